Context: an optimization exercise on an open-source flow, tuned for small area and a short achievable clock period. The choices shown serve that exercise and are no tape-out recipe.
Where RTL was checked, it was by simulation tests only, not by an equivalence proof against the original.
The runs stand in the order in which they began. Some may have run side by side, so a run need not build on the results above it, and the first need not be the original design.
The series may have gaps, and a smaller design here may also do less where the tests do not look.
No functional check of the RTL was part of run 1.
Power is estimated from default activity; no workload was simulated.

[design.v]
module top_mips (
    input wire clk,
    input wire reset,
    output wire [31:0] imem_addr,
    input wire [31:0] imem_rdata,
    output wire [31:0] dmem_addr,
    output wire [31:0] dmem_wdata,
    output wire dmem_we,
    input wire [31:0] dmem_rdata,
    output wire [31:0] aluresout,
    output wire [31:0] shift_resultout,
    output wire [31:0] GP_DATA_INout
);
    reg [31:0] PC;
    wire [31:0] PC_plus_4;
    reg [31:0] next_PC;
    wire [1:0] PC_MUX_SEL;
    wire [31:0] instruction;
    wire [31:0] immediate_extended;
    wire [15:0] immediate;
    wire [25:0] jump_index;
    wire [4:0] RS, RT, RD;
    wire [4:0] CAD;
    wire [4:0] shamt;
    wire [31:0] portA_data, portB_data;
    reg [31:0] GP_data_in;
    wire GP_WE;
    wire [1:0] GP_MUX_SEL;
    wire [31:0] ALU_result;
    wire [31:0] ALU_operand_B;
    wire [3:0] ALU_function;
    wire ALU_OP_MUX_SEL;
    wire [2:0] af;
    wire [31:0] shift_result;
    wire [1:0] shift_function;
    wire [31:0] memory_data_out;
    wire memory_WE;
    wire E;  
    wire branch_taken;
    wire [31:0] branch_target;
    wire [31:0] jump_target;
    reg E_delayed;
    reg GP_WE_delayed;
    reg [4:0] CAD_delayed;
    reg [31:0] data_in_delayed;
    assign RS = instruction[25:21];
    assign RT = instruction[20:16];
    assign RD = instruction[15:11];
    assign immediate = instruction[15:0];
    assign jump_index = instruction[25:0];
    assign shamt = instruction[10:6];
    assign PC_plus_4 = PC + 32'd4;
    assign branch_target = PC_plus_4 + (immediate_extended << 2);
    assign jump_target = {PC_plus_4[31:28], jump_index, 2'b00};
    always @(*) begin
        case (PC_MUX_SEL)
            2'b00: next_PC = PC_plus_4;               
            2'b01: next_PC = branch_taken ? branch_target : PC_plus_4;  
            2'b10: next_PC = jump_target;              
            2'b11: next_PC = portA_data;               
            default: next_PC = PC_plus_4;
        endcase
    end
    always @(posedge clk or posedge reset) begin
        if (reset)
            PC <= 32'h00000000;
        else
            PC <= next_PC;
    end
    always @(posedge clk or posedge reset) begin
        if (reset) begin
            E_delayed <= 1'b0;
            GP_WE_delayed <= 1'b0;
            CAD_delayed <= 5'b0;
            data_in_delayed <= 32'b0;
        end else begin
            E_delayed <= E;
            GP_WE_delayed <= GP_WE;
            CAD_delayed <= CAD;
            data_in_delayed <= GP_data_in;
        end
    end
    assign ALU_operand_B = ALU_OP_MUX_SEL ? immediate_extended : portB_data;
    always @(*) begin
        case (GP_MUX_SEL)
            2'b00: GP_data_in = ALU_result;           
            2'b01: GP_data_in = memory_data_out;      
            2'b10: GP_data_in = shift_result;         
            2'b11: GP_data_in = PC_plus_4;            
            default: GP_data_in = ALU_result;
        endcase
    end
    Memory_Module memory_inst (
        .clk(clk),
        .reset(reset),
        .address(ALU_result),
        .write_data(portB_data),
        .WE(memory_WE),
        .instruction_address(PC),
        .mem_instruction(imem_rdata),
        .mem_data(dmem_rdata),
        .instruction(instruction),
        .data_out(memory_data_out),
        .E(E)
    );
    Instruction_Decoder decoder_inst (
        .instruction(instruction),
        .PC_MUX_SEL(PC_MUX_SEL),
        .GP_MUX_SEL(GP_MUX_SEL),
        .ALU_OP_MUX_SEL(ALU_OP_MUX_SEL),
        .ALU_function(ALU_function),
        .shift_function(shift_function),
        .GP_WE(GP_WE),
        .memory_WE(memory_WE),
        .CAD(CAD),
        .af(af)
    );
    GP_Registers gp_inst (
        .clk(clk),
        .reset(reset),
        .portA_addr(RS),
        .portB_addr(RT),
        .write_addr(CAD_delayed),
        .write_data(data_in_delayed),
        .write_enable(E_delayed & GP_WE_delayed),
        .portA_data(portA_data),
        .portB_data(portB_data)
    );
    ALU alu_inst (
        .operand_A(portA_data),
        .operand_B(ALU_operand_B),
        .ALU_function(ALU_function),
        .result(ALU_result),
        .zero_flag(),
        .overflow_flag()
    );
    Shifter shifter_inst (
        .data_in(portB_data),
        .shift_amount(shamt),
        .shift_variable(portA_data[4:0]),
        .shift_function(shift_function),
        .result(shift_result)
    );
    Immediate_Extension ext_inst (
        .immediate(immediate),
        .extension_type(af[2]),
        .extended_immediate(immediate_extended)
    );
    BCE bce_inst (
        .portA_data(portA_data),
        .portB_data(portB_data),
        .instruction(instruction),
        .branch_taken(branch_taken)
    );
    assign aluresout = ALU_result;
    assign shift_resultout = shift_result;
    assign GP_DATA_INout = GP_data_in;
    assign imem_addr = PC;
    assign dmem_addr = ALU_result;
    assign dmem_wdata = portB_data;
    assign dmem_we = memory_WE;
endmodule
module Memory_Module (
    input wire clk,
    input wire reset,
    input wire [31:0] address,
    input wire [31:0] write_data,
    input wire WE,
    input wire [31:0] instruction_address,
    input wire [31:0] mem_instruction,
    input wire [31:0] mem_data,
    output reg [31:0] instruction,
    output reg [31:0] data_out,
    output reg E
);
    always @(posedge clk or posedge reset) begin
        if (reset) begin
            E <= 1'b0;
            instruction <= 32'b0;
        end else begin
            instruction <= mem_instruction;
            E <= 1'b1;
        end
    end
    always @(posedge clk) begin
        if (!WE)
            data_out <= mem_data;
    end
endmodule
module GP_Registers (
    input wire clk,
    input wire reset,
    input wire [4:0] portA_addr,
    input wire [4:0] portB_addr,
    input wire [4:0] write_addr,
    input wire [31:0] write_data,
    input wire write_enable,
    output wire [31:0] portA_data,
    output wire [31:0] portB_data
);
    reg [31:0] registers [0:31];
    integer i;
    always @(posedge clk or posedge reset) begin
        if (reset) begin
            for (i = 0; i < 32; i = i + 1)
                registers[i] <= 32'b0;
        end else if (write_enable && write_addr != 5'b0) begin
            registers[write_addr] <= write_data;
        end
    end
    assign portA_data = (portA_addr == 5'b0) ? 32'b0 : registers[portA_addr];
    assign portB_data = (portB_addr == 5'b0) ? 32'b0 : registers[portB_addr];
endmodule
module ALU (
    input wire [31:0] operand_A,
    input wire [31:0] operand_B,
    input wire [3:0] ALU_function,
    output reg [31:0] result,
    output wire zero_flag,
    output wire overflow_flag
);
    always @(*) begin
        case (ALU_function)
            4'b0000: result = operand_A + operand_B;      
            4'b0001: result = operand_A - operand_B;      
            4'b0010: result = operand_A & operand_B;      
            4'b0011: result = operand_A | operand_B;      
            4'b0100: result = operand_A ^ operand_B;      
            4'b0101: result = ~(operand_A | operand_B);   
            4'b0110: result = (operand_A < operand_B) ? 32'b1 : 32'b0;  
            4'b0111: result = ($unsigned(operand_A) < $unsigned(operand_B)) ? 32'b1 : 32'b0;  
            default: result = 32'b0;
        endcase
    end
    assign zero_flag = (result == 32'b0);
    assign overflow_flag = 1'b0;  
endmodule
module Shifter (
    input wire [31:0] data_in,
    input wire [4:0] shift_amount,
    input wire [4:0] shift_variable,
    input wire [1:0] shift_function,
    output reg [31:0] result
);
    wire [4:0] actual_shift = (shift_function[1]) ? shift_variable : shift_amount;
    always @(*) begin
        case (shift_function[0])
            1'b0: result = data_in << actual_shift;      
            1'b1: result = data_in >> actual_shift;      
            default: result = $signed(data_in) >>> actual_shift;  
        endcase
    end
endmodule
module Immediate_Extension (
    input wire [15:0] immediate,
    input wire extension_type,
    output wire [31:0] extended_immediate
);
    assign extended_immediate = extension_type ? 
                               {16'b0, immediate} :          
                               {{16{immediate[15]}}, immediate};  
endmodule
module BCE (
    input wire [31:0] portA_data,
    input wire [31:0] portB_data,
    input wire [31:0] instruction,
    output reg branch_taken
);
    wire [5:0] opcode = instruction[31:26];
    wire [4:0] rt = instruction[20:16];
    always @(*) begin
        case (opcode)
            6'b000001:  
                branch_taken = rt[0] ? ($signed(portA_data) >= 0) : ($signed(portA_data) < 0);
            6'b000100:  
                branch_taken = (portA_data == portB_data);
            6'b000101:  
                branch_taken = (portA_data != portB_data);
            6'b000110:  
                branch_taken = ($signed(portA_data) <= 0);
            6'b000111:  
                branch_taken = ($signed(portA_data) > 0);
            default: branch_taken = 1'b0;
        endcase
    end
endmodule
module Instruction_Decoder (
    input wire [31:0] instruction,
    output reg [1:0] PC_MUX_SEL,
    output reg [1:0] GP_MUX_SEL,
    output reg ALU_OP_MUX_SEL,
    output reg [3:0] ALU_function,
    output reg [1:0] shift_function,
    output reg GP_WE,
    output reg memory_WE,
    output reg [4:0] CAD,
    output reg [2:0] af
);
    wire [5:0] opcode = instruction[31:26];
    wire [5:0] funct = instruction[5:0];
    wire [4:0] rt = instruction[20:16];
    wire [4:0] rd = instruction[15:11];
    always @(*) begin
        PC_MUX_SEL = 2'b00;
        GP_MUX_SEL = 2'b00;
        ALU_OP_MUX_SEL = 1'b0;
        ALU_function = 4'b0000;
        shift_function = 2'b00;
        GP_WE = 1'b0;
        memory_WE = 1'b0;
        CAD = 5'b0;
        af = 3'b000;
        case (opcode)
            6'b000000: begin  
                GP_WE = 1'b1;
                CAD = rd;
                case (funct)
                    6'b100000: ALU_function = 4'b0000;  
                    6'b100010: ALU_function = 4'b0001;  
                    6'b100100: ALU_function = 4'b0010;  
                    6'b100101: ALU_function = 4'b0011;  
                    6'b100110: ALU_function = 4'b0100;  
                    6'b100111: ALU_function = 4'b0101;  
                    6'b101010: ALU_function = 4'b0110;  
                    6'b101011: ALU_function = 4'b0111;  
                    6'b000000: begin  
                        GP_MUX_SEL = 2'b10;
                        shift_function = 2'b00;
                    end
                    6'b000010: begin  
                        GP_MUX_SEL = 2'b10;
                        shift_function = 2'b01;
                    end
                    6'b001000: begin  
                        PC_MUX_SEL = 2'b11;
                        GP_WE = 1'b0;
                    end
                    6'b001001: begin  
                        PC_MUX_SEL = 2'b11;
                        GP_MUX_SEL = 2'b11;
                        CAD = 5'd31;
                    end
                endcase
            end
            6'b100011: begin  
                ALU_OP_MUX_SEL = 1'b1;
                GP_WE = 1'b1;
                GP_MUX_SEL = 2'b01;
                CAD = rt;
                af[2] = 1'b0;  
            end
            6'b101011: begin  
                ALU_OP_MUX_SEL = 1'b1;
                memory_WE = 1'b1;
                af[2] = 1'b0;  
            end
            6'b001000: begin  
                ALU_OP_MUX_SEL = 1'b1;
                GP_WE = 1'b1;
                CAD = rt;
                af[2] = 1'b0;  
            end
            6'b001100: begin  
                ALU_OP_MUX_SEL = 1'b1;
                ALU_function = 4'b0010;
                GP_WE = 1'b1;
                CAD = rt;
                af[2] = 1'b1;  
            end
            6'b001101: begin  
                ALU_OP_MUX_SEL = 1'b1;
                ALU_function = 4'b0011;
                GP_WE = 1'b1;
                CAD = rt;
                af[2] = 1'b1;  
            end
            6'b000001, 6'b000100, 6'b000101, 6'b000110, 6'b000111: begin
                PC_MUX_SEL = 2'b01;
            end
            6'b000010: begin  
                PC_MUX_SEL = 2'b10;
            end
            6'b000011: begin  
                PC_MUX_SEL = 2'b10;
                GP_WE = 1'b1;
                GP_MUX_SEL = 2'b11;
                CAD = 5'd31;
            end
        endcase
    end
endmodule
[config.mk]
export PLATFORM = sky130hd
export DESIGN_NAME = top_mips
export DESIGN_NICKNAME = top_mips
export VERILOG_FILES = /design/flow/design.v
export SDC_FILE = /design/flow/constraint.sdc
export NUM_CORES = 4
export LEC_CHECK = 0
export ABC_CLOCK_PERIOD_IN_PS = 8000
export CAP_MARGIN = 20
export CORE_MARGIN = 2
export CORE_UTILIZATION = 35
export SETUP_SLACK_MARGIN = 0.5
export SLEW_MARGIN = 20
[run.sh]
#!/bin/bash
# synth_recipe.tcl (not shown) runs the flow's synth.tcl, then flattens the netlist and writes it again
# the make line also repeats each setting of config.mk as NAME=value (left out here)
make -C /OpenROAD-flow-scripts/flow DESIGN_CONFIG=/design/flow/config.mk WORK_HOME=/design/flow/orfs CLKGATE_MAP_FILE= SYNTH_SCRIPT=/design/flow/synth_recipe.tcl finish
[constraint.sdc]
create_clock -name core_clock -period 10.0 [get_ports {clk}]
set_input_delay 2.0000 -clock core_clock [delete_from_list [all_inputs] [get_ports {clk}]]
set_output_delay 2.0000 -clock core_clock [all_outputs]
set_load 0.01 [all_outputs]
==> results.yml, run 1 <==
worst_setup_path:
  critPathMostFrequentCell: "buf_4"
  critPathSlowestCell: "a2111oi_0"
  r2r_setup_slack_ns: 3.09
  worstPathArrival_ns: 7.56
  worstSetupPathType: "reg2out"
  timing.rr.start: "memory_inst.instruction[22]"
  crit_required_ns: 8.00
  slowest_delay_ns: 1.01
  rr_endpoint: "PC[29]"
  reg2reg_depth: 17
  crit_chain: "buf_4 -> nand3b_4 -> nor2_4 -> buf_4 -> buf_4 -> a2111oi_0 -> nand4_1 -> o21ai_4 -> inv_1 -> ha_1 -> inv_1 -> a21oi_1 -> a311oi_1 -> o21ai_0 -> buf_4 -> a211oi_1 -> o21ai_0 -> buf_4 -> nor2_4 -> nor2_1 -> buf_4 -> clkdlybuf4s50_1"
  critPathLaunchType: "flop"
  path_max_fanout: 15
  end_kind: "output port"
clocking:
  cts_tree: "done"
  clock_latency_ns: 0.84
  clockBufferDepth: 3
  cts_made_buffers: 130
  clockRootBuffer: "clkbuf_16"
  ctsHoldBuffers: 0
  htree_num_levels: 4
  cts.sinks: 1128
  clk_pin_slew_ns: 0.06
synthesis:
  synthSimpleGateAreaFrac_pct: 19.67
  yosys_warnings: 8
  synthDistinctLibCells: 107
  async_flop_share_pct: 97.16
  postSynthCellCount: 7199
  synth_ff_type: "dfrtp_1"
  yosys.area_share.adder_pct: 2.453
  synth_xor_area_share_pct: 1.081
  synth_nets: 7403
  synth_area_per_cell_sq_um: 9.905
  synth-compound-area-share_pct: 13.21
  synth_edf_count: 32
  synth_area_sq_um: 71310
  synth-seq-cells: 1128
  synth_top_family_by_area: "simple AND/OR/NAND/NOR gates"
  muxShareOfSynthArea_pct: 18.47
  ys_seq_area_share_pct: 39.81
grt:
  grt_pass1_vias: 68040
  grt_pass1_wl_mm: 572.9
  grt_max_degree: 156
  track_usage_pct: 39.48
  antenna_found_initial: 51
  grt-ovfl-total: 0
timing:
  fmax_mhz: 104.6
  finalHoldWorstSlack_ns: 0.3450
  rsz0062_at_grt: "true"
  slew_headroom_pct: 11.49
  final.setup_skew_ns: 0.05136
  hold_viol: 0
  setup_violations: 0
  worstMarginPinSlew_ns: 1.328
  worst_slack_ns: 0.4416
  tns_ns: 0
  fin_crit_ns: 9.558
  maxSlewViolCount: 0
  min_period_over_period_pct: 95.58
min_path:
  hold_path_startpoint: "memory_inst.E"
  whs_path_depth: 0
  hold_class: "reg2reg"
  hold_path_end: "E_delayed"
drt:
  vias: 73120
  drt_pass1_iterations: 9
  post-route-drc-count: 0
  ant_nets: 0
  dr.first_iter.drc_count: 12840
  wl_mm: 423.9
  via_per_inst: 7.118
  wl_per_cell_um: 41.27
placement:
  post_dp_cell_area_sq_um: 78530
  preCtsSetupSlack_ns: 0.4463
  hpwl_mm: 276.5
  dp_cells: 9882
  io_buffers: 258
  gp_congestion: 1.037
pwr:
  power_density_nw_per_um2: 143.3
  p_leak_nw: 40.44
  peakVddDrop_uv: 195.3
flow_run:
  drv_cap: 0
layout:
  syn2layout_area_growth_pct: 19.39
  post_route_cells_drive_above_1_share_pct: 28.66
  final_area_sq_um: 85130
  nets: 7663
  instances_no_fill: 10270
floorplanning:
  die_y_um: 455.4
  initial_core_util_pct: 35.24
  num_rows: 165
  ios: 259
  fp.dieW_um: 455.4
  core-area_sq_um: 202300
  dieArea_sq_um: 207400
run_status:
  status: "complete, no violations"
-- flip-flops by register name, indices dropped and copies added, names as in the netlist --
signal and cells:
memory_inst.data_out 32, PC 32, gp_inst.registers 992, memory_inst.instruction 32
memory_inst.E 1, E_delayed 1, CAD_delayed 5, data_in_delayed 32
GP_WE_delayed 1
-- where the power goes --
| part | internal [mW] | leakage (nW) | switching, mW |
|---|---|---|---|
| clock network | 2.87 | 2.17 | 2.20 |
| logic | 0.779 | 22.8 | 1.44 |
| registers | 4.68 | 15.5 | 0.237 |
| total | 8.33 | 40.4 | 3.87 |
-- cells in the mapped netlist, drive strengths merged (31+ instances only) --
| cell | count | area, sq um |
|---|---|---|
| and3 | 724 | 4529 |
| a31oi | 31 | 193.9 |
| inv | 140 | 525.5 |
| nand4 | 229 | 1433 |
| o21ai | 178 | 909.6 |
| a221o | 41 | 410.4 |
| a2bb2oi | 53 | 489.2 |
| ha | 135 | 1689 |
| a2111oi | 204 | 1797 |
| mux2 | 1012 | 11400 |
| a221oi | 119 | 1049 |
| xnor2 | 60 | 525.5 |
| dfrtp | 1096 | 27430 |
| mux2i | 80 | 800.8 |
| edfxtp | 32 | 960.9 |
| a21o | 49 | 367.9 |
| nor2 | 311 | 1175 |
| nand2 | 242 | 908.4 |
| buf | 286 | 1545 |
| a22oi | 48 | 360.4 |
| a21oi | 254 | 1294 |
| nand3 | 654 | 3278 |
| nor4 | 85 | 563.0 |
| mux4 | 43 | 968.4 |
| clkbuf | 452 | 1698 |
| nor3 | 51 | 260.3 |
-- what timing repair did --
item | CTS | global route
cloned | 15 | 6
buffers inserted | 45 | 50
gates resized for setup | 96 | 138
pin swaps | 16 | 27
setup endpoints to repair | 42 | 41
-- critical path: cells and delay by family, from the launching register on --
family	cells	cell delay, ns
AO/OA/AOI/OAI	7	2.73
buffers and inverters	9	2.02
adder cells (fa/ha/maj)	1	0.31
flip-flops	1	0.59
AND/OR/NAND/NOR	5	1.05
-- layout make-up --
class	count	area, sq um
antenna	42	105.1
clock buffer	184	3779
clock inverter	47	629.4
fill	19510	117200
inverter	144	548.0
multi-input combinational	5205	40480
sequential	1128	28430
tap	2672	3343
timing repair buffer	850	7810
-- cell families (layout without fill, tap and decap cells) --
kind of cell / after synthesis / after routing
adders and majority gates: 138 / 138
muxes: 1135 / 1135
AOI/OAI and AO/OA: 1282 / 1282
and+or+nand+nor: 2545 / 2561
xor gates and xnor gates: 88 / 88
buffers and inverters: 882 / 1225
DFF: 1128 / 1128
other: 1 / 43
-- stage by stage --
stage	util, %	power, mW
CTS	41.47	12.04
detailed placement	38.81	6.983
floorplan	-	5.999
finish	42.08	12.20
global route	42.03	12.42
global placement	38.78	6.980
-- metal layers --
layer | track usage (%) | up-vias | part of all wire [%]
met4 | 30.28 | 54 | 9.7
met1 | 47.51 | 36330 | 36
met3 | 18.33 | 2067 | 15
met5 | 0.3676 | - | 0.12
met2 | 54.17 | 6871 | 39
li1 | - | 27800 | -
-- how the worst max path moves through the flow --
stage / startpoint / end / slack [ns]
6_report: memory_inst.instruction[22] / GP_DATA_INout[28] / 0.44
5_1_grt: memory_inst.instruction[17] / GP_DATA_INout[18] / 0.48
4_1_cts: memory_inst.instruction[20] / GP_DATA_INout[28] / 0.48
3_5_place_dp: memory_inst.instruction[19] / GP_DATA_INout[28] / 0.45
3_3_place_gp: memory_inst.instruction[19] / GP_DATA_INout[28] / 0.38
2_1_floorplan: reset / CAD_delayed[0] / -7.12
-- cells in the final DEF, fill, tap and decap left out, types with 135 or more instances in the layout --
cell type	Yosys	layout
dfrtp_1	1096	1075
mux2_2	1011	1010
and3_1	724	722
nand3_1	653	646
buf_4	44	511
clkdlybuf4s50_1	0	258
nor2_1	308	253
nand2_1	242	235
a21oi_1	248	233
nand4_1	229	229
a2111oi_0	200	166
inv_1	139	136
clkbuf_16	0	135
==> run 2: changes to the inputs <==
==> design.v (replaced) <==
module top_mips (
    input wire clk,
    input wire reset,
    output wire [31:0] imem_addr,
    input wire [31:0] imem_rdata,
    output wire [31:0] dmem_addr,
    output wire [31:0] dmem_wdata,
    output wire dmem_we,
    input wire [31:0] dmem_rdata,
    output wire [31:0] aluresout,
    output wire [31:0] shift_resultout,
    output wire [31:0] GP_DATA_INout
);
    reg [31:0] PC;
    reg [31:0] IR;
    reg [31:0] A_r;       
    reg [31:0] B_r;       
    reg [31:0] X_r;       
    reg        cin_r;     
    reg [31:0] data_out;
    reg [31:0] regs [1:31];
    reg [31:1] valid;
    wire [5:0] op    = IR[31:26];
    wire [5:0] funct = IR[5:0];
    wire [4:0] rt    = IR[20:16];
    wire [4:0] rd    = IR[15:11];
    wire [4:0] shamt = IR[10:6];
    wire [15:0] imm  = IR[15:0];
    wire op_r    = (op == 6'b000000);
    wire op_lw   = (op == 6'b100011);
    wire op_sw   = (op == 6'b101011);
    wire op_addi = (op == 6'b001000);
    wire op_andi = (op == 6'b001100);
    wire op_ori  = (op == 6'b001101);
    wire op_j    = (op == 6'b000010);
    wire op_jal  = (op == 6'b000011);
    wire op_br1  = (op == 6'b000001);
    wire op_beq  = (op == 6'b000100);
    wire op_bne  = (op == 6'b000101);
    wire op_blez = (op == 6'b000110);
    wire op_bgtz = (op == 6'b000111);
    wire op_br   = op_br1 | op_beq | op_bne | op_blez | op_bgtz;
    wire f_sub  = (funct == 6'b100010);
    wire f_and  = (funct == 6'b100100);
    wire f_or   = (funct == 6'b100101);
    wire f_xor  = (funct == 6'b100110);
    wire f_nor  = (funct == 6'b100111);
    wire f_slt  = (funct == 6'b101010) | (funct == 6'b101011);
    wire f_sll  = (funct == 6'b000000);
    wire f_srl  = (funct == 6'b000010);
    wire f_jr   = (funct == 6'b001000);
    wire f_jalr = (funct == 6'b001001);
    wire alu_and = (op_r & f_and) | op_andi;
    wire alu_or  = (op_r & f_or) | op_ori;
    wire alu_xor = op_r & f_xor;
    wire alu_nor = op_r & f_nor;
    wire alu_slt = op_r & f_slt;
    wire alu_sum = ~(alu_and | alu_or | alu_xor | alu_nor | alu_slt);
    wire [32:0] sum = {1'b0, A_r} + {1'b0, X_r} + {32'b0, cin_r};
    reg [31:0] alu;
    always @(*) begin
        alu = ({32{alu_sum}} & sum[31:0])
            | ({32{alu_and}} & (A_r & X_r))
            | ({32{alu_or}}  & (A_r | X_r))
            | ({32{alu_xor}} & (A_r ^ X_r))
            | ({32{alu_nor}} & ~(A_r | X_r));
        alu[0] = alu[0] | (alu_slt & ~sum[32]);
    end
    wire [31:0] shift = (op_r & f_srl) ? (B_r >> shamt) : (B_r << shamt);
    wire [31:0] PC4 = PC + 32'd4;
    wire [31:0] sext = {{16{imm[15]}}, imm};
    wire [31:0] btarget = PC4 + {sext[29:0], 2'b00};
    wire a_zero = (A_r == 32'b0);
    wire a_neg  = A_r[31];
    wire ab_eq  = (A_r == B_r);
    wire taken = (op_br1 & (rt[0] ^ a_neg))
               | (op_beq & ab_eq)
               | (op_bne & ~ab_eq)
               | (op_blez & (a_neg | a_zero))
               | (op_bgtz & ~a_neg & ~a_zero);
    wire jr = op_r & (f_jr | f_jalr);
    reg [31:0] next_PC;
    always @(*) begin
        if (jr)
            next_PC = A_r;
        else if (op_j | op_jal)
            next_PC = {PC4[31:28], IR[25:0], 2'b00};
        else if (op_br & taken)
            next_PC = btarget;
        else
            next_PC = PC4;
    end
    wire gp_shift = op_r & (f_sll | f_srl);
    wire gp_pc    = op_jal | (op_r & f_jalr);
    wire [31:0] gp_data = op_lw    ? data_out :
                          gp_pc    ? PC4 :
                          gp_shift ? shift : alu;
    wire gp_we = (op_r & ~f_jr) | op_lw | op_addi | op_andi | op_ori | op_jal;
    wire [4:0] cad = (op_jal | (op_r & f_jalr)) ? 5'd31 :
                     op_r ? rd : rt;
    wire [5:0] n_op    = imem_rdata[31:26];
    wire [5:0] n_funct = imem_rdata[5:0];
    wire [4:0] n_rs    = imem_rdata[25:21];
    wire [4:0] n_rt    = imem_rdata[20:16];
    wire [15:0] n_imm  = imem_rdata[15:0];
    wire n_op_r   = (n_op == 6'b000000);
    wire n_zext   = (n_op == 6'b001100) | (n_op == 6'b001101);
    wire n_alusrc = (n_op == 6'b100011) | (n_op == 6'b101011) |
                    (n_op == 6'b001000) | n_zext;
    wire n_inv    = n_op_r & ((n_funct == 6'b100010) | (n_funct == 6'b101010) |
                              (n_funct == 6'b101011));
    reg [31:0] rA, rB;
    integer i;
    always @(*) begin
        rA = 32'b0;
        rB = 32'b0;
        for (i = 1; i < 32; i = i + 1) begin
            rA = rA | ({32{(n_rs == i) & valid[i]}} & regs[i]);
            rB = rB | ({32{(n_rt == i) & valid[i]}} & regs[i]);
        end
    end
    wire [31:0] n_ext = n_zext ? {16'b0, n_imm} : {{16{n_imm[15]}}, n_imm};
    wire [31:0] n_opb = n_alusrc ? n_ext : rB;
    wire [31:0] n_x   = n_inv ? ~n_opb : n_opb;
    always @(posedge clk or posedge reset) begin
        if (reset) begin
            PC    <= 32'b0;
            IR    <= 32'b0;
            A_r   <= 32'b0;
            B_r   <= 32'b0;
            X_r   <= 32'b0;
            cin_r <= 1'b0;
        end else begin
            PC    <= next_PC;
            IR    <= imem_rdata;
            A_r   <= rA;
            B_r   <= rB;
            X_r   <= n_x;
            cin_r <= n_inv;
        end
    end
    always @(posedge clk) begin
        if (!op_sw)
            data_out <= dmem_rdata;
    end
    integer k;
    always @(posedge clk or posedge reset) begin
        if (reset)
            valid <= 31'b0;
        else
            for (k = 1; k < 32; k = k + 1)
                if (gp_we && cad == k)
                    valid[k] <= 1'b1;
    end
    integer m;
    always @(posedge clk) begin
        for (m = 1; m < 32; m = m + 1)
            if (gp_we && cad == m)
                regs[m] <= gp_data;
    end
    assign imem_addr       = PC;
    assign dmem_addr       = alu;
    assign aluresout       = alu;
    assign dmem_wdata      = B_r;
    assign dmem_we         = op_sw;
    assign shift_resultout = shift;
    assign GP_DATA_INout   = gp_data;
endmodule
==> config.mk (replaced) <==
export PLATFORM = sky130hd
export DESIGN_NAME = top_mips
export DESIGN_NICKNAME = top_mips
export VERILOG_FILES = /design/flow/design.v
export SDC_FILE = /design/flow/constraint.sdc
export NUM_CORES = 4
export LEC_CHECK = 0
export ABC_CLOCK_PERIOD_IN_PS = 4000
export CAP_MARGIN = 20
export CORE_MARGIN = 2
export CORE_UTILIZATION = 50
export SETUP_SLACK_MARGIN = 5
export SLEW_MARGIN = 20
==> run 2 against run 1 <==
Still clean on timing, DRC and antenna. Clock skew up 0.012 ns. Critical path type unchanged. Critical endpoint is now GP_DATA_INout[3]. Synthesized cell count down 36%. Highest routed layer unchanged. Non-clock buffer count down 66. Sequential share of layout area up 14 points.
==> results.yml, run 2 <==
layout:
  nets: 5328
  fill_cells: 8621
  layout_common_cells: "edfxtp_1, a22oi_1, buf_4"
  final_area_sq_um: 74660
  regMostFlops: "regs"
  largest_reg_flops: 992
  post_route_cells_drive_above_1_share_pct: 27.57
  syn2layout_area_growth_pct: 26.93
  layout_commonest_cell: "edfxtp_1"
placement:
  post_dp_cell_area_sq_um: 63430
  io_buffers: 258
  gp_congestion: 0.9732
  hpwl_mm: 162.9
  preCtsSetupSlack_ns: 2.787
timing:
  tns_ns: 0
  fin_crit_ns: 6.192
  min_period_over_period_pct: 61.92
  worst_slack_ns: 3.808
  worstMarginPinSlew_ns: 1.301
  maxSlewViolCount: 0
  finalHoldWorstSlack_ns: 0.4735
  slew_headroom_pct: 13.27
  setup_violations: 0
  final.setup_skew_ns: 0.06380
  rsz0062_at_grt: "true"
  fmax_mhz: 161.5
  hold_viol: 0
pwr:
  power.total_mw: 14.39
  peakVddDrop_uv: 199.6
  power_density_nw_per_um2: 192.7
  p_leak_nw: 27.50
grt:
  antenna_found_initial: 31
  grt_pass1_vias: 50040
  grt_max_degree: 143
  track_usage_pct: 51.38
  grt_pass1_wl_mm: 420.5
  grt-ovfl-total: 0
clocking:
  cts_tree: "done"
  cts.sinks: 1216
  cts_made_buffers: 130
  clockRootBuffer: "clkbuf_16"
  clock_latency_ns: 0.79
  ctsHoldBuffers: 0
  clockBufferDepth: 3
  clk_pin_slew_ns: 0.06
  htree_num_levels: 4
floorplanning:
  fp.dieW_um: 347.0
  initial_core_util_pct: 50.55
  die_y_um: 347.0
  ios: 259
  dieArea_sq_um: 120400
  core-area_sq_um: 116400
  num_rows: 125
synthesis:
  synthMostInstantiatedCell: "edfxtp_1"
  synth_area_per_cell_sq_um: 12.76
  synth-seq-cells: 1216
  yosys_warnings: 2
  synth_common_cells: "edfxtp_1, a22oi_1, clkbuf_1"
  synth_nets: 4771
  netlist_top_cells_area: "edfxtp_1, dfrtp_1, a22oi_1"
  ys_seq_area_share_pct: 60.45
  async_flop_share_pct: 15.79
  yosys.area.top_type: "edfxtp_1"
  postSynthCellCount: 4608
  synth_edf_count: 1024
  synth_ff_type: "edfxtp_1"
  synthDistinctLibCells: 89
  synth_top_area_share_pct: 52.28
  synth_area_sq_um: 58820
drt:
  via_per_inst: 8.034
  wl_per_cell_um: 46.87
  dr.first_iter.drc_count: 12450
  post-route-drc-count: 0
  drt_pass1_iterations: 13
  wl_mm: 319.7
  vias: 54800
  ant_nets: 0
worst_setup_path:
  worstPathArrival_ns: 4.19
  path_max_fanout: 25
  worstSetupPathType: "reg2out"
  crit_required_ns: 8.00
  end_kind: "output port"
  critPathLaunchType: "flop"
flow_run:
  drv_cap: 0
run_status:
  status: "complete, no violations"
min_path:
  hold_class: "reg2reg"
==> run 2: cell types whose count changed after synthesis, sizes merged, moves of 178 or more <==
cell,change
a2111oi,-200
a22oi,+538
and3,-643
buf,-189
dfrtp,-904
edfxtp,+992
mux2,-1008
nand3,-392
nand4,-178
==> run 2: kinds of logic after synthesis <==
kind of cell    synth area share (%)
compound gates                 19.03
simple gates                   8.818
buf+inv                        3.463
mux                            4.157
xor+xnor                       1.981
flops                          60.45
fa+ha+maj                      2.102
==> run 2: timing repair <==
item,in CTS,in global routing
pin swaps,158,107
hold endpoints to repair,0,0
buffers inserted,289,90
cloned,41,0
setup endpoints to repair,131,153
resized for setup,1046,267
==> run 2: critical path, cell delays in order, from the launching register on <==
cell	delay, ns
dfrtp_4	0.51
buf_4	0.16
buf_12	0.17
nor2_1	0.47
nand2_1	0.19
nand2_1	0.12
o21ai_0	0.16
nor2_1	0.28
o21ai_4	0.12
a21oi_2	0.19
a21oi_2	0.09
a21boi_4	0.16
o21ai_4	0.54
buf_2	0.24
==> run 2: path summary, 6_finish.rpt <==
kind                                 from               end  slack (ns)  cells past startpoint
worst min register to register  valid[19]         valid[19]        0.47                      1
worst max register to register      IR[1]      regs[28][28]        5.20                      9
min in group asynchronous           reset            IR[23]        1.81                      3
worst max-delay path                IR[6]  GP_DATA_INout[3]        3.81                     13
max in group asynchronous           reset           A_r[18]        6.77                      4
worst min-delay path            valid[19]         valid[19]        0.47                      1
==> run 2: per-layer routing <==
metal | GRT usage [%] | vias to the layer above | share of wire, %
li1 | - | 19880 | -
met1 | 59.99 | 26490 | 32
met2 | 69.35 | 6480 | 39
met3 | 30.32 | 1913 | 19
met4 | 36.73 | 34 | 9.5
met5 | 3.521 | - | 0.23
==> run 2: cell type report <==
type	count	area [sq um]	share of cell area, %
inverter	106	444.2	0.5949
sequential	1216	35600	47.68
timing repair buffer	784	7651	10.25
antenna	27	67.56	0.09050
clock buffer	152	3430	4.594
multi-input combinational	2927	24630	32.99
tap	1524	1907	2.554
clock inverter	85	929.6	1.245
==> run 2: per-stage QoR <==
| stage | cells | util [%] |
|---|---|---|
| after global routing | 6797 | 64.11 |
| after detailed placement | 6136 | 54.51 |
| after CTS | 6703 | 62.78 |
| after floorplan | 4608 | - |
| after global placement | 6136 | 54.51 |
| final | 6821 | 64.16 |
==> run 2: report_power, final <==
group          internal [mW]  leakage (nW)  total, mW  switching [mW]
clock network           2.81          2.11       5.00            2.19
logic                   1.35          13.5       3.29            1.94
registers               5.87          11.9       6.09           0.222
==> run 3: changes to the inputs <==
==> design.v (replaced) <==
module top_mips (
    input wire clk,
    input wire reset,
    output wire [31:0] imem_addr,
    input wire [31:0] imem_rdata,
    output wire [31:0] dmem_addr,
    output wire [31:0] dmem_wdata,
    output wire dmem_we,
    input wire [31:0] dmem_rdata,
    output wire [31:0] aluresout,
    output wire [31:0] shift_resultout,
    output wire [31:0] GP_DATA_INout
);
    reg [31:0] PC;        
    reg [25:0] ir_r;      
    reg [31:0] B_r;       
    reg [31:0] p_r;       
    reg [31:0] g2_r;      
    reg [31:0] t2_r;      
    reg        cin_r;     
    reg [31:0] lgc_r;     
    reg [31:0] shift_r;   
    reg [31:0] oth_r;     
    reg        issum_r;   
    reg        isslt_r;   
    reg        gsum_r;    
    reg        galu_r;    
    reg        gsh_r;     
    reg        jr_r, jmp_r, br1_r, rt0_r, beq_r, bne_r, blez_r, bgtz_r;
    reg        aneg_r;    
    reg        azero_r;   
    reg [4:0]  wa_r;      
    reg        we_r;      
    reg [31:0] data_out;  
    reg [31:0] regs [1:31];
    reg [31:1] valid;
    wire [31:0] sum;
    wire        cout;
    Adder_Tail tail (.p(p_r), .g2(g2_r), .t2(t2_r), .ci(cin_r), .s(sum), .co(cout));
    wire [31:0] lgc_s = {lgc_r[31:1], lgc_r[0] | (isslt_r & ~cout)};
    wire [31:0] alu = ({32{issum_r}} & sum) | lgc_s;
    wire [31:0] pc4 = PC + 32'd4;
    wire [31:0] gp, gp_w;
    GP_Sel gp_out (.sum(sum), .lgc(lgc_s), .shift(shift_r), .oth(oth_r),
                   .gsum(gsum_r), .galu(galu_r), .gsh(gsh_r), .q(gp));
    GP_Sel gp_reg (.sum(sum), .lgc(lgc_s), .shift(shift_r), .oth(oth_r),
                   .gsum(gsum_r), .galu(galu_r), .gsh(gsh_r), .q(gp_w));
    wire [31:0] a_val = p_r ^ B_r;        
    wire ab_eq = (p_r == 32'b0);          
    wire taken = (br1_r & (rt0_r ^ aneg_r))
               | (beq_r & ab_eq)
               | (bne_r & ~ab_eq)
               | (blez_r & (aneg_r | azero_r))
               | (bgtz_r & ~aneg_r & ~azero_r);
    wire [31:0] btarget = pc4 + {{14{ir_r[15]}}, ir_r[15:0], 2'b00};
    reg [31:0] npc;
    always @(*) begin
        if (jr_r)
            npc = a_val;
        else if (jmp_r)
            npc = {pc4[31:28], ir_r, 2'b00};
        else if (taken)
            npc = btarget;
        else
            npc = pc4;
    end
    wire [31:0] ins   = imem_rdata;
    wire [5:0] op     = ins[31:26];
    wire [5:0] funct  = ins[5:0];
    wire [4:0] rs     = ins[25:21];
    wire [4:0] rt     = ins[20:16];
    wire [4:0] rd     = ins[15:11];
    wire [4:0] shamt  = ins[10:6];
    wire [15:0] imm   = ins[15:0];
    wire op_r    = (op == 6'b000000);
    wire op_lw   = (op == 6'b100011);
    wire op_sw   = (op == 6'b101011);
    wire op_addi = (op == 6'b001000);
    wire op_andi = (op == 6'b001100);
    wire op_ori  = (op == 6'b001101);
    wire op_j    = (op == 6'b000010);
    wire op_jal  = (op == 6'b000011);
    wire f_sub  = (funct == 6'b100010);
    wire f_and  = (funct == 6'b100100);
    wire f_or   = (funct == 6'b100101);
    wire f_xor  = (funct == 6'b100110);
    wire f_nor  = (funct == 6'b100111);
    wire f_slt  = (funct == 6'b101010) | (funct == 6'b101011);
    wire f_sll  = (funct == 6'b000000);
    wire f_srl  = (funct == 6'b000010);
    wire f_jr   = (funct == 6'b001000);
    wire f_jalr = (funct == 6'b001001);
    wire alu_and = (op_r & f_and) | op_andi;
    wire alu_or  = (op_r & f_or) | op_ori;
    wire alu_xor = op_r & f_xor;
    wire alu_nor = op_r & f_nor & ~reset;
    wire alu_slt = op_r & f_slt;
    wire alu_sum = ~(alu_and | alu_or | alu_xor | alu_nor | alu_slt);
    wire zext   = op_andi | op_ori;
    wire alusrc = (op_lw | op_sw | op_addi | zext) & ~reset;
    wire inv    = op_r & (f_sub | f_slt) & ~reset;
    wire srl      = op_r & f_srl;
    wire gp_shift = op_r & (f_sll | f_srl);
    wire gp_pc    = op_jal | (op_r & f_jalr);
    wire gp_alu   = ~(op_lw | gp_pc | gp_shift);
    wire gp_we    = (op_r & ~f_jr) | op_lw | op_addi | op_andi | op_ori | op_jal;
    wire [4:0] cad = gp_pc ? 5'd31 : op_r ? rd : rt;
    wire [32*31-1:0] regsf;
    genvar gi;
    generate
        for (gi = 1; gi < 32; gi = gi + 1) begin : rf
            assign regsf[32*(gi-1) +: 32] = regs[gi];
        end
    endgenerate
    wire [31:0] rA, rB;
    Reg_Read rda (.a(rs), .valid(valid), .regsf(regsf), .q(rA));
    Reg_Read rdb (.a(rt), .valid(valid), .regsf(regsf), .q(rB));
    wire [31:0] ext = zext ? {16'b0, imm} : {{16{imm[15]}}, imm};
    wire [31:0] opb = alusrc ? ext : rB;
    wire [31:0] x   = inv ? ~opb : opb;
    wire [31:0] p, g2, t2;
    Adder_Head head (.a(rA), .b(x), .ci(inv), .p(p), .g2(g2), .t2(t2));
    wire [31:0] lgc = ({32{alu_and}} & (rA & opb))
                    | ({32{alu_or}}  & (rA | opb))
                    | ({32{alu_xor}} & (rA ^ opb))
                    | ({32{alu_nor}} & ~(rA | opb));
    function [31:0] rev32(input [31:0] v);
        integer q;
        for (q = 0; q < 32; q = q + 1)
            rev32[q] = v[31-q];
    endfunction
    wire [31:0] sh_in  = srl ? rev32(rB) : rB;
    wire [31:0] sh_out = sh_in << shamt;
    wire [31:0] shift  = srl ? rev32(sh_out) : sh_out;
    wire [31:0] dout = we_r ? data_out : dmem_rdata;
    wire [31:0] npc4 = npc + 32'd4;
    wire [31:0] oth = (op_lw & ~reset) ? dout : (gp_pc & ~reset) ? npc4 : 32'b0;
    always @(posedge clk or posedge reset) begin
        if (reset) begin
            PC      <= 32'd0;
            cin_r   <= 1'b0;
            issum_r <= 1'b0;
            isslt_r <= 1'b0;
            gsum_r  <= 1'b0;
            galu_r  <= 1'b0;
            gsh_r   <= 1'b0;
            jr_r    <= 1'b0;
            jmp_r   <= 1'b0;
            br1_r   <= 1'b0;
            rt0_r   <= 1'b0;
            beq_r   <= 1'b0;
            bne_r   <= 1'b0;
            blez_r  <= 1'b0;
            bgtz_r  <= 1'b0;
            aneg_r  <= 1'b0;
            azero_r <= 1'b0;
            wa_r    <= 5'b0;
            we_r    <= 1'b0;
        end else begin
            PC      <= npc;
            cin_r   <= inv;
            issum_r <= alu_sum;
            isslt_r <= alu_slt;
            gsum_r  <= alu_sum & gp_alu;
            galu_r  <= gp_alu;
            gsh_r   <= gp_shift;
            jr_r    <= op_r & (f_jr | f_jalr);
            jmp_r   <= op_j | op_jal;
            br1_r   <= (op == 6'b000001);
            rt0_r   <= rt[0];
            beq_r   <= (op == 6'b000100);
            bne_r   <= (op == 6'b000101);
            blez_r  <= (op == 6'b000110);
            bgtz_r  <= (op == 6'b000111);
            aneg_r  <= rA[31];
            azero_r <= (rA == 32'b0);
            wa_r    <= gp_we ? cad : 5'b0;
            we_r    <= op_sw;
        end
    end
    always @(posedge clk) begin
        ir_r    <= ins[25:0];
        B_r     <= rB;
        p_r     <= p;
        g2_r    <= g2;
        t2_r    <= t2;
        lgc_r   <= lgc;
        shift_r <= shift;
        oth_r   <= oth;
    end
    always @(posedge clk) begin
        if (!we_r)
            data_out <= dmem_rdata;
    end
    always @(posedge clk or posedge reset) begin
        if (reset)
            valid <= 31'b0;
        else if (wa_r != 5'd0)
            valid[wa_r] <= 1'b1;
    end
    always @(posedge clk) begin
        if (wa_r != 5'd0)
            regs[wa_r] <= gp_w;
    end
    assign imem_addr       = PC;
    assign dmem_addr       = alu;
    assign aluresout       = alu;
    assign dmem_wdata      = B_r;
    assign dmem_we         = we_r;
    assign shift_resultout = shift_r;
    assign GP_DATA_INout   = gp;
endmodule
module Reg_Read (
    input wire [4:0] a,
    input wire [31:1] valid,
    input wire [32*31-1:0] regsf,
    output reg [31:0] q
);
    wire [32*32-1:0] rf = {regsf, 32'b0};
    wire [31:0] v = {valid, 1'b0};
    reg [7:0] lo;
    reg [3:0] hi;
    reg [31:0] grp;
    integer h, l;
    always @(*) begin
        for (l = 0; l < 8; l = l + 1)
            lo[l] = (a[2:0] == l);
        for (h = 0; h < 4; h = h + 1)
            hi[h] = (a[4:3] == h);
        q = 32'b0;
        for (h = 0; h < 4; h = h + 1) begin
            grp = 32'b0;
            for (l = 0; l < 8; l = l + 1)
                grp = grp | ({32{lo[l] & v[8*h+l]}} & rf[32*(8*h+l) +: 32]);
            q = q | ({32{hi[h]}} & grp);
        end
    end
endmodule
module Adder_Head (
    input wire [31:0] a,
    input wire [31:0] b,
    input wire ci,
    output wire [31:0] p,
    output wire [31:0] g2,
    output wire [31:0] t2
);
    assign p = a ^ b;
    wire [31:0] g0 = (a & b) | {31'b0, p[0] & ci};
    wire [31:0] g1 = g0 | (p & {g0[30:0], 1'b0});
    wire [31:0] t1 = p & {p[30:0], 1'b1};
    assign g2 = g1 | (t1 & {g1[29:0], 2'b0});
    assign t2 = t1 & {t1[29:0], 2'b11};
endmodule
module Adder_Tail (
    input wire [31:0] p,
    input wire [31:0] g2,
    input wire [31:0] t2,
    input wire ci,
    output wire [31:0] s,
    output wire co
);
    wire [31:0] g3 = g2 | (t2 & {g2[27:0], 4'b0});
    wire [31:0] t3 = t2 & {t2[27:0], 4'hf};
    wire [31:0] g4 = g3 | (t3 & {g3[23:0], 8'b0});
    wire [31:0] t4 = t3 & {t3[23:0], 8'hff};
    wire [31:0] g5 = g4 | (t4 & {g4[15:0], 16'b0});
    assign s  = p ^ {g5[30:0], ci};
    assign co = g5[31];
endmodule
module GP_Sel (
    input wire [31:0] sum,
    input wire [31:0] lgc,
    input wire [31:0] shift,
    input wire [31:0] oth,
    input wire gsum,
    input wire galu,
    input wire gsh,
    output wire [31:0] q
);
    assign q = ({32{gsum}} & sum) | ({32{galu}} & lgc) | ({32{gsh}} & shift) | oth;
endmodule
--- a/config.mk
+++ b/config.mk
@@ -11,3 +11,6 @@
 export CORE_UTILIZATION = 50
 export SETUP_SLACK_MARGIN = 5
 export SLEW_MARGIN = 20
+export SYNTH_HIERARCHICAL = 1
+export SYNTH_MINIMUM_KEEP_SIZE = 0
+export TNS_END_PERCENT = 0
==> run 3 against run 2 <==
Die area increased by 9.6%. Setup slack improved by 0.96 ns. Register-to-register slack got worse by 0.33 ns. First-iteration DRC count decreased by 34%. Design area decreased by 0.14%. Flip-flop and latch count increased by 139. Largest cell class unchanged. Largest power group unchanged.
==> results.yml, run 3 <==
min_path:
  hold_path_startpoint: "data_out[29]"
  hold_class: "reg2reg"
clocking:
  clock_latency_ns: 0.82
  cts.sinks: 1355
  clockBufferDepth: 3
  ctsHoldBuffers: 0
  clk_pin_slew_ns: 0.06
  cts_made_buffers: 146
  clockRootBuffer: "clkbuf_16"
  htree_num_levels: 4
  cts_tree: "done"
placement:
  io_buffers: 258
  hpwl_mm: 178.3
  gp_congestion: 0.9934
  preCtsSetupSlack_ns: 3.438
synthesis:
  yosys_warnings: 8
  synth_nets: 5369
  postSynthCellCount: 5163
  synth_area_sq_um: 64550
  synth_area_per_cell_sq_um: 12.50
floorplanning:
  fp.dieW_um: 363.3
  die_y_um: 363.3
  ios: 259
  num_rows: 131
  core-area_sq_um: 127800
  initial_core_util_pct: 50.49
  dieArea_sq_um: 132000
timing:
  slew_headroom_pct: 20.34
  setup_violations: 0
  tns_ns: 0
  min_period_over_period_pct: 52.29
  worst_slack_ns: 4.771
  maxSlewViolCount: 0
  fmax_mhz: 191.2
  rsz0062_at_grt: "true"
  hold_viol: 0
  fin_crit_ns: 5.229
  final.setup_skew_ns: 0.04827
  worstMarginPinSlew_ns: 1.186
layout:
  nets: 5552
  fill_cells: 10340
  multi_input_area_sq_um: 25620
  fin_util_pct: 58.31
  largest_reg_flops: 992
  post_route_cells_drive_above_1_share_pct: 13.95
  regMostFlops: "regs"
  layout_common_cells: "edfxtp_1, nand2_1, a22o_1"
  register_area_sq_um: 37490
  syn2layout_area_growth_pct: 15.50
  layout_commonest_cell: "edfxtp_1"
worst_setup_path:
  path_max_fanout: 27
  timing.rr.start: "PC[3]"
  end_kind: "flop"
  worstSetupPathType: "in2reg"
  crit_required_ns: 10.67
  worstPathArrival_ns: 5.90
  critPathLaunchType: "input pin"
  timing.critical_path.from: "imem_rdata[23]"
pwr:
  pwr-share-seq_pct: 43.0
  power.total_mw: 15.93
  power_density_nw_per_um2: 213.7
  net-switching-power_mw: 4.928
  switching_share_pct: 30.94
  p_int_mw: 11.00
  p_leak_nw: 26.65
  p_clk_share_pct: 35.0
  peakVddDrop_uv: 213.9
  combPwrFrac_pct: 22.0
grt:
  grt_pass1_wl_mm: 365.8
  antenna_found_initial: 30
  grt_pass1_vias: 47440
  track_usage_pct: 39.49
  grt-ovfl-total: 0
  grt_max_degree: 65
drt:
  wl_per_cell_um: 37.36
  drt_pass1_iterations: 10
  ant_nets: 0
  dr.first_iter.drc_count: 8224
  post-route-drc-count: 0
  via_per_inst: 7.127
  wl_mm: 266.7
  vias: 50880
run_status:
  status: "complete, no violations"
flow_run:
  drv_cap: 0
## run 3: what timing repair did
action / 4_1_cts / 5_1_grt
setup endpoints to repair: 199 / 169
cloned: 2 / 0
setup buffers: 17 / 5
pin swaps: 18 / 7
gates resized for setup: 83 / 67
## run 3: critical path: stages
cell and delay [ns]:
clkdlybuf4s50_1 0.45, buf_4 0.40, and4b_2 0.53, buf_4 0.40, a22o_1 0.20, a21oi_1 0.04, nand3_1 0.37, and4_1 0.70
inv_1 0.10, ha_1 0.24, nor2_1 0.11, a21oi_1 0.05, a221o_1 0.29
## run 3: worst paths after layout
check | depth (start not counted) | end | slack [ns]
max | 13 | lgc_r[26] | 4.77
min | 1 | data_out[29] | 0.47
max reg2reg | 17 | oth_r[28] | 4.87
min reg2reg | 1 | data_out[29] | 0.47
max in group asynchronous | 4 | wa_r[1] | 6.76
min in group asynchronous | 3 | issum_r | 2.11
## run 3: area by class of cell
class,count,share of cell area (%)
clock inverter,77,1.197
sequential,1355,50.28
timing repair buffer,443,5.379
inverter,117,0.5941
tap,1662,2.789
multi-input combinational,3283,34.36
clock buffer,194,5.370
antenna,8,0.02685
## run 3: per-stage QoR
step           hold slack, ns  cell area [sq um]  cells
3_5_place_dp           0.4555              68920   6836
6_report               0.4696              74550   7139
5_1_grt                0.4837              74540   7132
4_1_cts                0.4681              74270   7126
3_3_place_gp           0.4508              68920   6836
2_1_floorplan          0.4299              64610   5163
## run 3: power groups by stage
stage | Sequential, mW | Clock, mW | Combinational, mW
5_1_grt | 6.86 | 5.81 | 3.67
3_3_place_gp | 6.95 | 0 | 3.30
4_1_cts | 6.84 | 5.60 | 3.38
6_report | 6.86 | 5.57 | 3.50
3_5_place_dp | 6.96 | 0 | 3.33
2_1_floorplan | 6.86 | 0 | 1.79
## run 3: metal layers
layer	global-route usage [%]	share of wire, %
met1	49.77	36
met2	58.68	43
met3	9.820	12
met4	30.17	9.2
met5	0	0.028
==> run 4: changes to the inputs <==
--- a/design.v
+++ b/design.v
@@ -12,6 +12,7 @@
     output wire [31:0] GP_DATA_INout
 );
     reg [31:0] PC;        
+    reg [31:0] PC4_r;     
     reg [25:0] ir_r;      
     reg [31:0] B_r;       
     reg [31:0] p_r;       
@@ -26,6 +27,7 @@
     reg        gsum_r;    
     reg        galu_r;    
     reg        gsh_r;     
+    reg        gpc_r;     
     reg        jr_r, jmp_r, br1_r, rt0_r, beq_r, bne_r, blez_r, bgtz_r;
     reg        aneg_r;    
     reg        azero_r;   
@@ -39,12 +41,12 @@
     Adder_Tail tail (.p(p_r), .g2(g2_r), .t2(t2_r), .ci(cin_r), .s(sum), .co(cout));
     wire [31:0] lgc_s = {lgc_r[31:1], lgc_r[0] | (isslt_r & ~cout)};
     wire [31:0] alu = ({32{issum_r}} & sum) | lgc_s;
-    wire [31:0] pc4 = PC + 32'd4;
+    wire [31:0] pc4 = PC4_r;
     wire [31:0] gp, gp_w;
-    GP_Sel gp_out (.sum(sum), .lgc(lgc_s), .shift(shift_r), .oth(oth_r),
-                   .gsum(gsum_r), .galu(galu_r), .gsh(gsh_r), .q(gp));
-    GP_Sel gp_reg (.sum(sum), .lgc(lgc_s), .shift(shift_r), .oth(oth_r),
-                   .gsum(gsum_r), .galu(galu_r), .gsh(gsh_r), .q(gp_w));
+    GP_Sel gp_out (.sum(sum), .lgc(lgc_s), .shift(shift_r), .pc4(pc4), .oth(oth_r),
+                   .gsum(gsum_r), .galu(galu_r), .gsh(gsh_r), .gpc(gpc_r), .q(gp));
+    GP_Sel gp_reg (.sum(sum), .lgc(lgc_s), .shift(shift_r), .pc4(pc4), .oth(oth_r),
+                   .gsum(gsum_r), .galu(galu_r), .gsh(gsh_r), .gpc(gpc_r), .q(gp_w));
     wire [31:0] a_val = p_r ^ B_r;        
     wire ab_eq = (p_r == 32'b0);          
     wire taken = (br1_r & (rt0_r ^ aneg_r))
@@ -133,17 +135,18 @@
     wire [31:0] sh_out = sh_in << shamt;
     wire [31:0] shift  = srl ? rev32(sh_out) : sh_out;
     wire [31:0] dout = we_r ? data_out : dmem_rdata;
-    wire [31:0] npc4 = npc + 32'd4;
-    wire [31:0] oth = (op_lw & ~reset) ? dout : (gp_pc & ~reset) ? npc4 : 32'b0;
+    wire [31:0] oth = (op_lw & ~reset) ? dout : 32'b0;
     always @(posedge clk or posedge reset) begin
         if (reset) begin
             PC      <= 32'd0;
+            PC4_r   <= 32'd4;
             cin_r   <= 1'b0;
             issum_r <= 1'b0;
             isslt_r <= 1'b0;
             gsum_r  <= 1'b0;
             galu_r  <= 1'b0;
             gsh_r   <= 1'b0;
+            gpc_r   <= 1'b0;
             jr_r    <= 1'b0;
             jmp_r   <= 1'b0;
             br1_r   <= 1'b0;
@@ -158,12 +161,14 @@
             we_r    <= 1'b0;
         end else begin
             PC      <= npc;
+            PC4_r   <= npc + 32'd4;
             cin_r   <= inv;
             issum_r <= alu_sum;
             isslt_r <= alu_slt;
             gsum_r  <= alu_sum & gp_alu;
             galu_r  <= gp_alu;
             gsh_r   <= gp_shift;
+            gpc_r   <= gp_pc;
             jr_r    <= op_r & (f_jr | f_jalr);
             jmp_r   <= op_j | op_jal;
             br1_r   <= (op == 6'b000001);
@@ -271,11 +276,14 @@
     input wire [31:0] sum,
     input wire [31:0] lgc,
     input wire [31:0] shift,
+    input wire [31:0] pc4,
     input wire [31:0] oth,
     input wire gsum,
     input wire galu,
     input wire gsh,
+    input wire gpc,
     output wire [31:0] q
 );
-    assign q = ({32{gsum}} & sum) | ({32{galu}} & lgc) | ({32{gsh}} & shift) | oth;
-endmodule
+    assign q = ({32{gsum}} & sum) | ({32{galu}} & lgc) | ({32{gsh}} & shift) |
+               ({32{gpc}} & pc4) | oth;
+endmodule
==> flow/run.sh (new file) <==
#!/bin/bash
set -euo pipefail
bash standard.sh synth > synth.log 2>&1
bash standard.sh SETUP_SLACK_MARGIN=6.5 \
    "BUFFER_PORTS_ARGS=-buffer_cell sky130_fd_sc_hd__buf_2" \
    finish > layout.log 2>&1
test -s out/final.def
==> standard.sh (new file) <==
#!/bin/bash
# synth_recipe.tcl (not shown) runs the flow's synth.tcl, then flattens the netlist and writes it again
# the make line also repeats each setting of config.mk as NAME=value (left out here)
make -C /OpenROAD-flow-scripts/flow DESIGN_CONFIG=/design/flow/config.mk WORK_HOME=/design/flow/orfs CLKGATE_MAP_FILE= SYNTH_SCRIPT=/design/flow/synth_recipe.tcl "${@:-finish}"
removed: run.sh
==> run 4 against run 3 <==
Hold slack got worse by 0.0012 ns. Setup slack improved by 0.56 ns. Sequential share of layout area rose by 0.33 points. Largest power group unchanged. Global-route usage fell by 1.4 points. Via count rose by 1.4%. Largest cell class unchanged. Still clean on timing, DRC and antenna. Clock power rose by 1%.
==> results.yml, run 4 <==
worst_setup_path:
  crit_required_ns: 10.66
  timing.rr.start: "p_r[27]"
  end_kind: "flop"
  worstSetupPathType: "in2reg"
  reg2reg_depth: 10
  rr_endpoint: "PC4_r[27]"
  critical_path.endpoint: "shift_r[2]"
  timing.critical_path.from: "imem_rdata[16]"
  critPathLaunchType: "input pin"
  worstPathArrival_ns: 5.33
  r2r_setup_slack_ns: 5.59
  path_max_fanout: 32
drt:
  ant_nets: 0
  vias: 51580
  wl_mm: 262.4
  wl_per_cell_um: 36.55
  drt_pass1_iterations: 12
  post-route-drc-count: 0
  dr.first_iter.drc_count: 9303
  via_per_inst: 7.184
pwr:
  power.total_mw: 15.81
  combPwrFrac_pct: 19.1
  p_clk_share_pct: 35.6
  power_density_nw_per_um2: 209.1
  peakVddDrop_uv: 160.3
  pwr-share-seq_pct: 45.2
  net-switching-power_mw: 4.807
  p_int_mw: 11.01
  p_leak_nw: 27.48
  switching_share_pct: 30.40
flow_run:
  drv_cap: 0
run_status:
  status: "complete, no violations"
timing:
  fin_crit_ns: 4.670
  slew_headroom_pct: 30.89
  final.setup_skew_ns: 0.02644
  rsz0062_at_grt: "true"
  worstMarginPinSlew_ns: 1.037
  tns_ns: 0
  hold_viol: 0
  setup_violations: 0
  min_period_over_period_pct: 46.70
  maxSlewViolCount: 0
  fmax_mhz: 214.1
clocking:
  clk_pin_slew_ns: 0.06
  htree_num_levels: 4
  ctsHoldBuffers: 0
  cts_tree: "done"
  clockRootBuffer: "clkbuf_16"
  cts_made_buffers: 151
  clock_latency_ns: 0.80
  cts.sinks: 1386
  clockBufferDepth: 3
layout:
  post_route_cells_drive_above_1_share_pct: 22.56
  layout_common_cells: "edfxtp_1, nand2_1, a21oi_1"
  fill_cells: 10550
  largest_reg_flops: 992
  regMostFlops: "regs"
  syn2layout_area_growth_pct: 15.88
  register_area_sq_um: 38280
  multi_input_area_sq_um: 26220
  final_area_sq_um: 75630
  layout_commonest_cell: "edfxtp_1"
  nets: 5513
floorplanning:
  dieArea_sq_um: 133400
  num_rows: 132
  die_y_um: 365.3
  initial_core_util_pct: 50.40
  ios: 259
  core-area_sq_um: 129500
  fp.dieW_um: 365.3
grt:
  grt_max_degree: 89
  grt-ovfl-total: 0
  track_usage_pct: 38.10
  grt_pass1_vias: 47180
  antenna_found_initial: 14
  grt_pass1_wl_mm: 359.1
placement:
  hpwl_mm: 170.8
  gp_congestion: 0.9877
  io_buffers: 258
  post_dp_cell_area_sq_um: 68610
synthesis:
  synth_nets: 5300
  synth_area_per_cell_sq_um: 12.81
  synth_area_sq_um: 65270
  postSynthCellCount: 5095
  yosys_warnings: 8
min_path:
  hold_class: "reg2reg"
[run 4: what timing repair did]
item	in CTS	in global routing
gates resized for setup	119	205
endpoints found under the setup margin	381	353
setup buffers	13	40
gates cloned	0	11
pin swaps	23	75
[run 4: critical path, cell delays in order]
cell	delay, ns
clkbuf_16	0.16
and4b_1	0.23
buf_8	0.19
a222oi_1	0.59
nand3_4	0.21
and4_4	0.30
buf_4	0.16
mux4_2	0.50
mux2i_2	0.24
mux2i_1	0.15
mux2i_1	0.18
mux2i_1	0.11
nand2_1	0.10
o21ai_0	0.11
[run 4: worst min-delay path by stage]
| stage | depth (start not counted) | to | slack (ns) | start |
|---|---|---|---|---|
| floorplan | 1 | valid[1] | 0.44 | valid[1] |
| global placement | 1 | data_out[6] | 0.45 | data_out[6] |
| detailed placement | 1 | data_out[14] | 0.45 | data_out[14] |
| CTS | 1 | data_out[3] | 0.47 | data_out[3] |
| global route | 1 | data_out[3] | 0.48 | data_out[3] |
| finish | 1 | data_out[3] | 0.47 | data_out[3] |
[run 4: final cells by class]
| cell class | count | share of cell area [%] |
|---|---|---|
| Antenna cell | 9 | 0.02978 |
| Clock buffer | 193 | 5.393 |
| Clock inverter | 81 | 1.090 |
| Inverter | 102 | 0.5128 |
| Multi-Input combinational cell | 3182 | 34.67 |
| Sequential cell | 1386 | 50.61 |
| Tap cell | 1742 | 2.882 |
| Timing Repair Buffer | 485 | 4.804 |
[run 4: power by group through the flow]
stage | Combinational [mW] | Clock [mW] | Sequential, mW
floorplan | 1.72 | 0 | 7.07
global placement | 2.81 | 0 | 7.25
detailed placement | 2.85 | 0 | 7.24
CTS | 2.90 | 5.66 | 7.13
global route | 3.23 | 5.91 | 7.14
finish | 3.03 | 5.63 | 7.15
[run 4: metal layers]
metal / share of wire, % / vias up / global-route usage (%)
met2: 44 / 3891 / 57.83
met1: 37 / 25830 / 49.08
met4: 6.5 / 8 / 21.83
met5: 0.059 / - / 0.6173
li1: - / 21080 / -
met3: 12 / 767 / 10.57
[run 4: per-stage QoR]
step | instances | hold slack [ns] | setup WS (ns) | util (%)
floorplan | 5095 | 0.4387 | 5.180 | -
global placement | 6830 | 0.4506 | 3.628 | 52.96
detailed placement | 6833 | 0.4550 | 3.585 | 52.99
CTS | 7120 | 0.4687 | 5.364 | 57.24
global route | 7171 | 0.4812 | 5.312 | 58.39
finish | 7180 | 0.4683 | 5.330 | 58.41
==> run 5: changes to the inputs <==
--- a/design.v
+++ b/design.v
@@ -16,18 +16,18 @@
     reg [25:0] ir_r;      
     reg [31:0] B_r;       
     reg [31:0] p_r;       
-    reg [31:0] g2_r;      
-    reg [31:0] t2_r;      
+    reg [31:0] g3_r;      
+    reg [31:0] t3_r;      
     reg        cin_r;     
     reg [31:0] lgc_r;     
     reg [31:0] shift_r;   
-    reg [31:0] oth_r;     
     reg        issum_r;   
     reg        isslt_r;   
     reg        gsum_r;    
     reg        galu_r;    
     reg        gsh_r;     
     reg        gpc_r;     
+    reg        glw_r;     
     reg        jr_r, jmp_r, br1_r, rt0_r, beq_r, bne_r, blez_r, bgtz_r;
     reg        aneg_r;    
     reg        azero_r;   
@@ -38,15 +38,17 @@
     reg [31:1] valid;
     wire [31:0] sum;
     wire        cout;
-    Adder_Tail tail (.p(p_r), .g2(g2_r), .t2(t2_r), .ci(cin_r), .s(sum), .co(cout));
+    Adder_Tail tail (.p(p_r), .g3(g3_r), .t3(t3_r), .ci(cin_r), .s(sum), .co(cout));
     wire [31:0] lgc_s = {lgc_r[31:1], lgc_r[0] | (isslt_r & ~cout)};
     wire [31:0] alu = ({32{issum_r}} & sum) | lgc_s;
     wire [31:0] pc4 = PC4_r;
     wire [31:0] gp, gp_w;
-    GP_Sel gp_out (.sum(sum), .lgc(lgc_s), .shift(shift_r), .pc4(pc4), .oth(oth_r),
-                   .gsum(gsum_r), .galu(galu_r), .gsh(gsh_r), .gpc(gpc_r), .q(gp));
-    GP_Sel gp_reg (.sum(sum), .lgc(lgc_s), .shift(shift_r), .pc4(pc4), .oth(oth_r),
-                   .gsum(gsum_r), .galu(galu_r), .gsh(gsh_r), .gpc(gpc_r), .q(gp_w));
+    GP_Sel gp_out (.sum(sum), .lgc(lgc_s), .shift(shift_r), .pc4(pc4), .dout(data_out),
+                   .gsum(gsum_r), .galu(galu_r), .gsh(gsh_r), .gpc(gpc_r), .glw(glw_r),
+                   .q(gp));
+    GP_Sel gp_reg (.sum(sum), .lgc(lgc_s), .shift(shift_r), .pc4(pc4), .dout(data_out),
+                   .gsum(gsum_r), .galu(galu_r), .gsh(gsh_r), .gpc(gpc_r), .glw(glw_r),
+                   .q(gp_w));
     wire [31:0] a_val = p_r ^ B_r;        
     wire ab_eq = (p_r == 32'b0);          
     wire taken = (br1_r & (rt0_r ^ aneg_r))
@@ -120,8 +122,8 @@
     wire [31:0] ext = zext ? {16'b0, imm} : {{16{imm[15]}}, imm};
     wire [31:0] opb = alusrc ? ext : rB;
     wire [31:0] x   = inv ? ~opb : opb;
-    wire [31:0] p, g2, t2;
-    Adder_Head head (.a(rA), .b(x), .ci(inv), .p(p), .g2(g2), .t2(t2));
+    wire [31:0] p, g3, t3;
+    Adder_Head head (.a(rA), .b(x), .ci(inv), .p(p), .g3(g3), .t3(t3));
     wire [31:0] lgc = ({32{alu_and}} & (rA & opb))
                     | ({32{alu_or}}  & (rA | opb))
                     | ({32{alu_xor}} & (rA ^ opb))
@@ -134,8 +136,6 @@
     wire [31:0] sh_in  = srl ? rev32(rB) : rB;
     wire [31:0] sh_out = sh_in << shamt;
     wire [31:0] shift  = srl ? rev32(sh_out) : sh_out;
-    wire [31:0] dout = we_r ? data_out : dmem_rdata;
-    wire [31:0] oth = (op_lw & ~reset) ? dout : 32'b0;
     always @(posedge clk or posedge reset) begin
         if (reset) begin
             PC      <= 32'd0;
@@ -147,6 +147,7 @@
             galu_r  <= 1'b0;
             gsh_r   <= 1'b0;
             gpc_r   <= 1'b0;
+            glw_r   <= 1'b0;
             jr_r    <= 1'b0;
             jmp_r   <= 1'b0;
             br1_r   <= 1'b0;
@@ -169,6 +170,7 @@
             galu_r  <= gp_alu;
             gsh_r   <= gp_shift;
             gpc_r   <= gp_pc;
+            glw_r   <= op_lw;
             jr_r    <= op_r & (f_jr | f_jalr);
             jmp_r   <= op_j | op_jal;
             br1_r   <= (op == 6'b000001);
@@ -187,11 +189,10 @@
         ir_r    <= ins[25:0];
         B_r     <= rB;
         p_r     <= p;
-        g2_r    <= g2;
-        t2_r    <= t2;
+        g3_r    <= g3;
+        t3_r    <= t3;
         lgc_r   <= lgc;
         shift_r <= shift;
-        oth_r   <= oth;
     end
     always @(posedge clk) begin
         if (!we_r)
@@ -246,26 +247,26 @@
     input wire [31:0] b,
     input wire ci,
     output wire [31:0] p,
-    output wire [31:0] g2,
-    output wire [31:0] t2
+    output wire [31:0] g3,
+    output wire [31:0] t3
 );
     assign p = a ^ b;
     wire [31:0] g0 = (a & b) | {31'b0, p[0] & ci};
     wire [31:0] g1 = g0 | (p & {g0[30:0], 1'b0});
     wire [31:0] t1 = p & {p[30:0], 1'b1};
-    assign g2 = g1 | (t1 & {g1[29:0], 2'b0});
-    assign t2 = t1 & {t1[29:0], 2'b11};
+    wire [31:0] g2 = g1 | (t1 & {g1[29:0], 2'b0});
+    wire [31:0] t2 = t1 & {t1[29:0], 2'b11};
+    assign g3 = g2 | (t2 & {g2[27:0], 4'b0});
+    assign t3 = t2 & {t2[27:0], 4'hf};
 endmodule
 module Adder_Tail (
     input wire [31:0] p,
-    input wire [31:0] g2,
-    input wire [31:0] t2,
+    input wire [31:0] g3,
+    input wire [31:0] t3,
     input wire ci,
     output wire [31:0] s,
     output wire co
 );
-    wire [31:0] g3 = g2 | (t2 & {g2[27:0], 4'b0});
-    wire [31:0] t3 = t2 & {t2[27:0], 4'hf};
     wire [31:0] g4 = g3 | (t3 & {g3[23:0], 8'b0});
     wire [31:0] t4 = t3 & {t3[23:0], 8'hff};
     wire [31:0] g5 = g4 | (t4 & {g4[15:0], 16'b0});
@@ -277,13 +278,14 @@
     input wire [31:0] lgc,
     input wire [31:0] shift,
     input wire [31:0] pc4,
-    input wire [31:0] oth,
+    input wire [31:0] dout,
     input wire gsum,
     input wire galu,
     input wire gsh,
     input wire gpc,
+    input wire glw,
     output wire [31:0] q
 );
     assign q = ({32{gsum}} & sum) | ({32{galu}} & lgc) | ({32{gsh}} & shift) |
-               ({32{gpc}} & pc4) | oth;
-endmodule
+               ({32{gpc}} & pc4) | ({32{glw}} & dout);
+endmodule
==> run 5 against run 4 <==
Critical path type unchanged. Register-to-register slack got worse by 0.25 ns. Area after synthesis fell by 1.5%. Total power fell by 0.97%. Sequential share of layout area rose by 0.47 points. Setup slack got worse by 0.32 ns. Die area fell by 1.5%. Fmax fell by 6.4%. Still clean.
==> results.yml, run 5 <==
worst_setup_path:
  rr_endpoint: "PC4_r[30]"
  path_delay_family: "simple AND/OR/NAND/NOR gates"
  crit_chain: "buf_2 -> buf_8 -> nor4bb_4 -> buf_4 -> a221o_1 -> a221oi_2 -> nand2_2 -> and4_2 -> nor4_1 -> nand4_1 -> nor2_1"
  crit_cells: 11
  slowest_delay_ns: 0.58
  end_kind: "flop"
  worstPathArrival_ns: 5.61
  critPathSlowestCell: "nor4_1"
  timing.rr.start: "p_r[17]"
  critPathLaunchType: "input pin"
  r2r_setup_slack_ns: 5.34
  crit_required_ns: 10.62
  reg2reg_depth: 10
  crit_buf_inv: 3
  worstSetupPathType: "in2reg"
  path_max_fanout: 32
floorplanning:
  num_rows: 131
  initial_core_util_pct: 50.40
  ios: 259
  die_y_um: 362.5
  fp.dieW_um: 362.5
  core-area_sq_um: 127500
  dieArea_sq_um: 131400
pwr:
  p_leak_nw: 26.38
  power_density_nw_per_um2: 211.1
  power.total_mw: 15.66
  peakVddDrop_uv: 204.9
grt:
  grt_max_degree: 75
  grt_pass1_wl_mm: 380.5
  grt_pass1_vias: 47090
  track_usage_pct: 41.59
  antenna_found_initial: 56
  grt-ovfl-total: 0
synthesis:
  postSynthCellCount: 5010
  yosys_warnings: 8
  synth_area_per_cell_sq_um: 12.83
  synth_area_sq_um: 64270
  synth_nets: 5215
min_path:
  hold_path_end: "valid[23]"
  hold_path_startpoint: "valid[23]"
  whs_path_depth: 1
  hold_class: "reg2reg"
drt:
  drt_pass1_iterations: 12
  ant_nets: 0
  dr.first_iter.drc_count: 10080
  via_per_inst: 7.398
  wl_per_cell_um: 40.05
  post-route-drc-count: 0
  wl_mm: 280.6
  vias: 51830
layout:
  fin_util_pct: 58.17
  largest_reg_flops: 992
  multi_input_area_sq_um: 25690
  fill_cells: 10210
  regMostFlops: "regs"
  syn2layout_area_growth_pct: 15.42
  nets: 5400
  final_area_sq_um: 74180
  layout_common_cells: "edfxtp_1, nand2_1, a22o_1"
  layout_commonest_cell: "edfxtp_1"
  post_route_cells_drive_above_1_share_pct: 20.57
  instances_no_fill: 7006
  register_area_sq_um: 37890
placement:
  preCtsSetupSlack_ns: 2.787
  gp_congestion: 1.038
  hpwl_mm: 191.2
  dp_cells: 6671
  post_dp_cell_area_sq_um: 67350
  io_buffers: 258
timing:
  setup_violations: 0
  fin_crit_ns: 4.990
  worstMarginPinSlew_ns: 1.229
  worst_slack_ns: 5.010
  tns_ns: 0
  finalHoldWorstSlack_ns: 0.4964
  final.setup_skew_ns: 0.02675
  hold_viol: 0
  fmax_mhz: 200.4
  min_period_over_period_pct: 49.90
  maxSlewViolCount: 0
  slew_headroom_pct: 18.08
  rsz0062_at_grt: "true"
clocking:
  clock_latency_ns: 0.79
  htree_num_levels: 4
  ctsHoldBuffers: 0
  cts.sinks: 1351
  clk_pin_slew_ns: 0.06
  cts_tree: "done"
  cts_made_buffers: 147
  clockBufferDepth: 3
  clockRootBuffer: "clkbuf_16"
flow_run:
  drv_cap: 0
run_status:
  status: "complete, no violations"
run 5: worst max-delay path by stage:
stage | start | to | slack [ns]
finish | imem_rdata[21] | azero_r | 5.01
global route | imem_rdata[16] | g3_r[28] | 5.11
CTS | imem_rdata[16] | shift_r[7] | 5.28
detailed placement | imem_rdata[18] | g3_r[29] | 2.79
global placement | imem_rdata[18] | g3_r[29] | 2.85
floorplan | imem_rdata[29] | g3_r[28] | 4.95
run 5: what timing repair did:
| action | in CTS | in global routing |
|---|---|---|
| endpoints found under the setup margin | 378 | 360 |
| pin swaps | 55 | 19 |
| resized for setup | 367 | 49 |
| cloned | 6 | 1 |
| buffers inserted | 24 | 3 |
run 5: cell type report:
class / instances / area share, %
flip-flops and latches: 1351 / 51.08
diodes: 31 / 0.1046
clock buffers: 194 / 5.472
inverters: 106 / 0.5414
clock inverters: 73 / 0.8012
repair buffers: 454 / 4.569
multi-input cells: 3135 / 34.63
well taps: 1662 / 2.803
run 5: layer usage:
metal  vias to the layer above  wire length, um  GRT usage (%)
met5                         -              161              0
met4                        22            21770          27.74
met3                       860            39720          13.07
met2                      4197           118200          59.10
met1                     25920           100700          54.58
li1                      20830                -              -
run 5: worst register-to-register path, cell delays in order (launching register included):
cell and delay, ns:
dfxtp_1 0.37, nor4_1 0.52, nand4_1 0.55, nor3_4 0.56, o21a_4 0.50, o211ai_1 0.24
o32a_1 0.38, nor4bb_1 0.39, and3_1 0.62, nand4_1 0.24, xnor2_1 0.18
run 5: power by group:
| part | internal (mW) | leakage, nW | switching (mW) |
|---|---|---|---|
| Combinational | 0.999 | 11.3 | 2.28 |
| Sequential | 6.63 | 12.8 | 0.403 |
| Clock | 3.04 | 2.29 | 2.31 |
==> run 6: changes to the inputs <==
--- a/design.v
+++ b/design.v
@@ -16,8 +16,8 @@
     reg [25:0] ir_r;      
     reg [31:0] B_r;       
     reg [31:0] p_r;       
-    reg [31:0] g3_r;      
-    reg [31:0] t3_r;      
+    reg [31:0] g2_r;      
+    reg [31:0] t2_r;      
     reg        cin_r;     
     reg [31:0] lgc_r;     
     reg [31:0] shift_r;   
@@ -38,7 +38,7 @@
     reg [31:1] valid;
     wire [31:0] sum;
     wire        cout;
-    Adder_Tail tail (.p(p_r), .g3(g3_r), .t3(t3_r), .ci(cin_r), .s(sum), .co(cout));
+    Adder_Tail tail (.p(p_r), .g2(g2_r), .t2(t2_r), .ci(cin_r), .s(sum), .co(cout));
     wire [31:0] lgc_s = {lgc_r[31:1], lgc_r[0] | (isslt_r & ~cout)};
     wire [31:0] alu = ({32{issum_r}} & sum) | lgc_s;
     wire [31:0] pc4 = PC4_r;
@@ -122,8 +122,8 @@
     wire [31:0] ext = zext ? {16'b0, imm} : {{16{imm[15]}}, imm};
     wire [31:0] opb = alusrc ? ext : rB;
     wire [31:0] x   = inv ? ~opb : opb;
-    wire [31:0] p, g3, t3;
-    Adder_Head head (.a(rA), .b(x), .ci(inv), .p(p), .g3(g3), .t3(t3));
+    wire [31:0] p, g2, t2;
+    Adder_Head head (.a(rA), .b(x), .ci(inv), .p(p), .g2(g2), .t2(t2));
     wire [31:0] lgc = ({32{alu_and}} & (rA & opb))
                     | ({32{alu_or}}  & (rA | opb))
                     | ({32{alu_xor}} & (rA ^ opb))
@@ -189,8 +189,8 @@
         ir_r    <= ins[25:0];
         B_r     <= rB;
         p_r     <= p;
-        g3_r    <= g3;
-        t3_r    <= t3;
+        g2_r    <= g2;
+        t2_r    <= t2;
         lgc_r   <= lgc;
         shift_r <= shift;
     end
@@ -247,26 +247,26 @@
     input wire [31:0] b,
     input wire ci,
     output wire [31:0] p,
-    output wire [31:0] g3,
-    output wire [31:0] t3
+    output wire [31:0] g2,
+    output wire [31:0] t2
 );
     assign p = a ^ b;
     wire [31:0] g0 = (a & b) | {31'b0, p[0] & ci};
     wire [31:0] g1 = g0 | (p & {g0[30:0], 1'b0});
     wire [31:0] t1 = p & {p[30:0], 1'b1};
-    wire [31:0] g2 = g1 | (t1 & {g1[29:0], 2'b0});
-    wire [31:0] t2 = t1 & {t1[29:0], 2'b11};
-    assign g3 = g2 | (t2 & {g2[27:0], 4'b0});
-    assign t3 = t2 & {t2[27:0], 4'hf};
+    assign g2 = g1 | (t1 & {g1[29:0], 2'b0});
+    assign t2 = t1 & {t1[29:0], 2'b11};
 endmodule
 module Adder_Tail (
     input wire [31:0] p,
-    input wire [31:0] g3,
-    input wire [31:0] t3,
+    input wire [31:0] g2,
+    input wire [31:0] t2,
     input wire ci,
     output wire [31:0] s,
     output wire co
 );
+    wire [31:0] g3 = g2 | (t2 & {g2[27:0], 4'b0});
+    wire [31:0] t3 = t2 & {t2[27:0], 4'hf};
     wire [31:0] g4 = g3 | (t3 & {g3[23:0], 8'b0});
     wire [31:0] t4 = t3 & {t3[23:0], 8'hff};
     wire [31:0] g5 = g4 | (t4 & {g4[15:0], 16'b0});
==> run 6 against run 5 <==
Via count decreased by 1.1%. Wire length fell by 3.6%. Sequential share of layout area is 0.054 points higher. Clock power down 0.7%. Critical path depth unchanged. Utilization up 0.077 points. Total power is 1.7% lower. Critical path type unchanged.
==> results.yml, run 6 <==
placement:
  io_buffers: 258
  hpwl_mm: 178.5
  gp_congestion: 0.9982
floorplanning:
  initial_core_util_pct: 50.40
  core-area_sq_um: 127500
  die_y_um: 362.5
  ios: 259
  num_rows: 131
  dieArea_sq_um: 131400
  fp.dieW_um: 362.5
flow_run:
  drv_cap: 0
grt:
  grt_pass1_vias: 47980
  grt_pass1_wl_mm: 371.3
  grt_max_degree: 62
  antenna_found_initial: 20
  grt-ovfl-total: 0
  track_usage_pct: 40.21
clocking:
  cts_made_buffers: 146
  cts.sinks: 1355
  clockBufferDepth: 3
  clock_latency_ns: 0.83
  clk_pin_slew_ns: 0.06
  cts_tree: "done"
  clockRootBuffer: "clkbuf_16"
  htree_num_levels: 4
  ctsHoldBuffers: 0
layout:
  layout_common_cells: "edfxtp_1, nand2_1, a22o_1"
  layout_commonest_cell: "edfxtp_1"
  fin_util_pct: 58.25
  regMostFlops: "regs"
  largest_reg_flops: 992
  syn2layout_area_growth_pct: 15.57
  nets: 5428
  post_route_cells_drive_above_1_share_pct: 21.12
  fill_cells: 10330
worst_setup_path:
  worstSetupPathType: "in2reg"
  crit_required_ns: 10.74
  worstPathArrival_ns: 5.54
  path_max_fanout: 27
  end_kind: "flop"
  critPathLaunchType: "input pin"
drt:
  via_per_inst: 7.311
  vias: 51240
  ant_nets: 0
  post-route-drc-count: 0
  dr.first_iter.drc_count: 9387
  wl_mm: 270.5
  drt_pass1_iterations: 11
  wl_per_cell_um: 38.60
timing:
  final.setup_skew_ns: 0.05509
  finalHoldWorstSlack_ns: 0.5024
  fmax_mhz: 208.0
  worstMarginPinSlew_ns: 0.9921
  fin_crit_ns: 4.808
  rsz0062_at_grt: "true"
  min_period_over_period_pct: 48.08
  hold_viol: 0
  slew_headroom_pct: 33.86
  maxSlewViolCount: 0
  setup_violations: 0
  tns_ns: 0
synthesis:
  synth_nets: 5213
  synth_area_per_cell_sq_um: 12.83
  postSynthCellCount: 5008
  synth_area_sq_um: 64270
  yosys_warnings: 8
pwr:
  power.total_mw: 15.39
  p_leak_nw: 26.49
  power_density_nw_per_um2: 207.2
  peakVddDrop_uv: 213.3
min_path:
  hold_class: "reg2reg"
run_status:
  status: "complete, no violations"
run 6: through the flow:
| step | cells | area (sq um) | setup WS [ns] |
|---|---|---|---|
| after floorplan | 5008 | 64270 | 5.083 |
| after global placement | 6677 | 67370 | 3.552 |
| after detailed placement | 6677 | 67370 | 3.547 |
| after CTS | 6994 | 74110 | 5.379 |
| after global routing | 7000 | 74260 | 5.230 |
| final | 7008 | 74280 | 5.192 |
run 6: layout make-up:
cell class	count	area, sq um	share of cell area, %
sequential	1355	37980	51.14
multi-input combinational	3130	25620	34.49
clock buffer	181	3826	5.151
timing repair buffer	481	3561	4.794
tap	1662	2079	2.800
clock inverter	81	772.0	1.039
inverter	109	412.9	0.5559
antenna	9	22.52	0.03032
run 6: timing repair:
action                     CTS  global route
pin swaps                   94            25
cloned                      13             0
buffers inserted            42             5
setup endpoints to repair  419           363
resized for setup          375            27
run 6: routing by layer:
metal	up-vias	track usage (%)	part of all wire (%)
li1	20850	-	-
met1	25630	51.18	36
met2	3913	59.61	43
met3	833	11.30	12
met4	10	27.60	8.0
met5	-	0	0.024
run 6: critical path: stages:
cell and delay, ns:
buf_4 0.41, and4b_1 0.25, buf_4 0.20, buf_4 0.27, a22o_1 0.23, a221oi_2 0.17, nand3_1 0.52, and4_1 0.59
ha_1 0.46, nand2_1 0.13, nor2_1 0.20
run 6: worst paths after layout:
path                             endpoint  slack [ns]      startpoint  cells past startpoint
worst max-delay path             t2_r[16]        5.19  imem_rdata[21]                     11
worst min-delay path            valid[14]        0.50       valid[14]                      1
worst max register to register  PC4_r[27]        5.51         p_r[16]                     10
worst min register to register  valid[14]        0.50       valid[14]                      1
max in group asynchronous       valid[28]        6.99           reset                      4
min in group asynchronous       PC4_r[10]        1.51           reset                      3
run 6: power by group:
group          switching, mW  internal [mW]  leakage (nW)
registers              0.345           6.64          12.9
clock network           2.38           2.93          2.23
logic                   2.08           1.01          11.4
total                   4.80           10.6          26.5
==> run 7: changes to the inputs <==
--- a/config.mk
+++ b/config.mk
@@ -9,6 +9,8 @@
 export CAP_MARGIN = 20
 export CORE_MARGIN = 2
 export CORE_UTILIZATION = 50
+export CTS_CLUSTER_DIAMETER = 60
+export CTS_CLUSTER_SIZE = 24
 export SETUP_SLACK_MARGIN = 5
 export SLEW_MARGIN = 20
 export SYNTH_HIERARCHICAL = 1
==> run 7 against run 6 <==
Fmax fell by 0.93%. Sequential power barely moved. Critical path depth did not move. First-iteration DRC count fell by 0.39%. Clock-buffer cell count fell by 50. Via count barely moved. Register-to-register slack got worse by 0.23 ns.
==> results.yml, run 7 <==
min_path:
  hold_path_end: "valid[6]"
  hold_class: "reg2reg"
  whs_path_depth: 1
  hold_path_startpoint: "valid[6]"
worst_setup_path:
  r2r_setup_slack_ns: 5.28
  rr_endpoint: "PC4_r[17]"
  timing.critical_path.from: "imem_rdata[21]"
  reg2reg_depth: 10
  crit_required_ns: 10.64
  worstSetupPathType: "in2reg"
  end_kind: "flop"
  timing.rr.start: "p_r[2]"
  critPathLaunchType: "input pin"
  worstPathArrival_ns: 5.50
  path_max_fanout: 27
synthesis:
  synth_area_sq_um: 64270
  yosys_warnings: 8
  postSynthCellCount: 5008
  synth_area_per_cell_sq_um: 12.83
  synth_nets: 5213
layout:
  post_route_cells_drive_above_1_share_pct: 21.15
  final_area_sq_um: 73840
  layout_common_cells: "edfxtp_1, nand2_1, a22o_1"
  fill_cells: 10400
  largest_reg_flops: 992
  syn2layout_area_growth_pct: 14.89
  layout_commonest_cell: "edfxtp_1"
  instances_no_fill: 6978
  fin_util_pct: 57.90
  nets: 5408
  regMostFlops: "regs"
floorplanning:
  fp.dieW_um: 362.5
  num_rows: 131
  ios: 259
  core-area_sq_um: 127500
  initial_core_util_pct: 50.40
  dieArea_sq_um: 131400
  die_y_um: 362.5
drt:
  ant_nets: 0
  wl_mm: 270.1
  vias: 51230
  post-route-drc-count: 0
  wl_per_cell_um: 38.70
  dr.first_iter.drc_count: 9350
  drt_pass1_iterations: 14
  via_per_inst: 7.342
clocking:
  cts_tree: "done"
  htree_num_levels: 3
  clock_latency_ns: 0.80
  ctsHoldBuffers: 0
  clockRootBuffer: "clkbuf_16"
  clockBufferDepth: 3
  clk_pin_slew_ns: 0.08
  cts.sinks: 1355
  cts_made_buffers: 117
placement:
  io_buffers: 258
  post_dp_cell_area_sq_um: 67370
  hpwl_mm: 178.5
  preCtsSetupSlack_ns: 3.547
  dp_cells: 6677
  gp_congestion: 0.9982
timing:
  slew_headroom_pct: 34.36
  tns_ns: 0
  worstMarginPinSlew_ns: 0.9847
  worst_slack_ns: 5.147
  maxSlewViolCount: 0
  setup_violations: 0
  rsz0062_at_grt: "true"
  final.setup_skew_ns: 0.05173
  min_period_over_period_pct: 48.53
  fmax_mhz: 206.1
  hold_viol: 0
  finalHoldWorstSlack_ns: 0.5016
  fin_crit_ns: 4.853
run_status:
  status: "complete, no violations"
grt:
  track_usage_pct: 40.10
  antenna_found_initial: 18
  grt_pass1_wl_mm: 371.0
  grt_max_degree: 62
  grt_pass1_vias: 47620
  grt-ovfl-total: 0
pwr:
  p_leak_nw: 26.27
  switching_share_pct: 32.34
  net-switching-power_mw: 4.818
  p_clk_share_pct: 32.6
  p_int_mw: 10.08
  combPwrFrac_pct: 20.6
  power.total_mw: 14.90
  power_density_nw_per_um2: 201.8
  peakVddDrop_uv: 176.1
  pwr-share-seq_pct: 46.8
flow_run:
  drv_cap: 0
-- run 7: cell type report --
class / instances / area, sq um / share of cell area [%]
timing repair buffer: 491 / 3700 / 5.011
sequential: 1355 / 37970 / 51.43
clock buffer: 131 / 3002 / 4.065
multi-input combinational: 3129 / 25570 / 34.64
inverter: 109 / 412.9 / 0.5592
antenna: 12 / 30.03 / 0.04067
tap: 1662 / 2079 / 2.816
clock inverter: 89 / 1065 / 1.442
-- run 7: what timing repair did --
action                                  4_1_cts  5_1_grt
endpoints found under the setup margin      408      366
gates cloned                                 16        1
resized for setup                           348       38
pin swaps                                    84       21
setup buffers                                41       11
-- run 7: layer usage --
layer,global-route usage (%),part of all wire [%],vias to the layer above,wire (um)
met2,59.85,44,4018,117600
met1,51.34,36,25560,97180
met3,11.09,13,821,33950
met4,26.25,7.9,12,21230
li1,-,-,20820,-
met5,0,0.039,-,105
-- run 7: power groups by stage --
| stage | clock network [mW] | registers, mW | logic, mW |
|---|---|---|---|
| final | 4.85 | 6.97 | 3.08 |
| after global routing | 5.08 | 6.97 | 3.24 |
| after CTS | 4.88 | 6.95 | 2.98 |
| after detailed placement | 0 | 7.07 | 2.88 |
| after global placement | 0 | 7.07 | 2.86 |
| after floorplan | 0 | 6.95 | 1.68 |
-- run 7: worst max-delay path by stage --
stage | endpoint | slack [ns] | depth (start not counted)
2_1_floorplan | shift_r[13] | 5.08 | 14
5_1_grt | shift_r[15] | 5.16 | 14
3_3_place_gp | shift_r[3] | 3.55 | 15
3_5_place_dp | shift_r[3] | 3.55 | 15
6_report | g2_r[19] | 5.15 | 11
4_1_cts | shift_r[21] | 5.31 | 15
-- run 7: worst max-delay path, cell delays in order --
cell      delay [ns]
buf_4           0.40
and4b_1         0.25
buf_4           0.20
buf_4           0.27
a22o_1          0.24
a221oi_2        0.22
nand3_1         0.49
and4_1          0.53
ha_1            0.43
a21oi_1         0.27
o21ai_1         0.08
==> run 8: changes to the inputs <==
--- a/design.v
+++ b/design.v
@@ -19,15 +19,16 @@
     reg [31:0] g2_r;      
     reg [31:0] t2_r;      
     reg        cin_r;     
-    reg [31:0] lgc_r;     
+    reg [31:0] g0_r;      
     reg [31:0] shift_r;   
+    reg [31:0] oth_r;     
     reg        issum_r;   
+    reg        isand_r, isor_r, isxor_r, isnor_r;   
     reg        isslt_r;   
     reg        gsum_r;    
     reg        galu_r;    
     reg        gsh_r;     
     reg        gpc_r;     
-    reg        glw_r;     
     reg        jr_r, jmp_r, br1_r, rt0_r, beq_r, bne_r, blez_r, bgtz_r;
     reg        aneg_r;    
     reg        azero_r;   
@@ -39,16 +40,18 @@
     wire [31:0] sum;
     wire        cout;
     Adder_Tail tail (.p(p_r), .g2(g2_r), .t2(t2_r), .ci(cin_r), .s(sum), .co(cout));
-    wire [31:0] lgc_s = {lgc_r[31:1], lgc_r[0] | (isslt_r & ~cout)};
+    wire [31:0] lgc = ({32{isand_r}} & g0_r)
+                    | ({32{isor_r}}  & (p_r | g0_r))
+                    | ({32{isxor_r}} & p_r)
+                    | ({32{isnor_r}} & ~(p_r | g0_r));
+    wire [31:0] lgc_s = {lgc[31:1], lgc[0] | (isslt_r & ~cout)};
     wire [31:0] alu = ({32{issum_r}} & sum) | lgc_s;
     wire [31:0] pc4 = PC4_r;
     wire [31:0] gp, gp_w;
-    GP_Sel gp_out (.sum(sum), .lgc(lgc_s), .shift(shift_r), .pc4(pc4), .dout(data_out),
-                   .gsum(gsum_r), .galu(galu_r), .gsh(gsh_r), .gpc(gpc_r), .glw(glw_r),
-                   .q(gp));
-    GP_Sel gp_reg (.sum(sum), .lgc(lgc_s), .shift(shift_r), .pc4(pc4), .dout(data_out),
-                   .gsum(gsum_r), .galu(galu_r), .gsh(gsh_r), .gpc(gpc_r), .glw(glw_r),
-                   .q(gp_w));
+    GP_Sel gp_out (.sum(sum), .lgc(lgc_s), .shift(shift_r), .pc4(pc4), .oth(oth_r),
+                   .gsum(gsum_r), .galu(galu_r), .gsh(gsh_r), .gpc(gpc_r), .q(gp));
+    GP_Sel gp_reg (.sum(sum), .lgc(lgc_s), .shift(shift_r), .pc4(pc4), .oth(oth_r),
+                   .gsum(gsum_r), .galu(galu_r), .gsh(gsh_r), .gpc(gpc_r), .q(gp_w));
     wire [31:0] a_val = p_r ^ B_r;        
     wire ab_eq = (p_r == 32'b0);          
     wire taken = (br1_r & (rt0_r ^ aneg_r))
@@ -124,30 +127,24 @@
     wire [31:0] x   = inv ? ~opb : opb;
     wire [31:0] p, g2, t2;
     Adder_Head head (.a(rA), .b(x), .ci(inv), .p(p), .g2(g2), .t2(t2));
-    wire [31:0] lgc = ({32{alu_and}} & (rA & opb))
-                    | ({32{alu_or}}  & (rA | opb))
-                    | ({32{alu_xor}} & (rA ^ opb))
-                    | ({32{alu_nor}} & ~(rA | opb));
-    function [31:0] rev32(input [31:0] v);
-        integer q;
-        for (q = 0; q < 32; q = q + 1)
-            rev32[q] = v[31-q];
-    endfunction
-    wire [31:0] sh_in  = srl ? rev32(rB) : rB;
-    wire [31:0] sh_out = sh_in << shamt;
-    wire [31:0] shift  = srl ? rev32(sh_out) : sh_out;
+    wire [31:0] shift  = srl ? (rB >> shamt) : (rB << shamt);
+    wire [31:0] dout = we_r ? data_out : dmem_rdata;
+    wire [31:0] oth = (op_lw & ~reset) ? dout : 32'b0;
     always @(posedge clk or posedge reset) begin
         if (reset) begin
             PC      <= 32'd0;
             PC4_r   <= 32'd4;
             cin_r   <= 1'b0;
             issum_r <= 1'b0;
+            isand_r <= 1'b0;
+            isor_r  <= 1'b0;
+            isxor_r <= 1'b0;
+            isnor_r <= 1'b0;
             isslt_r <= 1'b0;
             gsum_r  <= 1'b0;
             galu_r  <= 1'b0;
             gsh_r   <= 1'b0;
             gpc_r   <= 1'b0;
-            glw_r   <= 1'b0;
             jr_r    <= 1'b0;
             jmp_r   <= 1'b0;
             br1_r   <= 1'b0;
@@ -165,12 +162,15 @@
             PC4_r   <= npc + 32'd4;
             cin_r   <= inv;
             issum_r <= alu_sum;
+            isand_r <= alu_and;
+            isor_r  <= alu_or;
+            isxor_r <= alu_xor;
+            isnor_r <= alu_nor;
             isslt_r <= alu_slt;
             gsum_r  <= alu_sum & gp_alu;
             galu_r  <= gp_alu;
             gsh_r   <= gp_shift;
             gpc_r   <= gp_pc;
-            glw_r   <= op_lw;
             jr_r    <= op_r & (f_jr | f_jalr);
             jmp_r   <= op_j | op_jal;
             br1_r   <= (op == 6'b000001);
@@ -191,8 +191,9 @@
         p_r     <= p;
         g2_r    <= g2;
         t2_r    <= t2;
-        lgc_r   <= lgc;
+        g0_r    <= rA & x;
         shift_r <= shift;
+        oth_r   <= oth;
     end
     always @(posedge clk) begin
         if (!we_r)
@@ -278,14 +279,13 @@
     input wire [31:0] lgc,
     input wire [31:0] shift,
     input wire [31:0] pc4,
-    input wire [31:0] dout,
+    input wire [31:0] oth,
     input wire gsum,
     input wire galu,
     input wire gsh,
     input wire gpc,
-    input wire glw,
     output wire [31:0] q
 );
     assign q = ({32{gsum}} & sum) | ({32{galu}} & lgc) | ({32{gsh}} & shift) |
-               ({32{gpc}} & pc4) | ({32{glw}} & dout);
-endmodule
+               ({32{gpc}} & pc4) | oth;
+endmodule
--- a/config.mk
+++ b/config.mk
@@ -9,8 +9,6 @@
 export CAP_MARGIN = 20
 export CORE_MARGIN = 2
 export CORE_UTILIZATION = 50
-export CTS_CLUSTER_DIAMETER = 60
-export CTS_CLUSTER_SIZE = 24
 export SETUP_SLACK_MARGIN = 5
 export SLEW_MARGIN = 20
 export SYNTH_HIERARCHICAL = 1
==> run 8 against run 7 <==
Clock power is 14% higher. Sequential power is 2% higher. Critical path depth stayed put. Setup slack better by 0.081 ns. Hold slack worse by 0.034 ns. Clock skew is 0.024 ns lower. Fmax is 1.7% higher. Area after synthesis is 1.1% higher. Largest power group unchanged. Still clean. Clock-buffer cell count is 58 higher. Total power is 6.3% higher.
==> results.yml, run 8 <==
worst_setup_path:
  rr_endpoint: "PC4_r[25]"
  r2r_setup_slack_ns: 5.39
  reg2reg_depth: 12
  critPathLaunchType: "input pin"
  end_kind: "flop"
  worstPathArrival_ns: 5.49
  timing.rr.start: "p_r[17]"
  path_max_fanout: 32
  worstSetupPathType: "in2reg"
  crit_required_ns: 10.72
drt:
  via_per_inst: 7.254
  post-route-drc-count: 0
  drt_pass1_iterations: 10
  wl_mm: 278.8
  wl_per_cell_um: 38.34
  dr.first_iter.drc_count: 9613
  vias: 52750
  ant_nets: 0
pwr:
  power_density_nw_per_um2: 211.4
  peakVddDrop_uv: 180.6
  power.total_mw: 15.84
  p_leak_nw: 26.68
synthesis:
  postSynthCellCount: 5209
  synth_area_per_cell_sq_um: 12.47
  yosys_warnings: 8
  synth_area_sq_um: 64970
  synth_nets: 5350
placement:
  gp_congestion: 0.9807
  hpwl_mm: 181.5
  io_buffers: 258
layout:
  post_route_cells_drive_above_1_share_pct: 20.32
  nets: 5537
  fin_util_pct: 58.01
  fill_cells: 10640
  largest_reg_flops: 992
  regMostFlops: "regs"
  layout_commonest_cell: "edfxtp_1"
  layout_common_cells: "edfxtp_1, nand2_1, a21oi_1, a22o_1, dfxtp_1"
  syn2layout_area_growth_pct: 15.32
timing:
  setup_violations: 0
  slew_headroom_pct: 16.81
  rsz0062_at_grt: "true"
  final.setup_skew_ns: 0.02786
  worstMarginPinSlew_ns: 1.248
  finalHoldWorstSlack_ns: 0.4678
  hold_viol: 0
  fin_crit_ns: 4.773
  tns_ns: 0
  maxSlewViolCount: 0
  min_period_over_period_pct: 47.73
  fmax_mhz: 209.5
clocking:
  cts.sinks: 1390
  clk_pin_slew_ns: 0.06
  cts_tree: "done"
  clockRootBuffer: "clkbuf_16"
  ctsHoldBuffers: 0
  htree_num_levels: 4
  clockBufferDepth: 3
  clock_latency_ns: 0.81
  cts_made_buffers: 151
run_status:
  status: "complete, no violations"
flow_run:
  drv_cap: 0
grt:
  antenna_found_initial: 28
  track_usage_pct: 40.66
  grt-ovfl-total: 0
  grt_max_degree: 80
  grt_pass1_wl_mm: 378.8
  grt_pass1_vias: 48760
min_path:
  hold_class: "reg2reg"
  hold_path_end: "data_out[27]"
  whs_path_depth: 1
  hold_path_startpoint: "data_out[27]"
floorplanning:
  initial_core_util_pct: 50.30
  fp.dieW_um: 364.5
  die_y_um: 364.5
  ios: 259
  num_rows: 132
  core-area_sq_um: 129200
  dieArea_sq_um: 132800
==> run 8: how the worst max path moves through the flow <==
stage,from,to,slack (ns)
floorplan,imem_rdata[17],shift_r[7],5.51
global placement,imem_rdata[22],azero_r,3.35
detailed placement,imem_rdata[16],shift_r[16],3.64
CTS,g2_r[3],GP_DATA_INout[0],5.33
global route,imem_rdata[17],shift_r[16],5.24
finish,imem_rdata[23],azero_r,5.23
==> run 8: stage by stage <==
step | worst slack, ns | std cells | cell area (sq um)
2_1_floorplan | 5.508 | 5209 | 65430
4_1_cts | 5.328 | 7231 | 74080
6_report | 5.227 | 7272 | 74920
3_3_place_gp | 3.353 | 6939 | 68400
3_5_place_dp | 3.636 | 6940 | 68420
5_1_grt | 5.244 | 7267 | 74910
==> run 8: what timing repair did <==
action | CTS | global route
pin swaps | 27 | 31
gates cloned | 0 | 6
setup endpoints to repair | 404 | 380
resized for setup | 167 | 133
buffers inserted | 18 | 21
==> run 8: final cells by class <==
class | count | area, sq um | area share [%]
Clock inverter | 84 | 777.0 | 1.037
Tap cell | 1742 | 2180 | 2.909
Clock buffer | 189 | 4035 | 5.386
Inverter | 50 | 192.7 | 0.2572
Timing Repair Buffer | 468 | 3337 | 4.454
Sequential cell | 1390 | 38380 | 51.23
Antenna cell | 14 | 35.03 | 0.04676
Multi-Input combinational cell | 3335 | 25980 | 34.68
==> run 8: layer usage <==
layer	up-vias	GRT usage (%)	part of all wire, %
li1	21520	-	-
met2	4136	61.77	44
met4	12	23.11	6.9
met5	-	0	0.029
met3	897	12.72	13
met1	26190	51.50	36
==> run 8: power breakdown <==
group	leakage, nW	total [mW]	internal (mW)	switching, mW
clock network	2.37	5.52	3.11	2.40
registers	13.1	7.12	6.81	0.308
logic	11.2	3.20	1.00	2.20
==> run 8: worst max-delay path, cell delays in order <==
cell and delay (ns):
buf_2 0.10, buf_6 0.20, nor4bb_4 0.19, buf_4 0.34, a221o_1 0.43, a221oi_1 0.75
nand2_1 0.19, and4_1 0.31, nor4_1 0.31, nand4_1 0.43, nor2_1 0.21
==> run 9: changes to the inputs <==
--- a/design.v
+++ b/design.v
@@ -21,7 +21,6 @@
     reg        cin_r;     
     reg [31:0] g0_r;      
     reg [31:0] shift_r;   
-    reg [31:0] oth_r;     
     reg        issum_r;   
     reg        isand_r, isor_r, isxor_r, isnor_r;   
     reg        isslt_r;   
@@ -29,6 +28,7 @@
     reg        galu_r;    
     reg        gsh_r;     
     reg        gpc_r;     
+    reg        glw_r;     
     reg        jr_r, jmp_r, br1_r, rt0_r, beq_r, bne_r, blez_r, bgtz_r;
     reg        aneg_r;    
     reg        azero_r;   
@@ -48,10 +48,12 @@
     wire [31:0] alu = ({32{issum_r}} & sum) | lgc_s;
     wire [31:0] pc4 = PC4_r;
     wire [31:0] gp, gp_w;
-    GP_Sel gp_out (.sum(sum), .lgc(lgc_s), .shift(shift_r), .pc4(pc4), .oth(oth_r),
-                   .gsum(gsum_r), .galu(galu_r), .gsh(gsh_r), .gpc(gpc_r), .q(gp));
-    GP_Sel gp_reg (.sum(sum), .lgc(lgc_s), .shift(shift_r), .pc4(pc4), .oth(oth_r),
-                   .gsum(gsum_r), .galu(galu_r), .gsh(gsh_r), .gpc(gpc_r), .q(gp_w));
+    GP_Sel gp_out (.sum(sum), .lgc(lgc_s), .shift(shift_r), .pc4(pc4), .dout(data_out),
+                   .gsum(gsum_r), .galu(galu_r), .gsh(gsh_r), .gpc(gpc_r), .glw(glw_r),
+                   .q(gp));
+    GP_Sel gp_reg (.sum(sum), .lgc(lgc_s), .shift(shift_r), .pc4(pc4), .dout(data_out),
+                   .gsum(gsum_r), .galu(galu_r), .gsh(gsh_r), .gpc(gpc_r), .glw(glw_r),
+                   .q(gp_w));
     wire [31:0] a_val = p_r ^ B_r;        
     wire ab_eq = (p_r == 32'b0);          
     wire taken = (br1_r & (rt0_r ^ aneg_r))
@@ -128,8 +130,6 @@
     wire [31:0] p, g2, t2;
     Adder_Head head (.a(rA), .b(x), .ci(inv), .p(p), .g2(g2), .t2(t2));
     wire [31:0] shift  = srl ? (rB >> shamt) : (rB << shamt);
-    wire [31:0] dout = we_r ? data_out : dmem_rdata;
-    wire [31:0] oth = (op_lw & ~reset) ? dout : 32'b0;
     always @(posedge clk or posedge reset) begin
         if (reset) begin
             PC      <= 32'd0;
@@ -145,6 +145,7 @@
             galu_r  <= 1'b0;
             gsh_r   <= 1'b0;
             gpc_r   <= 1'b0;
+            glw_r   <= 1'b0;
             jr_r    <= 1'b0;
             jmp_r   <= 1'b0;
             br1_r   <= 1'b0;
@@ -171,6 +172,7 @@
             galu_r  <= gp_alu;
             gsh_r   <= gp_shift;
             gpc_r   <= gp_pc;
+            glw_r   <= op_lw;
             jr_r    <= op_r & (f_jr | f_jalr);
             jmp_r   <= op_j | op_jal;
             br1_r   <= (op == 6'b000001);
@@ -193,7 +195,6 @@
         t2_r    <= t2;
         g0_r    <= rA & x;
         shift_r <= shift;
-        oth_r   <= oth;
     end
     always @(posedge clk) begin
         if (!we_r)
@@ -279,13 +280,14 @@
     input wire [31:0] lgc,
     input wire [31:0] shift,
     input wire [31:0] pc4,
-    input wire [31:0] oth,
+    input wire [31:0] dout,
     input wire gsum,
     input wire galu,
     input wire gsh,
     input wire gpc,
+    input wire glw,
     output wire [31:0] q
 );
     assign q = ({32{gsum}} & sum) | ({32{galu}} & lgc) | ({32{gsh}} & shift) |
-               ({32{gpc}} & pc4) | oth;
-endmodule
+               ({32{gpc}} & pc4) | ({32{glw}} & dout);
+endmodule
==> run 9 against run 8 <==
Still clean. Area after synthesis fell by 1.2%. Register-to-register slack got worse by 0.17 ns. Hold slack improved by 0.034 ns. Highest routed layer unchanged.
==> results.yml, run 9 <==
run_status:
  status: "complete, no violations"
floorplanning:
  fp.dieW_um: 362.3
  num_rows: 131
  ios: 259
  die_y_um: 362.3
  dieArea_sq_um: 131300
  core-area_sq_um: 127500
  initial_core_util_pct: 50.35
layout:
  regMostFlops: "regs"
  layout_common_cells: "edfxtp_1, nand2_1, a22o_1"
  post_route_cells_drive_above_1_share_pct: 18.76
  final_area_sq_um: 73340
  nets: 5428
  largest_reg_flops: 992
  multi_input_area_sq_um: 25130
  register_area_sq_um: 38090
  fill_cells: 10450
  layout_commonest_cell: "edfxtp_1"
  instances_no_fill: 7071
  syn2layout_area_growth_pct: 14.23
timing:
  slew_headroom_pct: 26.76
  rsz0062_at_grt: "true"
  fmax_mhz: 204.7
  fin_crit_ns: 4.885
  maxSlewViolCount: 0
  finalHoldWorstSlack_ns: 0.5018
  min_period_over_period_pct: 48.85
  setup_violations: 0
  worstMarginPinSlew_ns: 1.087
  hold_viol: 0
  final.setup_skew_ns: 0.03138
  tns_ns: 0
worst_setup_path:
  worstSetupPathType: "in2reg"
  critPathMostFrequentCell: "buf_4"
  timing.critical_path.from: "imem_rdata[23]"
  end_kind: "flop"
  crit_chain: "buf_4 -> nand2b_2 -> nor3b_4 -> buf_4 -> a221oi_1 -> nand2_1 -> and4_1 -> nor4_2 -> nand4_1 -> nor2_1"
  critPathSlowestCell: "nand4_1"
  worstPathArrival_ns: 5.57
  critPathLaunchType: "input pin"
  crit_required_ns: 10.68
  path_max_fanout: 32
  slowest_delay_ns: 0.45
  timing.rr.start: "p_r[26]"
synthesis:
  synth_nets: 5275
  postSynthCellCount: 5134
  synth_area_sq_um: 64200
  synth_area_per_cell_sq_um: 12.51
  yosys_warnings: 8
flow_run:
  drv_cap: 0
placement:
  gp_congestion: 1.006
  hpwl_mm: 165.6
  dp_cells: 6779
  io_buffers: 258
  post_dp_cell_area_sq_um: 67250
clocking:
  clock_latency_ns: 0.80
  cts_made_buffers: 150
  clockBufferDepth: 3
  clk_pin_slew_ns: 0.06
  cts.sinks: 1359
  clockRootBuffer: "clkbuf_16"
  htree_num_levels: 4
  cts_tree: "done"
min_path:
  hold_path_startpoint: "valid[4]"
  hold_class: "reg2reg"
grt:
  grt_max_degree: 98
  grt_pass1_wl_mm: 350.6
  antenna_found_initial: 15
  grt-ovfl-total: 0
  track_usage_pct: 37.27
  grt_pass1_vias: 47800
drt:
  vias: 50750
  wl_per_cell_um: 35.53
  post-route-drc-count: 0
  dr.first_iter.drc_count: 8446
  drt_pass1_iterations: 10
  ant_nets: 0
  wl_mm: 251.2
  via_per_inst: 7.177
pwr:
  p_leak_nw: 25.63
  peakVddDrop_uv: 202.4
  power_density_nw_per_um2: 213.5
[run 9: timing repair]
action / in CTS / in global routing
hold buffers: 0 / 0
setup endpoints to repair: 395 / 391
gates resized for setup: 132 / 172
pin swaps: 29 / 30
setup buffers: 14 / 4
[run 9: per-layer routing]
metal / wire length [um] / GRT usage, % / vias to the layer above
met3: 30850 / 11.43 / 626
met5: 66 / 0 / -
met4: 13840 / 18.62 / 10
li1: - / - / 21220
met2: 111000 / 56.93 / 3467
met1: 95540 / 48.14 / 25420
[run 9: stage by stage]
stage | setup slack, ns | total power [mW] | utilization (%)
after global routing | 5.223 | 16.13 | 57.51
after floorplan | 5.108 | 8.764 | -
after detailed placement | 3.529 | 9.988 | 52.74
after CTS | 5.299 | 15.57 | 57.11
after global placement | 3.586 | 9.928 | 52.62
final | 5.115 | 15.66 | 57.51
[run 9: path summary, 6_finish.rpt]
kind | end | slack [ns] | cells past startpoint
setup / recovery | azero_r | 5.12 | 10
hold / removal | valid[4] | 0.50 | 1
setup reg to reg | PC4_r[31] | 5.22 | 11
hold reg to reg | valid[4] | 0.50 | 1
max in group asynchronous | PC[22] | 7.39 | 3
min in group asynchronous | cin_r | 1.39 | 2
[run 9: final cells by class]
class                           instances  share of cell area, %
Sequential cell                      1359                  51.93
Clock inverter                         71                 0.9707
Clock buffer                          200                  5.746
Inverter                               51                 0.2661
Multi-Input combinational cell       3292                  34.27
Antenna cell                            3                0.01024
Tap cell                             1662                  2.835
Timing Repair Buffer                  433                  3.972
[run 9: power breakdown]
part / leakage (nW) / switching [mW] / internal, mW
Sequential: 12.9 / 0.307 / 6.71
Clock: 2.40 / 2.34 / 3.27
Combinational: 10.3 / 2.02 / 1.02
[run 9: worst max-delay path: cells and delay by family]
| family | cells | cell delay, ns |
|---|---|---|
| simple gates | 7 | 2.34 |
| compound gates | 1 | 0.38 |
| buf+inv | 2 | 0.70 |

==> separate check: timing with driven ports <==
How much do the figures lean on ideal ports? The routed layouts below were timed once more, with nothing changed but the port constraints. Step 1 (the two cells are an assumption about what drives the block):
set clk [get_ports {clk}]
set_driving_cell -lib_cell sky130_fd_sc_hd__clkbuf_16 $clk
set_driving_cell -lib_cell sky130_fd_sc_hd__buf_2 [delete_from_list [all_inputs] $clk]
Step 2 also shifts input and output timing later by t, the mid clock arrival at the registers, as if the neighbouring blocks saw the same clock. Slacks: ideal / step 1 / step 2; pairs: ideal / step 1.
| run | t, ns | setup slack, ns | worst setup path after step 2 | slew at the worst register clock pin (ns) | worst data-port slew with drivers (ns) |
|---|---|---|---|---|---|
| run 1 | 0.907 | 0.442 / 0.351 / 1.257 | register to output | 0.07 / 0.07 | 0.05 |
| run 2 | 0.833 | 3.808 / 3.732 / 4.111 | input to register | 0.08 / 0.08 | 0.06 |
| run 3 | 0.883 | 4.771 / 4.809 / 3.946 | input to register | 0.07 / 0.07 | 0.12 |
| run 4 | 0.872 | 5.330 / 5.220 / 4.348 | input to register | 0.07 / 0.07 | 0.23 |
| run 5 | 0.859 | 5.010 / 5.051 / 4.192 | input to register | 0.07 / 0.07 | 0.16 |
| run 6 | 0.880 | 5.192 / 5.238 / 4.359 | input to register | 0.07 / 0.07 | 0.07 |
| run 7 | 0.855 | 5.147 / 5.184 / 4.342 | input to register | 0.09 / 0.09 | 0.08 |
| run 8 | 0.881 | 5.227 / 5.227 / 4.406 | input to register | 0.07 / 0.07 | 0.14 |
| run 9 | 0.869 | 5.115 / 5.172 / 4.304 | input to register | 0.07 / 0.07 | 0.09 |
After both steps setup and hold are still met in every run listed. The setup slack of run 4, which loses most, moves by -0.110 ns with the drivers and by -0.982 ns with both steps.
